Background: an optimization exercise with open tools, aiming at small area. Do not read the settings as production practice. In this exercise RTL edits were held to simulation tests only and were not proved equivalent to the original. Runs are listed by start time; runs that overlapped did not see each other's results, and the first one shown may already differ from the original design. Some runs may be left out. An edit can pass the tests and still lose a function that they never use. The flow treats the clock pin as an ideal source, which a real chip does not have. No activity file was given, so power comes from the tool's default toggle rates.

$ cat flow/run.sh
#!/bin/bash
# synth_recipe.tcl (not shown) runs the flow's synth.tcl, then flattens the netlist and writes it again
# the make line also repeats each setting of config.mk as NAME=value (left out here)
make -C /OpenROAD-flow-scripts/flow DESIGN_CONFIG=/design/flow/config.mk WORK_HOME=/design/flow/orfs CLKGATE_MAP_FILE= SYNTH_SCRIPT=/design/flow/synth_recipe.tcl finish
$ cat flow/config.mk
export PLATFORM = sky130hd
export DESIGN_NAME = multiple
export DESIGN_NICKNAME = multiple
export VERILOG_FILES = /design/flow/design.v
export SDC_FILE = /design/flow/constraint.sdc
export NUM_CORES = 4
export LEC_CHECK = 0
export CAP_MARGIN = 20
export CORE_MARGIN = 2
export CORE_UTILIZATION = 40
export SLEW_MARGIN = 20
$ cat flow/constraint.sdc
create_clock -name core_clock -period 10.0 [get_ports {CLOCK_50}]
set_input_delay 2.0000 -clock core_clock [delete_from_list [all_inputs] [get_ports {CLOCK_50}]]
set_output_delay 2.0000 -clock core_clock [all_outputs]
set_load 0.01 [all_outputs]
$ cat flow/design.v
module uart_tx (
    input clk,
    input rst,
    input tx_start,
    input [7:0] tx_data,
    output reg tx_line,
    output reg tx_busy
);
    parameter CLOCK_RATE = 50_000_000;
    parameter BAUD_RATE = 9600;
    localparam CLOCK_DIVIDE = CLOCK_RATE / (BAUD_RATE * 16);
    reg [3:0] bit_count;
    reg [7:0] shift_reg;
    reg [9:0] baud_count;
    always @(posedge clk) begin
        if (rst) begin
            tx_busy <= 1'b0;
            tx_line <= 1'b1;
            shift_reg <= 8'd0;
            bit_count <= 4'd0;
            baud_count <= 10'd0;
        end else if (!tx_busy && tx_start) begin
            tx_busy <= 1'b1;
            shift_reg <= tx_data;
            bit_count <= 4'd0;
            tx_line <= 1'b0;   
            baud_count <= 10'd0;
        end else if (tx_busy) begin
            if (baud_count == CLOCK_DIVIDE) begin
                baud_count <= 10'd0;
                if (bit_count < 8) begin
                    tx_line <= shift_reg[0];
                    shift_reg <= {1'b0, shift_reg[7:1]};
                    bit_count <= bit_count + 1'b1;
                end else if (bit_count == 8) begin
                    tx_line <= 1'b1;
                    bit_count <= bit_count + 1'b1;
                end else begin
                    tx_busy <= 1'b0;
                end
            end else begin
                baud_count <= baud_count + 1'b1;
            end
        end
    end
endmodule
module uart_rx (
    input clk,
    input rst,
    input rx_line,
    output reg [7:0] rx_data,
    output reg rx_ready
);
    parameter CLOCK_RATE = 50_000_000;
    parameter BAUD_RATE = 9600;
    localparam CLOCK_DIVIDE = CLOCK_RATE / (BAUD_RATE * 16);
    reg [3:0] bit_count;
    reg [9:0] baud_count;
    reg [7:0] shift_reg;
    reg receiving;
    always @(posedge clk) begin
        if (rst) begin
            receiving <= 1'b0;
            bit_count <= 4'd0;
            baud_count <= 10'd0;
            shift_reg <= 8'd0;
            rx_data <= 8'd0;
            rx_ready <= 1'b0;
        end else begin
            if (!receiving && !rx_line) begin
                receiving <= 1'b1;
                bit_count <= 4'd0;
                baud_count <= {10{1'b1}} - (CLOCK_DIVIDE >> 1);
                rx_ready <= 1'b0;
            end
            if (receiving) begin
                if (baud_count == CLOCK_DIVIDE) begin
                    baud_count <= 10'd0;
                    if (bit_count < 8) begin
                        shift_reg <= {rx_line, shift_reg[7:1]};
                        bit_count <= bit_count + 1'b1;
                    end else if (bit_count == 8) begin
                        rx_data <= shift_reg;
                        rx_ready <= 1'b1;
                        receiving <= 1'b0;
                    end
                end else begin
                    baud_count <= baud_count + 1'b1;
                end
            end
        end
    end
endmodule
module lcd (
    input wire clk,         
    input wire rst,         
    input wire [7:0] input_data,  
    input wire data_valid,   
    output reg [7:0] data,  
    output reg rs,          
    output reg rw,          
    output reg en           
);
    localparam IDLE     = 3'b000,
               INIT     = 3'b001,
               WRITE    = 3'b010,
               FINISH   = 3'b011;
    localparam SLOW_DIV = 16'd9;
    reg [2:0] state;
    reg [19:0] delay_counter;   
    reg [3:0] char_index;
    reg [15:0] clk_divider;
    reg slow_clk;
    wire slow_tick = (clk_divider == SLOW_DIV) && !slow_clk;
    always @(posedge clk) begin
        if (rst) begin
            clk_divider <= 0;
            slow_clk <= 0;
        end else if (clk_divider == SLOW_DIV) begin
            clk_divider <= 0;
            slow_clk <= ~slow_clk;
        end else begin
            clk_divider <= clk_divider + 1;
        end
    end
    always @(posedge clk) begin
        if (rst) begin
            state <= IDLE;
            delay_counter <= 0;
            char_index <= 0;
            en <= 0;
            data <= 8'h00;
            rs <= 0;
            rw <= 0;
        end else if (slow_tick) begin
            case (state)
                IDLE: begin
                    delay_counter <= 20'd0;
                    en <= 0;
                    state <= INIT;
                end
                INIT: begin
                    if (delay_counter < 20'd1_000) begin  
                        delay_counter <= delay_counter + 1;
                    end else begin
                        delay_counter <= 0;
                        state <= WRITE;
                    end
                end
                WRITE: begin
                    if (data_valid) begin
                        data <= input_data;
                        rs <= 1;  
                        en <= 1;
                        if (delay_counter < 20'd20) begin
                            delay_counter <= delay_counter + 1;
                        end else begin
                            en <= 0;
                            delay_counter <= 0;
                            if (char_index < 15) begin
                                char_index <= char_index + 1;
                            end else begin
                                state <= FINISH;
                            end
                        end
                    end
                end
                FINISH: begin
                    en <= 0;
                end
            endcase
        end
    end
endmodule
module multiple (
    input CLOCK_50,        
    input rst,             
    input UART_RXD,       
    output UART_TXD,      
    input SWITCH_1,       
    output [7:0] lcd_data,   
    output lcd_rs,        
    output lcd_rw,        
    output lcd_en         
);
    wire rx_ready;
    wire tx_busy;
    wire [7:0] rx_data;
    reg [7:0] tx_data;
    reg tx_start;
    reg [1:0] state;  
    reg [7:0] lcd_message [0:15];   
    reg [3:0] lcd_index;   
    integer i;
    uart_tx transmitter (
        .clk(CLOCK_50),
        .rst(rst),
        .tx_start(tx_start),
        .tx_data(tx_data),
        .tx_line(UART_TXD),
        .tx_busy(tx_busy)
    );
    uart_rx receiver (
        .clk(CLOCK_50),
        .rst(rst),
        .rx_line(UART_RXD),
        .rx_data(rx_data),
        .rx_ready(rx_ready)
    );
    lcd lcd_display (
        .clk(CLOCK_50),
        .rst(rst),
        .input_data(lcd_message[lcd_index]),   
        .data_valid(rx_ready),   
        .data(lcd_data),
        .rs(lcd_rs),
        .rw(lcd_rw),
        .en(lcd_en)
    );
    always @(posedge CLOCK_50) begin
        if (rst) begin
            for (i = 0; i < 16; i = i + 1)
                lcd_message[i] <= 8'd0;
        end else if (rx_ready) begin
            lcd_message[lcd_index] <= rx_data;   
        end
    end
    always @(posedge CLOCK_50) begin
        if (rst) begin
            state <= 2'b00;
            tx_data <= 8'd0;
            tx_start <= 1'b0;
        end else if (SWITCH_1) begin  
            case (state)
                2'b00: begin
                    if (!tx_busy) begin
                        tx_data <= 8'd50;  
                        tx_start <= 1'b1;
                        state <= 2'b01;
                    end
                end
                2'b01: begin
                    if (tx_busy) begin
                        tx_start <= 1'b0;
                    end else if (!tx_busy) begin
                        state <= 2'b10;
                    end
                end
                2'b10: begin
                    if (!tx_busy) begin
                        tx_data <= 8'd52;  
                        tx_start <= 1'b1;
                        state <= 2'b11;
                    end
                end
                2'b11: begin
                    if (tx_busy) begin
                        tx_start <= 1'b0;
                    end else if (!tx_busy) begin
                        state <= 2'b00;  
                    end
                end
            endcase
        end else begin
            state <= 2'b00;
        end
    end
    always @(posedge CLOCK_50) begin
        if (rst) begin
            lcd_index <= 4'd0;
        end else if (rx_ready && lcd_index < 15) begin
            lcd_index <= lcd_index + 1;   
        end else if (lcd_index == 15) begin
            lcd_index <= 0;  
        end
    end
endmodule
==> results.toml, run 1 <==
[worst_setup_path]
cp-end-kind = "register"
worstSetupPathType = "primary input to register"
worstPathMaxFanout = 40
r2r_cells = 5
cp.required_ns = 10.23
worstSetupStartpointType = "primary input"
critPathSlowestCell = "nor3_1"
arrival_ns = 3.82
cp_cell_sequence = "buf_2, buf_4, nor2b_1, nand2_1, nor3_1, or2_2"
critPathMaxStageDelay_ns = 0.59

[yosys]
yosys.area_share.simple_pct = 21.5
synth_area_leaders = "edfxtp_1, dfxtp_1, and2_1"
synth-xor-area-share_pct = 3.12
syn-num-nets = 1014
synth_mux_area_share_pct = 8.92
yosys.area_share.adder_pct = 2.67
syn-cell-area_um2 = 11200
synth_top_area_share_pct = 34.2
syn_avg_cell_area_um2 = 11.4
syn-instance-count = 986
synth_compound_area_share_pct = 6.13
ys_seq_area_share_pct = 55.1
postSynth.asyncResetShare_pct = 0
synth_edf_count = 128
synth_top_area_cell = "edfxtp_1"
ys_top_cells_by_count = "and2_1, edfxtp_1, dfxtp_1, nor2_1, nand2_1"
synth_top_family_by_area = "simple AND/OR/NAND/NOR gates"
ys_types = 62
ys_ff_latch = 245
yosysMostFrequentCell = "and2_1"
synth_warnings = 4
ys.flop_type = "edfxtp_1"

[min_path]
holdPathStages = 2
min_path_type = "register to register"

[floorplanning]
die_w_um = 172
initial_core_util_pct = 40.5
ios = 16
rows = 61
core_area_um2 = 27700
die_h_um = 172
dieArea_um2 = 29400

[sta]
post-route-min-period_ns = 3.59
finClkSkew_ns = 0.0108
worst_slew_pin_slew_ns = 0.951
rsz0062_at_grt = "false"
maxSlewViolCount = 0
setup_viol = 0
finalWorstSetupSlack_ns = 6.41
fmax_ghz = 0.278
final.setup.tns_ns = 0
slew_headroom_pct = 36.1
finalHoldViolCount = 0
post-route-period-util_pct = 35.9

[job]
max_cap_violations = 0

[clocking]
cts_made_buffers = 27
postCtsSetupRepairBufs = 0
ctsResizeCount = 0
cts.sinks = 245
cts_hold_repair.buffers = 0
cts_tree = "done"
clk_pin_slew_ns = 0.06
clk_latency_ns = 0.53
ctsRootBufferMaster = "clkbuf_16"
htree_num_levels = 1
clk_path_buf_depth = 3

[cells_and_area]
fin_area_um2 = 12500
top_register = "lcd_message"
diodes = 0
fin_nets = 1014
fin_util_pct = 45.1
syn_to_final_growth_pct = 11.3
largestRegisters = "lcd_message: 128 flops, lcd_display.delay_counter: 20 flops, lcd_display.clk_divider: 16 flops"
final_cells = 1384
largest_reg_flops = 128
drive_above_1_share_pct = 10.6

[pwr]
ir_worst_vdd_uv = 121
power_frac_clock_pct = 44.6
comb_power_share_pct = 3.3
p_leak_nw = 4.42
sw_frac_of_total_pct = 21.3
seqPwrFrac_pct = 52.1
switchingPower_mw = 0.451
p_int_mw = 1.66
powerDensity_nw_per_um2 = 169

[global_routing]
grt_pass1_vias = 6873
grt_max_degree = 53
antenna_found_initial = 0
grt_overflow = 0
grt_use_total_pct = 16.1
grt_pass1_wl_mm = 37.5

[routing]
drc = 0
vias = 7130
wl_per_cell_um = 16.6
wirelength_mm = 23.0
vias_per_cell = 5.15
drt_iter0_markers = 562
ant_nets = 0
drt_first_pass_iters = 5

[placed_design]
dpl.hpwl_mm = 15.4
placedInstanceArea_um2 = 11700
io_buffers = 14
place.gp.congestion = 0.781
dp.cells = 1335
post-place-ws_ns = 5.86

[run_status]
outcome = "no timing/DRC/antenna violations"
==> cells by family (layout without fill, tap and decap cells) <==
family / count (synthesis) / in the layout
buffers and inverters: 67 / 87
AOI/OAI and AO/OA: 101 / 101
muxes: 60 / 60
and+or+nand+nor: 448 / 448
DFF: 245 / 245
xor gates and xnor gates: 40 / 40
other: 1 / 1
adders and majority gates: 24 / 24
==> layer usage <==
layer	vias to the layer above	global-route usage (%)	share of wire, %	wire length, um
met1	3456	22.5	48	11100
li1	3520	-	-	-
met4	0	5.49	3.5	798
met3	52	2.25	3.0	687
met5	-	0	0	0
met2	102	25.8	45	10400
==> power groups by stage <==
stage                     logic [mW]  clock network [mW]  registers (mW)
final                         0.0696               0.944            1.10
after global routing          0.0781                1.00            1.10
after CTS                     0.0707               0.960            1.10
after detailed placement      0.0705                   0            1.12
after global placement        0.0691                   0            1.12
after floorplan               0.0591                   0            1.11
==> cell usage in the layout (no fill, tap or decap), types with 13 or more instances in the layout <==
| cell | count |
|---|---|
| edfxtp_1 | 128 |
| ha_1 | 24 |
| nand4_1 | 15 |
| nor2_1 | 116 |
| mux4_2 | 32 |
| clkbuf_16 | 27 |
| a21oi_1 | 37 |
| or2_2 | 18 |
| clkbuf_1 | 14 |
| and2_1 | 133 |
| nand2_1 | 59 |
| clkdlybuf4s50_1 | 13 |
| mux2i_1 | 27 |
| nor3_1 | 15 |
| dfxtp_1 | 116 |
| xor2_1 | 16 |
| inv_1 | 18 |
| a22oi_1 | 19 |
| xnor2_1 | 24 |
| nand3_1 | 17 |
==> critical path: cells and delay by family <==
family                 cells  cell delay, ns
AND/OR/NAND/NOR            4            1.45
buffers and inverters      2            0.35
==> final timing paths <==
check                                                                   to                                        from  slack [ns]
worst min-delay path            lcd_display.delay_counter[19]$_SDFFE_PP0P_  lcd_display.delay_counter[19]$_SDFFE_PP0P_        0.46
worst max register to register             lcd_message[3][6]$_SDFFCE_PN0P_                   lcd_index[0]$_SDFFE_PP0P_        6.97
worst min register to register  lcd_display.delay_counter[19]$_SDFFE_PP0P_  lcd_display.delay_counter[19]$_SDFFE_PP0P_        0.46
worst max-delay path                       lcd_message[3][6]$_SDFFCE_PN0P_                                         rst        6.41
==> through the flow <==
stage          hold WS, ns  power (mW)
2_1_floorplan        0.429        1.17
3_3_place_gp         0.446        1.19
3_5_place_dp         0.455        1.19
4_1_cts              0.468        2.13
5_1_grt              0.486        2.18
6_report             0.462        2.12
==> layout make-up <==
cell class                      instances  area [um^2]
Clock buffer                           45          783
Clock inverter                          4         46.3
Fill cell                            2585        15200
Inverter                               18         67.6
Multi-Input combinational cell        674         4760
Sequential cell                       245         6190
Tap cell                              378          473
Timing Repair Buffer                   20          180
==> run 2: changes to the inputs <==
==> flow/design.v (replaced) <==
module multiple (
    input CLOCK_50,        
    input rst,             
    input UART_RXD,        
    output UART_TXD,       
    input SWITCH_1,        
    output [7:0] lcd_data, 
    output lcd_rs,         
    output lcd_rw,         
    output lcd_en          
);
    reg       rx_busy;
    reg [8:0] rx_sr;
    reg [8:0] rx_baud;
    wire rx_tick  = (rx_baud == 9'd325);
    wire rx_ready = !rx_busy & rx_sr[0];
    wire [7:0] rx_data = rx_sr[8:1];
    always @(posedge CLOCK_50) begin
        if (rst)
            rx_busy <= 1'b0;
        else if (!rx_busy)
            rx_busy <= !UART_RXD;
        else if (rx_tick && rx_sr[0])
            rx_busy <= 1'b0;
    end
    always @(posedge CLOCK_50) begin
        if (rst)
            rx_sr[0] <= 1'b0;
        else if (!rx_busy) begin
            if (!UART_RXD) rx_sr[0] <= 1'b0;
        end else if (rx_tick && !rx_sr[0])
            rx_sr[0] <= rx_sr[1];
    end
    always @(posedge CLOCK_50) begin
        if (!rx_busy) begin
            if (!UART_RXD) rx_sr[8:1] <= 8'h80;
            rx_baud <= 9'd349;    
        end else if (rx_tick) begin
            rx_baud <= 9'd0;
            if (!rx_sr[0]) rx_sr[8:1] <= {UART_RXD, rx_sr[8:2]};
        end else
            rx_baud <= rx_baud + 9'd1;
    end
    reg [127:0] mb;
    reg [3:0]   idx;
    reg         wrapped;
    reg         w15;
    wire at15 = &idx;
    wire rot  = rx_ready | at15;
    wire [7:0] rot_in = rx_ready ? rx_data : mb[7:0];
    wire entry_valid = wrapped & (!at15 | w15);
    always @(posedge CLOCK_50)
        if (rot) mb <= {rot_in, mb[127:8]};
    always @(posedge CLOCK_50) begin
        if (rst) begin
            idx <= 4'd0;
            wrapped <= 1'b0;
            w15 <= 1'b0;
        end else begin
            if (rot) idx <= idx + 4'd1;
            if (at15) wrapped <= 1'b1;
            if (at15 & rx_ready) w15 <= 1'b1;
        end
    end
    reg [4:0] div;
    reg [9:0] cnt;
    reg       lcd_w;
    reg [7:0] data_q;
    wire tick = div[4] & div[1] & div[0];
    wire done = lcd_w & cnt[9];
    wire wr_tick = tick & lcd_w & !cnt[9] & rx_ready;
    wire cnt_en = tick & (!lcd_w | (rx_ready & !cnt[9]));
    wire [10:0] cnt_inc = {1'b0, cnt} + 11'd1;
    wire low_wrap = (&cnt[4:0]) & (lcd_w | (&cnt[9:5]));
    always @(posedge CLOCK_50) begin
        if (rst)
            div <= 5'd10;
        else if (tick)
            div <= 5'd0;
        else
            div <= div + 5'd1;
    end
    always @(posedge CLOCK_50) begin
        if (rst) begin
            cnt <= 10'd22;
            lcd_w <= 1'b0;
        end else if (cnt_en) begin
            cnt <= {cnt_inc[9:5], low_wrap ? 5'd11 : cnt_inc[4:0]};
            if (cnt_inc[10]) lcd_w <= 1'b1;
        end
    end
    always @(posedge CLOCK_50) begin
        if (rst)
            data_q <= 8'h00;
        else if (wr_tick)
            data_q <= entry_valid ? mb[7:0] : 8'h00;
    end
    assign lcd_data = data_q;
    assign lcd_en = lcd_w & (cnt[4:0] != 5'd11);
    assign lcd_rs = lcd_w & ((cnt[4:0] != 5'd11) | (|cnt[9:5]));
    assign lcd_rw = 1'b0;
    reg [1:0] st;
    reg       sel;
    reg       tx_start;
    reg       tx_busy;
    always @(posedge CLOCK_50) begin
        if (rst) begin
            st <= 2'b00;
            tx_start <= 1'b0;
        end else if (SWITCH_1) begin
            if (!st[0]) begin
                if (!tx_busy) begin
                    tx_start <= 1'b1;
                    st[0] <= 1'b1;
                end
            end else if (tx_busy)
                tx_start <= 1'b0;
            else
                st <= {~st[1], 1'b0};
        end else
            st <= 2'b00;
    end
    always @(posedge CLOCK_50)
        if (SWITCH_1 && !st[0] && !tx_busy) sel <= st[1];
    reg       tx_sel;
    reg [3:0] tx_bc;
    reg [8:0] tx_baud;
    wire tx_tick = tx_baud[8] & tx_baud[6] & tx_baud[2] & tx_baud[0];  
    always @(posedge CLOCK_50) begin
        if (rst)
            tx_busy <= 1'b0;
        else if (!tx_busy)
            tx_busy <= tx_start;
        else if (tx_tick && tx_bc == 4'd9)
            tx_busy <= 1'b0;
    end
    always @(posedge CLOCK_50) begin
        if (!tx_busy) begin
            tx_sel <= sel;
            tx_bc <= 4'd0;
            tx_baud <= 9'd0;
        end else if (tx_tick) begin
            tx_baud <= 9'd0;
            tx_bc <= tx_bc + 4'd1;
        end else
            tx_baud <= tx_baud + 9'd1;
    end
    reg tx_bit;
    always @(*) begin
        case (tx_bc)
            4'd2: tx_bit = !tx_sel;
            4'd3: tx_bit = tx_sel;
            4'd5, 4'd6, 4'd9: tx_bit = 1'b1;
            default: tx_bit = 1'b0;
        endcase
    end
    assign UART_TXD = !tx_busy | tx_bit;
endmodule
==> run 2 against run 1 <==
Global-route usage is 4.1 points lower. Combinational power shrank about 60%. Area after synthesis down 39%. Sequential power down about 20%.
==> results.toml, run 2 <==
[yosys]
ys_types = 54
synth_top_area_share_pct = 60.2
ys_seq_area_share_pct = 77.1
synth_edf_count = 138
postSynth.asyncResetShare_pct = 0
syn-num-nets = 452
synth_area_leaders = "edfxtp_1, dfxtp_1, nor2_1"
ys_ff_latch = 196
syn-cell-area_um2 = 6880
syn-instance-count = 437
ys_top_cells_by_count = "edfxtp_1, dfxtp_1, nor2_1, nand2_1, nand3_1"
synth_warnings = 1
yosysMostFrequentCell = "edfxtp_1"
ys.flop_type = "edfxtp_1"
synth_top_area_cell = "edfxtp_1"
syn_avg_cell_area_um2 = 15.7

[routing]
wl_per_cell_um = 14.9
ant_nets = 0
vias_per_cell = 4.96
wirelength_mm = 10.3
vias = 3454
drt_iter0_markers = 369
drc = 0
drt_first_pass_iters = 4

[global_routing]
antenna_found_initial = 0
grt_pass1_wl_mm = 16.8
grt_pass1_vias = 3418
grt_max_degree = 92
grt_use_total_pct = 12.0
grt_overflow = 0

[cells_and_area]
largestRegisters = "mb: 128 flops, cnt: 10 flops"
diodes = 0
top_register = "mb"
final_cell_mix = "edfxtp_1, dfxtp_1, nor2_1, nand2_1, clkbuf_16"
syn_to_final_growth_pct = 14.8
layout_commonest_cell = "edfxtp_1"
fin_util_pct = 47.3
fin_area_um2 = 7900
drive_above_1_share_pct = 10.9
fin_nets = 478
largest_reg_flops = 128

[worst_setup_path]
worstSetupStartpointType = "register"
arrival_ns = 2.27
worstPathMaxFanout = 5
cp.required_ns = 8.00
worstSetupPathType = "register to primary output"
cp-end-kind = "primary output"

[floorplanning]
ios = 16
die_h_um = 135
rows = 47
die_w_um = 135
initial_core_util_pct = 41.2
dieArea_um2 = 18300
core_area_um2 = 16700

[job]
max_cap_violations = 0

[sta]
rsz0062_at_grt = "false"
slew_headroom_pct = 46.3
finalHoldViolCount = 0
final.setup.tns_ns = 0
setup_viol = 0
fmax_ghz = 0.234
whs_ns = 0.411
worst_slew_pin_slew_ns = 0.806
maxSlewViolCount = 0
post-route-period-util_pct = 42.7
finClkSkew_ns = 0.00840
post-route-min-period_ns = 4.27

[clocking]
cts.sinks = 196
clk_pin_slew_ns = 0.07
cts_tree = "done"
cts_hold_repair.buffers = 0
ctsRootBufferMaster = "clkbuf_16"
cts_made_buffers = 17
ctsResizeCount = 0
clk_path_buf_depth = 2
postCtsSetupRepairBufs = 0
clk_latency_ns = 0.42
htree_num_levels = 4

[placed_design]
placedInstanceArea_um2 = 7280
io_buffers = 14
dpl.hpwl_mm = 6.09
place.gp.congestion = 0.832

[pwr]
p_leak_nw = 2.55
p_total_mw = 1.61
powerDensity_nw_per_um2 = 204
ir_worst_vdd_uv = 133

[min_path]
min_path_type = "register to register"

[run_status]
outcome = "no timing/DRC/antenna violations"
run 2: path summary, 6_finish.rpt:
kind | startpoint | slack [ns] | depth (start not counted) | to
setup / recovery | tx_bc[0]$_SDFFE_PN0P_ | 5.73 | 6 | UART_TXD
hold / removal | mb[76]$_DFFE_PP_ | 0.41 | 0 | mb[68]$_DFFE_PP_
setup reg to reg | rx_busy$_SDFF_PP0_ | 7.50 | 5 | idx[1]$_SDFFE_PP0P_
hold reg to reg | mb[76]$_DFFE_PP_ | 0.41 | 0 | mb[68]$_DFFE_PP_
run 2: worst max-delay path, cell delays in order, from the launching register on:
cell and delay [ns]:
dfxtp_1 0.41, inv_1 0.08, ha_1 0.21, nor2b_1 0.12, a2111oi_0 0.39, o21ai_0 0.14, clkdlybuf4s50_1 0.49
run 2: area by class of cell:
type / instances / area [um^2]
well taps: 220 / 275
fillers: 1440 / 8800
clock inverters: 14 / 185
multi-input cells: 222 / 1510
inverters: 9 / 33.8
repair buffers: 17 / 166
flip-flops and latches: 196 / 5310
clock buffers: 18 / 429
run 2: logic make-up (layout without fill, tap and decap cells):
kind of cell	after synthesis	in the layout	synth area share [%]
xor+xnor	21	21	2.67
fa+ha+maj	11	11	2.00
other cells	1	1	0.0545
compound gates	58	58	6.53
simple gates	122	122	9.07
mux	9	9	1.45
flops	196	196	77.1
buf+inv	19	58	1.13
run 2: report_power, final:
part	switching [mW]	internal [mW]	total, mW
logic	0.0149	0.0128	0.0277
clock network	0.289	0.418	0.707
registers	0.0102	0.868	0.878
run 2: through the flow:
step,setup WS (ns),instances
floorplan,5.63,437
global placement,6.30,664
detailed placement,6.20,664
CTS,5.73,696
global route,5.58,696
finish,5.73,696
run 2: routing by layer:
layer	vias up	routed length, um	GRT usage, %
met3	11	294	3.93
met2	40	4940	19.1
li1	1688	-	-
met4	0	135	4.69
met5	-	0	0
met1	1715	4970	15.4
==> run 3: changes to the inputs <==
--- a/flow/design.v
+++ b/flow/design.v
@@ -12,7 +12,7 @@
     reg       rx_busy;
     reg [8:0] rx_sr;
     reg [8:0] rx_baud;
-    wire rx_tick  = (rx_baud == 9'd325);
+    wire rx_tick  = (rx_baud == 9'd28);    
     wire rx_ready = !rx_busy & rx_sr[0];
     wire [7:0] rx_data = rx_sr[8:1];
     always @(posedge CLOCK_50) begin
@@ -34,12 +34,12 @@
     always @(posedge CLOCK_50) begin
         if (!rx_busy) begin
             if (!UART_RXD) rx_sr[8:1] <= 8'h80;
-            rx_baud <= 9'd349;    
+            rx_baud <= 9'd82;     
         end else if (rx_tick) begin
             rx_baud <= 9'd0;
             if (!rx_sr[0]) rx_sr[8:1] <= {UART_RXD, rx_sr[8:2]};
         end else
-            rx_baud <= rx_baud + 9'd1;
+            rx_baud <= {rx_baud[7:0], ~(rx_baud[8] ^ rx_baud[4])};
     end
     reg [127:0] mb;
     reg [3:0]   idx;
@@ -66,28 +66,35 @@
     reg [9:0] cnt;
     reg       lcd_w;
     reg [7:0] data_q;
-    wire tick = div[4] & div[1] & div[0];
-    wire done = lcd_w & cnt[9];
-    wire wr_tick = tick & lcd_w & !cnt[9] & rx_ready;
-    wire cnt_en = tick & (!lcd_w | (rx_ready & !cnt[9]));
-    wire [10:0] cnt_inc = {1'b0, cnt} + 11'd1;
-    wire low_wrap = (&cnt[4:0]) & (lcd_w | (&cnt[9:5]));
+    wire tick = (div == 5'd29);                  
+    wire [4:0] lo = cnt[4:0];
+    wire [4:0] hi = cnt[9:5];
+    wire done = (hi == 5'd23);                   
+    wire lo_wrap = (lo == 5'd27);                
+    wire init_end = (cnt == 10'd712);            
+    wire wr_tick = tick & lcd_w & !done & rx_ready;
+    wire [4:0] lo_next = lo_wrap ? 5'd0 : {lo[3:0], ~(lo[4] ^ lo[2])};
+    wire [4:0] hi_next = lo_wrap ? {hi[3:0], ~(hi[4] ^ hi[2])} : hi;
     always @(posedge CLOCK_50) begin
         if (rst)
-            div <= 5'd10;
+            div <= 5'd17;                        
         else if (tick)
             div <= 5'd0;
         else
-            div <= div + 5'd1;
+            div <= {div[3:0], ~(div[4] ^ div[2])};
     end
     always @(posedge CLOCK_50) begin
         if (rst) begin
-            cnt <= 10'd22;
+            cnt <= 10'd0;
             lcd_w <= 1'b0;
-        end else if (cnt_en) begin
-            cnt <= {cnt_inc[9:5], low_wrap ? 5'd11 : cnt_inc[4:0]};
-            if (cnt_inc[10]) lcd_w <= 1'b1;
-        end
+        end else if (tick && !lcd_w) begin
+            if (init_end) begin
+                lcd_w <= 1'b1;
+                cnt <= 10'd0;
+            end else
+                cnt <= {cnt[8:0], ~(cnt[9] ^ cnt[6])};
+        end else if (wr_tick)
+            cnt <= {hi_next, lo_next};
     end
     always @(posedge CLOCK_50) begin
         if (rst)
@@ -96,8 +103,8 @@
             data_q <= entry_valid ? mb[7:0] : 8'h00;
     end
     assign lcd_data = data_q;
-    assign lcd_en = lcd_w & (cnt[4:0] != 5'd11);
-    assign lcd_rs = lcd_w & ((cnt[4:0] != 5'd11) | (|cnt[9:5]));
+    assign lcd_en = lcd_w & (|lo);
+    assign lcd_rs = lcd_w & (|cnt);
     assign lcd_rw = 1'b0;
     reg [1:0] st;
     reg       sel;
@@ -125,7 +132,7 @@
     reg       tx_sel;
     reg [3:0] tx_bc;
     reg [8:0] tx_baud;
-    wire tx_tick = tx_baud[8] & tx_baud[6] & tx_baud[2] & tx_baud[0];  
+    wire tx_tick = (tx_baud == 9'd28);           
     always @(posedge CLOCK_50) begin
         if (rst)
             tx_busy <= 1'b0;
@@ -141,16 +148,16 @@
             tx_baud <= 9'd0;
         end else if (tx_tick) begin
             tx_baud <= 9'd0;
-            tx_bc <= tx_bc + 4'd1;
+            tx_bc <= {tx_bc[2:0], ~(tx_bc[3] ^ tx_bc[2])};
         end else
-            tx_baud <= tx_baud + 9'd1;
+            tx_baud <= {tx_baud[7:0], ~(tx_baud[8] ^ tx_baud[4])};
     end
     reg tx_bit;
     always @(*) begin
         case (tx_bc)
-            4'd2: tx_bit = !tx_sel;
-            4'd3: tx_bit = tx_sel;
-            4'd5, 4'd6, 4'd9: tx_bit = 1'b1;
+            4'd3: tx_bit = !tx_sel;              
+            4'd7: tx_bit = tx_sel;               
+            4'd13, 4'd11, 4'd9: tx_bit = 1'b1;   
             default: tx_bit = 1'b0;
         endcase
     end
--- a/flow/config.mk
+++ b/flow/config.mk
@@ -8,4 +8,5 @@
 export CAP_MARGIN = 20
 export CORE_MARGIN = 2
 export CORE_UTILIZATION = 40
+export CTS_BUF_LIST = sky130_fd_sc_hd__clkbuf_8
 export SLEW_MARGIN = 20
==> run 3 against run 2 <==
First-iteration DRC count is 21% lower. Sequential power is 0.5% lower. Combinational power is 28% lower. Core utilization is 1.6 points lower. Fmax is 1.6% lower. Die area is 2.6% lower. Final cell count is 1.6% lower. Critical path type unchanged. Largest cell class unchanged. Largest power group unchanged.
==> results.toml, run 3 <==
[global_routing]
grt_pass1_vias = 3188
antenna_found_initial = 0
grt_max_degree = 97
grt_overflow = 0
grt_pass1_wl_mm = 15.7
grt_use_total_pct = 11.5

[cells_and_area]
multiInputGateArea_um2 = 1300
syn_to_final_growth_pct = 12.3
top_register = "mb"
fin_nets = 462
fill_cells = 1446
largestRegisters = "mb: 128 flops, cnt: 10 flops"
drive_above_1_share_pct = 9.25
layout_commonest_cell = "edfxtp_1"
final_cell_mix = "edfxtp_1, dfxtp_1, nand2_1, nor2_1, a21oi_1"
largest_reg_flops = 128
diodes = 0
regArea_um2 = 5310

[min_path]
min_path_type = "register to register"
holdPathStages = 0

[pwr]
ir_worst_vdd_uv = 86.9
p_total_mw = 1.47
p_leak_nw = 2.53
powerDensity_nw_per_um2 = 195

[yosys]
ys.flop_type = "edfxtp_1"
synth_warnings = 1
ys_top_cells_by_count = "edfxtp_1, dfxtp_1, nand2_1, nor2_1, a21oi_1"
syn-num-nets = 440
ys_types = 46
synth_edf_count = 138
syn_avg_cell_area_um2 = 15.6
syn-cell-area_um2 = 6700
ys_ff_latch = 196
synth_top_area_cell = "edfxtp_1"
synth_area_leaders = "edfxtp_1, dfxtp_1, nand2_1"
synth_top_area_share_pct = 61.9
ys_seq_area_share_pct = 79.2
syn-instance-count = 430
yosysMostFrequentCell = "edfxtp_1"
postSynth.asyncResetShare_pct = 0

[floorplanning]
die_w_um = 133
ios = 16
core_area_um2 = 16500
initial_core_util_pct = 40.7
dieArea_um2 = 17800
rows = 47
die_h_um = 133

[worst_setup_path]
r2r_cells = 3
worstPathMaxFanout = 5
worstSetupStartpointType = "register"
worstSetupPathType = "register to primary output"
cp.required_ns = 8.00
arrival_ns = 2.33
cp-end-kind = "primary output"

[clocking]
cts.sinks = 196
htree_num_levels = 4
clk_path_buf_depth = 2
postCtsSetupRepairBufs = 0
clk_pin_slew_ns = 0.09
cts_hold_repair.buffers = 0
clk_latency_ns = 0.45
cts_tree = "done"
ctsRootBufferMaster = "clkbuf_8"
ctsResizeCount = 0
cts_made_buffers = 17

[job]
max_cap_violations = 0

[sta]
finClkSkew_ns = 0.0113
post-route-min-period_ns = 4.33
slew_headroom_pct = 44.9
finalHoldViolCount = 0
final.setup.tns_ns = 0
maxSlewViolCount = 0
rsz0062_at_grt = "false"
post-route-period-util_pct = 43.3
worst_slew_pin_slew_ns = 0.826
setup_viol = 0
fmax_ghz = 0.231

[routing]
ant_nets = 0
drt_first_pass_iters = 4
drt_iter0_markers = 292
wirelength_mm = 9.66
vias_per_cell = 4.76
vias = 3260
drc = 0
wl_per_cell_um = 14.1

[run_status]
outcome = "no timing/DRC/antenna violations"

[placed_design]
place.gp.congestion = 0.734
io_buffers = 14
dpl.hpwl_mm = 5.73
-- run 3: cell type report --
class                      count  share of cell area, %
clock inverter                15                   3.01
multi-input combinational    215                   17.2
clock buffer                  17                   3.11
timing repair buffer          16                   2.11
inverter                       6                  0.300
sequential                   196                   70.6
tap                          220                   3.66
-- run 3: logic make-up after synthesis --
kind of cell / count (synthesis) / share of synthesized area [%]
buffers and inverters: 19 / 1.55
muxes: 9 / 1.35
and+or+nand+nor: 153 / 12.1
xor gates and xnor gates: 9 / 1.18
adders and majority gates: 6 / 1.12
other: 1 / 0.0560
AOI/OAI and AO/OA: 37 / 3.40
DFF: 196 / 79.2
-- run 3: worst paths after layout --
kind,to,start,slack (ns)
setup / recovery,lcd_rs,cnt[4]$_SDFFE_PP0P_,5.67
hold / removal,mb[80]$_DFFE_PP_,mb[88]$_DFFE_PP_,0.42
setup reg to reg,mb[63]$_DFFE_PP_,rx_busy$_SDFF_PP0_,7.41
hold reg to reg,mb[80]$_DFFE_PP_,mb[88]$_DFFE_PP_,0.42
-- run 3: where the power goes --
| part | internal, mW | leakage (nW) | total (mW) | switching, mW |
|---|---|---|---|---|
| registers | 0.867 | 1.72 | 0.874 | 0.00742 |
| logic | 0.00958 | 0.580 | 0.0199 | 0.0103 |
| clock network | 0.301 | 0.234 | 0.574 | 0.274 |
| total | 1.18 | 2.53 | 1.47 | 0.291 |
-- run 3: worst max-delay path: stages (launching register included) --
cell,delay [ns]
dfxtp_1,0.36
or3_1,0.41
or3_1,0.35
o31a_1,0.30
clkdlybuf4s50_1,0.47
-- run 3: per-stage QoR --
step           hold slack (ns)  area [um^2]  worst slack [ns]  std cells  utilization [%]
6_report                 0.419         7520              5.67        685             45.7
5_1_grt                  0.428         7520              5.58        685             45.7
4_1_cts                  0.422         7510              5.62        685             45.6
3_5_place_dp             0.405         7050              6.15        653             42.8
3_3_place_gp             0.403         7050              6.18        653             42.8
2_1_floorplan            0.400         6700              5.84        430                -
-- run 3: metal layers --
metal	vias up	share of wire, %	track usage [%]
li1	1588	-	-
met1	1614	50	15.9
met2	44	46	16.7
met3	14	2.9	3.39
met4	0	1.7	5.97
met5	-	0	0
==> run 4: changes to the inputs <==
--- a/flow/config.mk
+++ b/flow/config.mk
@@ -7,6 +7,6 @@
 export LEC_CHECK = 0
 export CAP_MARGIN = 20
 export CORE_MARGIN = 2
-export CORE_UTILIZATION = 40
-export CTS_BUF_LIST = sky130_fd_sc_hd__clkbuf_8
+export CORE_UTILIZATION = 80
+export CTS_BUF_LIST = sky130_fd_sc_hd__clkbuf_4
 export SLEW_MARGIN = 20
==> run 4 against run 3 <==
The run now fails in detailed placement. Synthesized cell count did not move. Area after synthesis did not move.
==> results.toml, run 4 <==
[run_status]
outcome = "did not finish"
haltStage = "detailed placement"
error_line = "[ERROR DPL-0033] detailed placement checks failed during check placement."

[placed_design]
io_buffers = 14
dpl.hpwl_mm = 7.10
place.gp.congestion = 0.858

[yosys]
synth_area_leaders = "edfxtp_1, dfxtp_1, nand2_1"
syn-instance-count = 430
ys.flop_type = "edfxtp_1"
syn-cell-area_um2 = 6700
yosysMostFrequentCell = "edfxtp_1"
ys_seq_area_share_pct = 79.2
synth_top_area_share_pct = 61.9
postSynth.asyncResetShare_pct = 0
ys_types = 46
synth_edf_count = 138
synth_top_area_cell = "edfxtp_1"
synth_warnings = 1
syn_avg_cell_area_um2 = 15.6
ys_top_cells_by_count = "edfxtp_1, dfxtp_1, nand2_1, nor2_1, a21oi_1"
syn-num-nets = 440
ys_ff_latch = 196

[floorplanning]
rows = 33
die_w_um = 95.5
initial_core_util_pct = 81.9
die_h_um = 95.5
ios = 16
-- run 4: cell counts after synthesis --
No cell type changed its count.
-- run 4: power by group through the flow --
stage / Sequential, mW / Clock [mW] / Combinational (mW)
after floorplan: 0.889 / 0 / 0.0170
after global placement: 0.892 / 0 / 0.0188
-- run 4: how the worst max path moves through the flow --
stage | end | startpoint | slack [ns] | cells after the start
global placement | lcd_rs | cnt[4]$_SDFFE_PP0P_ | 6.19 | 4
floorplan | idx[3]$_SDFFE_PP0P_ | idx[0]$_SDFFE_PP0P_ | 5.84 | 6
-- run 4: cells by family after synthesis --
family | count (synthesis) | synth area share [%]
AOI/OAI and AO/OA | 37 | 3.40
xor gates and xnor gates | 9 | 1.18
adders and majority gates | 6 | 1.12
buffers and inverters | 19 | 1.55
DFF | 196 | 79.2
muxes | 9 | 1.35
other | 1 | 0.0560
and+or+nand+nor | 153 | 12.1
==> run 5: changes to the inputs <==
--- a/flow/config.mk
+++ b/flow/config.mk
@@ -7,6 +7,6 @@
 export LEC_CHECK = 0
 export CAP_MARGIN = 20
 export CORE_MARGIN = 2
-export CORE_UTILIZATION = 80
-export CTS_BUF_LIST = sky130_fd_sc_hd__clkbuf_4
+export CORE_UTILIZATION = 65
+export CTS_BUF_LIST = sky130_fd_sc_hd__clkbuf_8
 export SLEW_MARGIN = 20
==> run 5 against run 4 <==
The run now finishes clean. Synthesized cell count stayed put. Area after synthesis unchanged.
==> results.toml, run 5 <==
[clocking]
clk_path_buf_depth = 2
clk_latency_ns = 0.45
htree_num_levels = 4
cts_tree = "done"
clk_pin_slew_ns = 0.09
ctsRootBufferMaster = "clkbuf_8"
cts.sinks = 196
ctsResizeCount = 0
cts_made_buffers = 17
cts_hold_repair.buffers = 0
postCtsSetupRepairBufs = 0

[cells_and_area]
drive_above_1_share_pct = 7.96
largest_reg_flops = 128
syn_to_final_growth_pct = 8.93
fin_area_um2 = 7300
fin_nets = 462
top_register = "mb"
diodes = 0
final_cells = 601
final_cell_mix = "edfxtp_1, dfxtp_1, nand2_1, nor2_1"
layout_commonest_cell = "edfxtp_1"
largestRegisters = "mb: 128 flops, cnt: 10 flops"

[yosys]
postSynth.asyncResetShare_pct = 0
synth_area_leaders = "edfxtp_1, dfxtp_1, nand2_1"
synth_warnings = 1
syn_avg_cell_area_um2 = 15.6
syn-num-nets = 440
ys_ff_latch = 196
synth_top_area_cell = "edfxtp_1"
ys_seq_area_share_pct = 79.2
synth_top_area_share_pct = 61.9
syn-instance-count = 430
yosysMostFrequentCell = "edfxtp_1"
ys_top_cells_by_count = "edfxtp_1, dfxtp_1, nand2_1, nor2_1, a21oi_1"
ys_types = 46
syn-cell-area_um2 = 6700
synth_edf_count = 138
ys.flop_type = "edfxtp_1"

[floorplanning]
ios = 16
die_h_um = 106
core_area_um2 = 10200
die_w_um = 106
rows = 37
initial_core_util_pct = 65.8
dieArea_um2 = 11100

[pwr]
p_total_mw = 1.34
ir_worst_vdd_uv = 128
powerDensity_nw_per_um2 = 183
p_leak_nw = 2.51

[worst_setup_path]
worstPathMaxFanout = 5
cp_common_cell = "or3_1"
worstSetupPathType = "register to primary output"
worstSetupStartpointType = "register"
arrival_ns = 2.31
cp_cell_sequence = "or3_1, or3_1, o31a_1, clkdlybuf4s50_1"
r2r_cells = 3
rrSetupSlack_ns = 7.36
cp.required_ns = 8.00
r2r-start = "rx_busy$_SDFF_PP0_"
critPathSlowestCell = "clkdlybuf4s50_1"
cp-end-kind = "primary output"
critPathMaxStageDelay_ns = 0.47
reg2reg_to = "mb[69]$_DFFE_PP_"

[global_routing]
grt_use_total_pct = 18.2
antenna_found_initial = 0
grt_max_degree = 97
grt_overflow = 0
grt_pass1_wl_mm = 15.0
grt_pass1_vias = 3046

[sta]
post-route-period-util_pct = 43.1
worst_slew_pin_slew_ns = 0.803
fmax_ghz = 0.232
rsz0062_at_grt = "false"
finClkSkew_ns = 0.00954
finalWorstSetupSlack_ns = 5.69
setup_viol = 0
maxSlewViolCount = 0
slew_headroom_pct = 46.5
final.setup.tns_ns = 0
finalHoldViolCount = 0
post-route-min-period_ns = 4.31

[min_path]
min_path_type = "register to register"
min-delay-start = "mb[64]$_DFFE_PP_"
holdPathStages = 0
min_to = "mb[56]$_DFFE_PP_"

[placed_design]
place.gp.congestion = 0.828
post-place-ws_ns = 6.18
dp.cells = 569
io_buffers = 14
placedInstanceArea_um2 = 6950
dpl.hpwl_mm = 5.52

[routing]
vias = 3224
wl_per_cell_um = 15.5
vias_per_cell = 5.36
drt_iter0_markers = 177
drc = 0
drt_first_pass_iters = 4
wirelength_mm = 9.32
ant_nets = 0

[job]
max_cap_violations = 0

[run_status]
outcome = "no timing/DRC/antenna violations"
run 5: cell counts after synthesis:
Identical to the previous run, type by type.
run 5: cell families after synthesis:
group | Yosys count | share of synthesized area, %
AOI/OAI and AO/OA | 37 | 3.40
xor gates and xnor gates | 9 | 1.18
adders and majority gates | 6 | 1.12
buffers and inverters | 19 | 1.55
DFF | 196 | 79.2
muxes | 9 | 1.35
other | 1 | 0.0560
and+or+nand+nor | 153 | 12.1
run 5: layout make-up:
| class | instances | area [um^2] |
|---|---|---|
| well taps | 136 | 170 |
| flip-flops and latches | 196 | 5310 |
| repair buffers | 16 | 159 |
| clock buffers | 19 | 262 |
| clock inverters | 13 | 81.3 |
| fillers | 670 | 2890 |
| multi-input cells | 215 | 1300 |
| inverters | 6 | 22.5 |
run 5: layer usage:
metal | wire length [um] | vias to the layer above | share of wire [%] | track usage (%)
met2 | 4320 | 53 | 46 | 25.9
met1 | 4520 | 1580 | 49 | 25.8
met5 | 0 | - | 0 | 0
met4 | 79 | 0 | 0.85 | 7.61
li1 | - | 1586 | - | -
met3 | 393 | 5 | 4.2 | 6.68
run 5: how the worst max path moves through the flow:
| stage | slack, ns | cells after the start | from | endpoint |
|---|---|---|---|---|
| after floorplan | 5.84 | 6 | idx[0]$_SDFFE_PP0P_ | idx[3]$_SDFFE_PP0P_ |
| after global placement | 6.20 | 4 | cnt[4]$_SDFFE_PP0P_ | lcd_rs |
| after detailed placement | 6.18 | 4 | cnt[4]$_SDFFE_PP0P_ | lcd_rs |
| after CTS | 5.66 | 4 | cnt[4]$_SDFFE_PP0P_ | lcd_rs |
| after global routing | 5.58 | 4 | cnt[4]$_SDFFE_PP0P_ | lcd_rs |
| final | 5.69 | 4 | cnt[4]$_SDFFE_PP0P_ | lcd_rs |
run 5: metrics by stage:
step	util [%]	hold WS, ns
after floorplan	-	0.400
after detailed placement	68.2	0.405
final	71.6	0.413
after global placement	68.2	0.402
after CTS	71.6	0.418
after global routing	71.6	0.428
run 5: worst max-delay path: cells and delay by family, from the launching register on:
family / cells / cell delay, ns
AOI/OAI and AO/OA: 1 / 0.30
buffers and inverters: 1 / 0.47
DFF: 1 / 0.36
and+or+nand+nor: 2 / 0.73
run 5: power by group:
part / switching [mW] / internal (mW) / total [mW]
logic: 0.00990 / 0.00955 / 0.0195
clock network: 0.242 / 0.202 / 0.444
registers: 0.00753 / 0.867 / 0.874
==> run 6: changes to the inputs <==
==> flow/flow/run.sh (new file) <==
#!/bin/bash
# Standard ORFS flow with two layout options changed: plain buf_1 cells for
# the port buffers, and no dummy loads in the clock tree.
bash standard.sh \
  "BUFFER_PORTS_ARGS=-buffer_cell sky130_fd_sc_hd__buf_1" \
  "CTS_ARGS=-sink_clustering_enable -repair_clock_nets -dont_use_dummy_load -buf_list sky130_fd_sc_hd__clkbuf_8" \
  finish > flow.log 2>&1
==> flow/standard.sh (new file) <==
#!/bin/bash
# synth_recipe.tcl (not shown) runs the flow's synth.tcl, then flattens the netlist and writes it again
# the make line also repeats each setting of config.mk as NAME=value (left out here)
make -C /OpenROAD-flow-scripts/flow DESIGN_CONFIG=/design/flow/config.mk WORK_HOME=/design/flow/orfs CLKGATE_MAP_FILE= SYNTH_SCRIPT=/design/flow/synth_recipe.tcl "${@:-finish}"
removed: flow/run.sh
==> run 6 against run 5 <==
Die area unchanged. Area after synthesis unchanged. Core utilization shrank 1.9 points. Critical endpoint unchanged. Combinational power fell by 7%.
==> results.toml, run 6 <==
[yosys]
ys_ff_latch = 196
ys_top_cells_by_count = "edfxtp_1, dfxtp_1, nand2_1, nor2_1, a21oi_1"
ys.flop_type = "edfxtp_1"
syn_avg_cell_area_um2 = 15.6
synth_top_area_share_pct = 61.9
synth_area_leaders = "edfxtp_1, dfxtp_1, nand2_1"
syn-num-nets = 440
syn-cell-area_um2 = 6700
postSynth.asyncResetShare_pct = 0
synth_top_area_cell = "edfxtp_1"
yosysMostFrequentCell = "edfxtp_1"
ys_seq_area_share_pct = 79.2
ys_types = 46
synth_edf_count = 138
syn-instance-count = 430
synth_warnings = 1

[global_routing]
grt_overflow = 0
grt_pass1_vias = 2965
grt_use_total_pct = 17.6
grt_max_degree = 97
grt_pass1_wl_mm = 14.7
antenna_found_initial = 0

[sta]
post-route-min-period_ns = 3.93
post-route-period-util_pct = 39.3
maxSlewViolCount = 0
worst_slew_pin_slew_ns = 0.811
slew_headroom_pct = 46.0
finalWorstSetupSlack_ns = 6.07
rsz0062_at_grt = "false"
final.setup.tns_ns = 0
whs_ns = 0.414
setup_viol = 0
finalHoldViolCount = 0
fmax_ghz = 0.254
finClkSkew_ns = 0.0209

[pwr]
seqPwrFrac_pct = 69.5
powerDensity_nw_per_um2 = 177
sw_frac_of_total_pct = 18.5
p_total_mw = 1.26
power_frac_clock_pct = 29.1
p_int_mw = 1.03
comb_power_share_pct = 1.4
p_leak_nw = 2.39
switchingPower_mw = 0.233
ir_worst_vdd_uv = 122

[routing]
drt_iter0_markers = 165
drc = 0
wl_per_cell_um = 15.0
wirelength_mm = 8.81
vias_per_cell = 5.47
drt_first_pass_iters = 5
ant_nets = 0
vias = 3205

[cells_and_area]
largest_reg_flops = 128
fin_util_pct = 69.7
drive_above_1_share_pct = 6.44
multiInputGateArea_um2 = 1300
syn_to_final_growth_pct = 6.00
fin_nets = 462
diodes = 0
regArea_um2 = 5310
fill_cells = 693
top_register = "mb"
final_cell_mix = "edfxtp_1, dfxtp_1, nand2_1, nor2_1, a21oi_1"
layout_commonest_cell = "edfxtp_1"
fin_area_um2 = 7100
final_cells = 586
largestRegisters = "mb: 128 flops, cnt: 10 flops"

[worst_setup_path]
rrSetupSlack_ns = 7.42
arrival_ns = 1.93
r2r-start = "rx_busy$_SDFF_PP0_"
endpoint = "lcd_rs"
worstPathMaxFanout = 5
startpoint = "cnt[4]$_SDFFE_PP0P_"
r2r_cells = 3
worstSetupStartpointType = "register"
cp-end-kind = "primary output"
reg2reg_to = "mb[81]$_DFFE_PP_"
worstSetupPathType = "register to primary output"
cp.required_ns = 8.00

[run_status]
outcome = "no timing/DRC/antenna violations"

[clocking]
cts_made_buffers = 17
ctsRootBufferMaster = "clkbuf_8"
ctsResizeCount = 0
clk_latency_ns = 0.44
htree_num_levels = 4
cts_tree = "done"
cts_hold_repair.buffers = 0
clk_path_buf_depth = 2
clk_pin_slew_ns = 0.09
postCtsSetupRepairBufs = 0
cts.sinks = 196

[placed_design]
io_buffers = 14
post-place-ws_ns = 6.52
dp.cells = 569
dpl.hpwl_mm = 5.26
place.gp.congestion = 0.806
placedInstanceArea_um2 = 6860

[floorplanning]
dieArea_um2 = 11100
ios = 16
rows = 37
core_area_um2 = 10200
die_w_um = 106
die_h_um = 106
initial_core_util_pct = 65.8

[min_path]
min_path_type = "register to register"

[job]
max_cap_violations = 0
==> run 6: cell counts after synthesis <==
Identical to the previous run, type by type.
==> run 6: per-layer routing <==
| metal | routed length (um) | GRT usage (%) | vias up |
|---|---|---|---|
| met5 | 0 | 0 | - |
| met4 | 97 | 6.48 | 0 |
| met3 | 452 | 5.94 | 9 |
| met2 | 3850 | 24.1 | 61 |
| met1 | 4410 | 26.5 | 1567 |
| li1 | - | - | 1568 |
==> run 6: worst max-delay path, stage by stage, from the launching register on <==
cell	delay (ns)
dfxtp_1	0.35
or3_1	0.40
or3_1	0.33
o31a_1	0.30
buf_1	0.13
==> run 6: worst min-delay path by stage <==
stage	slack, ns	cells past startpoint	start	to
after floorplan	0.40	0	mb[8]$_DFFE_PP_	mb[0]$_DFFE_PP_
final	0.41	0	mb[49]$_DFFE_PP_	mb[41]$_DFFE_PP_
after detailed placement	0.40	0	mb[117]$_DFFE_PP_	mb[109]$_DFFE_PP_
after global placement	0.40	0	mb[111]$_DFFE_PP_	mb[103]$_DFFE_PP_
after CTS	0.41	0	mb[48]$_DFFE_PP_	mb[40]$_DFFE_PP_
after global routing	0.41	0	mb[24]$_DFFE_PP_	mb[16]$_DFFE_PP_
==> run 6: cell type report <==
type	instances	area share [%]
multi-input combinational	215	18.3
clock buffer	17	3.30
inverter	6	0.317
tap	136	2.40
timing repair buffer	16	1.00
sequential	196	74.7
==> run 6: kinds of logic after synthesis <==
kind of cell | Yosys count | share of synthesized area (%)
AOI/OAI and AO/OA | 37 | 3.40
xor gates and xnor gates | 9 | 1.18
adders and majority gates | 6 | 1.12
buffers and inverters | 19 | 1.55
DFF | 196 | 79.2
muxes | 9 | 1.35
other | 1 | 0.0560
and+or+nand+nor | 153 | 12.1
==> run 6: power groups by stage <==
stage	logic [mW]	clock network (mW)	registers (mW)
after floorplan	0.0170	0	0.889
after global placement	0.0177	0	0.893
after detailed placement	0.0183	0	0.893
after CTS	0.0184	0.381	0.875
after global routing	0.0210	0.408	0.876
final	0.0182	0.366	0.875
==> run 7: changes to the inputs <==
==> flow/run.sh (new file) <==
#!/bin/bash
# synth_recipe.tcl (not shown) runs the flow's synth.tcl, then flattens the netlist and writes it again
# the make line also repeats each setting of config.mk as NAME=value (left out here)
make -C /OpenROAD-flow-scripts/flow DESIGN_CONFIG=/design/flow/config.mk WORK_HOME=/design/flow/orfs CLKGATE_MAP_FILE= SYNTH_SCRIPT=/design/flow/synth_recipe.tcl finish
--- a/flow/config.mk
+++ b/flow/config.mk
@@ -5,8 +5,8 @@
 export SDC_FILE = /design/flow/constraint.sdc
 export NUM_CORES = 4
 export LEC_CHECK = 0
-export CAP_MARGIN = 20
+export CAP_MARGIN = 0
 export CORE_MARGIN = 2
 export CORE_UTILIZATION = 65
 export CTS_BUF_LIST = sky130_fd_sc_hd__clkbuf_8
-export SLEW_MARGIN = 20
+export SLEW_MARGIN = 0
removed: flow/flow/run.sh
removed: flow/standard.sh
==> run 7 against run 6 <==
Design area rose by 2.7%. Register-to-register slack got worse by 0.30 ns. Critical path depth did not move. Area after synthesis did not move. Count of clock-buffer cells in the layout rose by 2. Hold slack got worse by 0.0026 ns. First-iteration DRC count rose by 4.2%. Non-clock buffer count did not move.
==> results.toml, run 7 <==
[cells_and_area]
multiInputGateArea_um2 = 1300
fin_nets = 462
largestRegisters = "mb: 128 flops, cnt: 10 flops"
top_register = "mb"
syn_to_final_growth_pct = 8.87
regArea_um2 = 5310
drive_above_1_share_pct = 7.96
final_cell_mix = "edfxtp_1, dfxtp_1, nand2_1, nor2_1"
fill_cells = 670
largest_reg_flops = 128
final_cells = 601
diodes = 0
fin_area_um2 = 7290
layout_commonest_cell = "edfxtp_1"

[yosys]
synth_area_leaders = "edfxtp_1, dfxtp_1, nand2_1"
syn-cell-area_um2 = 6700
synth_top_family_by_area = "simple AND/OR/NAND/NOR gates"
synth_edf_count = 138
synth_warnings = 1
postSynth.asyncResetShare_pct = 0
syn_avg_cell_area_um2 = 15.6
synth_compound_area_share_pct = 3.40
synth_mux_area_share_pct = 1.35
synth-xor-area-share_pct = 1.18
ys.flop_type = "edfxtp_1"
synth_top_area_cell = "edfxtp_1"
synth_top_area_share_pct = 61.9
syn-num-nets = 440
ys_ff_latch = 196
syn-instance-count = 430
yosysMostFrequentCell = "edfxtp_1"
yosys.area_share.adder_pct = 1.12
ys_seq_area_share_pct = 79.2
yosys.area_share.simple_pct = 12.1
ys_top_cells_by_count = "edfxtp_1, dfxtp_1, nand2_1, nor2_1, a21oi_1"
ys_types = 46

[sta]
worst_slew_pin_slew_ns = 1.11
slew_headroom_pct = 26.0
fmax_ghz = 0.232
rsz0062_at_grt = "false"
setup_viol = 0
finalHoldViolCount = 0
post-route-period-util_pct = 43.1
final.setup.tns_ns = 0
post-route-min-period_ns = 4.31
finClkSkew_ns = 0.00863
maxSlewViolCount = 0

[clocking]
clk_pin_slew_ns = 0.09
postCtsSetupRepairBufs = 0
cts_made_buffers = 17
htree_num_levels = 4
cts_tree = "done"
ctsRootBufferMaster = "clkbuf_8"
cts_hold_repair.buffers = 0
clk_latency_ns = 0.45
clk_path_buf_depth = 2
ctsResizeCount = 0
cts.sinks = 196

[floorplanning]
rows = 37
initial_core_util_pct = 65.8
die_w_um = 106
dieArea_um2 = 11100
ios = 16
core_area_um2 = 10200
die_h_um = 106

[worst_setup_path]
reg2reg_to = "mb[109]$_DFFE_PP_"
cp_common_cell = "or3_1"
rrSetupSlack_ns = 7.12
r2r_cells = 3
cp_cell_sequence = "or3_1, or3_1, o31a_1, clkdlybuf4s50_1"
r2r-start = "rx_busy$_SDFF_PP0_"
cp.required_ns = 8.00
worstSetupPathType = "register to primary output"
critPathSlowestCell = "clkdlybuf4s50_1"
arrival_ns = 2.31
cp-end-kind = "primary output"
worstSetupStartpointType = "register"
worstPathMaxFanout = 5
critPathMaxStageDelay_ns = 0.47

[min_path]
min-delay-start = "mb[64]$_DFFE_PP_"
min_to = "mb[56]$_DFFE_PP_"
holdPathStages = 0
min_path_type = "register to register"

[placed_design]
dp.cells = 569
dpl.hpwl_mm = 5.52
io_buffers = 14
placedInstanceArea_um2 = 6950
place.gp.congestion = 0.828

[global_routing]
grt_overflow = 0
grt_use_total_pct = 18.2
grt_max_degree = 97
antenna_found_initial = 0
grt_pass1_wl_mm = 15.0
grt_pass1_vias = 3046

[routing]
drt_first_pass_iters = 5
vias_per_cell = 5.39
wl_per_cell_um = 15.5
vias = 3237
drt_iter0_markers = 172
ant_nets = 0
wirelength_mm = 9.32
drc = 0

[job]
max_cap_violations = 0

[pwr]
p_leak_nw = 2.51
p_total_mw = 1.34
ir_worst_vdd_uv = 128
powerDensity_nw_per_um2 = 183

[run_status]
outcome = "no timing/DRC/antenna violations"
==> run 7: layout make-up <==
class                      instances  area share (%)
sequential                       196            72.8
multi-input combinational        215            17.8
clock buffer                      19            3.59
tap                              136            2.33
timing repair buffer              16            2.13
clock inverter                    13            1.12
inverter                           6           0.309
==> run 7: logic make-up after synthesis <==
family | after synthesis
xor gates and xnor gates | 9
muxes | 9
buffers and inverters | 19
DFF | 196
other | 1
and+or+nand+nor | 153
adders and majority gates | 6
AOI/OAI and AO/OA | 37
==> run 7: worst max-delay path: cells and delay by family (launching register included) <==
kind                   cells  cell delay (ns)
AO/OA/AOI/OAI              1             0.30
buffers and inverters      1             0.47
flip-flops                 1             0.36
AND/OR/NAND/NOR            2             0.73
==> run 7: stage by stage <==
stage          hold WS, ns  utilization (%)  setup WS [ns]
5_1_grt              0.428             71.6           5.58
3_3_place_gp         0.402             68.2           6.20
4_1_cts              0.418             71.6           5.66
6_report             0.412             71.6           5.69
3_5_place_dp         0.405             68.2           6.18
2_1_floorplan        0.400                -           5.84
==> run 7: how the worst max path moves through the flow <==
stage	slack (ns)	depth (start not counted)	from	to
floorplan	5.84	6	idx[0]$_SDFFE_PP0P_	idx[3]$_SDFFE_PP0P_
global placement	6.20	4	cnt[4]$_SDFFE_PP0P_	lcd_rs
detailed placement	6.18	4	cnt[4]$_SDFFE_PP0P_	lcd_rs
CTS	5.66	4	cnt[4]$_SDFFE_PP0P_	lcd_rs
global route	5.58	4	cnt[4]$_SDFFE_PP0P_	lcd_rs
finish	5.69	4	cnt[4]$_SDFFE_PP0P_	lcd_rs
==> run 7: report_power, final <==
part	internal [mW]	leakage, nW	switching [mW]
Sequential	0.867	1.72	0.00756
Combinational	0.00956	0.579	0.00997
Clock	0.202	0.208	0.242
Total	1.08	2.51	0.260
==> run 7: routing by layer <==
metal  vias up  wire, um  track usage [%]
li1       1585         -                -
met1      1582      4500             25.8
met2        57      4290             25.9
met3        13       401             6.68
met4         0       121             7.61
met5         -         0                0
==> run 8: changes to the inputs <==
==> flow/flow/run.sh (new file) <==
#!/bin/bash
# Standard ORFS flow (standard.sh) with these layout options changed:
#  - port buffers use sky130_fd_sc_hd__buf_1;
#  - the clock tree uses clkbuf_4 and no dummy loads; after CTS, leaf
#    buffers whose sinks would see too slow a clock edge become clkbuf_8
#    (flow/resize_clk.tcl, run as ORFS's POST_CTS_TCL hook).
# Each tool's output goes to ORFS's own logs; make's output to flow.log.
HERE=$(pwd)
bash standard.sh \
  "BUFFER_PORTS_ARGS=-buffer_cell sky130_fd_sc_hd__buf_1" \
  "CTS_ARGS=-sink_clustering_enable -repair_clock_nets -dont_use_dummy_load -buf_list sky130_fd_sc_hd__clkbuf_4" \
  "POST_CTS_TCL=$HERE/flow/resize_clk.tcl" \
  finish > flow.log 2>&1
==> flow/flow/resize_clk.tcl (new file) <==
# Upsize clock-tree buffers whose flip-flop sinks see a slew above the threshold.
set_propagated_clock [all_clocks]
estimate_parasitics -placement
set changed 0
foreach inst [get_cells *] {
  set m [get_property $inst ref_name]
  if {$m == "sky130_fd_sc_hd__clkbuf_4"} {
    set out [get_pins -of_objects $inst -filter "direction==output"]
    set net [get_nets -of_objects $out]
    set w 0
    foreach p [get_pins -of_objects $net -filter "direction==input"] {
      set s [get_property $p slew_max]
      if {$s > $w} { set w $s }
    }
    if {$w > 0.112} {
      replace_cell $inst sky130_fd_sc_hd__clkbuf_8
      incr changed
      puts "resize_clk: [get_property $inst name] worst sink slew $w -> clkbuf_8"
    }
  }
}
puts "resize_clk: upsized $changed clock buffers"
if {$changed > 0} {
  detailed_placement
  check_placement -verbose
  estimate_parasitics -placement
}
==> flow/standard.sh (new file) <==
#!/bin/bash
# synth_recipe.tcl (not shown) runs the flow's synth.tcl, then flattens the netlist and writes it again
# the make line also repeats each setting of config.mk as NAME=value (left out here)
make -C /OpenROAD-flow-scripts/flow DESIGN_CONFIG=/design/flow/config.mk WORK_HOME=/design/flow/orfs CLKGATE_MAP_FILE= SYNTH_SCRIPT=/design/flow/synth_recipe.tcl "${@:-finish}"
==> flow/config.mk (replaced) <==
export PLATFORM = sky130hd
export DESIGN_NAME = multiple
export DESIGN_NICKNAME = multiple
export VERILOG_FILES = /design/flow/design.v
export SDC_FILE = /design/flow/constraint.sdc
export NUM_CORES = 4
export LEC_CHECK = 0
export CAP_MARGIN = 20
export CORE_MARGIN = 2
export CORE_UTILIZATION = 65
export CTS_BUF_LIST = sky130_fd_sc_hd__clkbuf_4
export SLEW_MARGIN = 20
removed: flow/run.sh
==> run 8 against run 7 <==
Design area decreased by 3.1%. Final cell count shrank 2.5%. Register-to-register slack better by 0.29 ns. Sequential power hardly changed. Critical endpoint unchanged.
==> results.toml, run 8 <==
[global_routing]
grt_pass1_vias = 2981
grt_pass1_wl_mm = 14.7
grt_max_degree = 97
grt_overflow = 0
grt_use_total_pct = 17.7
antenna_found_initial = 0

[floorplanning]
die_h_um = 106
core_area_um2 = 10200
die_w_um = 106
ios = 16
dieArea_um2 = 11100
initial_core_util_pct = 65.8
rows = 37

[worst_setup_path]
worstSetupStartpointType = "register"
critPathMaxStageDelay_ns = 0.40
path_buf_inv = 1
arrival_ns = 1.93
cp-end-kind = "primary output"
critical_path.top_delay_family = "simple AND/OR/NAND/NOR gates"
worstPathMaxFanout = 5
cp_common_cell = "or3_1"
worstSetupPathType = "register to primary output"
cp_cell_sequence = "or3_1, or3_1, o31a_1, buf_1"
cp.required_ns = 8.00
critPathSlowestCell = "or3_1"

[sta]
setup_viol = 0
finClkSkew_ns = 0.0343
finalWorstSetupSlack_ns = 6.07
finalHoldViolCount = 0
worst_slew_pin_slew_ns = 0.824
rsz0062_at_grt = "false"
final.setup.tns_ns = 0
fmax_ghz = 0.255
post-route-min-period_ns = 3.93
post-route-period-util_pct = 39.3
whs_ns = 0.386
maxSlewViolCount = 0
slew_headroom_pct = 45.1

[min_path]
min_path_type = "register to register"

[yosys]
ys.flop_type = "edfxtp_1"
ys_types = 46
syn-num-nets = 440
syn-cell-area_um2 = 6700
synth_warnings = 1
ys_top_cells_by_count = "edfxtp_1, dfxtp_1, nand2_1, nor2_1, a21oi_1"
ys_seq_area_share_pct = 79.2
postSynth.asyncResetShare_pct = 0
syn-instance-count = 430
yosysMostFrequentCell = "edfxtp_1"
syn_avg_cell_area_um2 = 15.6
synth_top_area_cell = "edfxtp_1"
synth_area_leaders = "edfxtp_1, dfxtp_1, nand2_1"
synth_edf_count = 138
synth_top_area_share_pct = 61.9
ys_ff_latch = 196

[clocking]
cts.sinks = 196
clk_latency_ns = 0.45
clk_pin_slew_ns = 0.11
cts_tree = "done"

[cells_and_area]
diodes = 0
layout_commonest_cell = "edfxtp_1"
largest_reg_flops = 128
fill_cells = 696
fin_nets = 462
final_cell_mix = "edfxtp_1, dfxtp_1, nand2_1, nor2_1, a21oi_1"
syn_to_final_growth_pct = 5.53
drive_above_1_share_pct = 6.44
largestRegisters = "mb: 128 flops, cnt: 10 flops"
top_register = "mb"

[pwr]
ir_worst_vdd_uv = 164
p_leak_nw = 2.38
powerDensity_nw_per_um2 = 175

[run_status]
outcome = "no timing/DRC/antenna violations"

[placed_design]
io_buffers = 14
place.gp.congestion = 0.806
dpl.hpwl_mm = 5.26
post-place-ws_ns = 6.52

[job]
max_cap_violations = 0

[routing]
vias_per_cell = 5.46
ant_nets = 0
drt_first_pass_iters = 4
drt_iter0_markers = 171
wirelength_mm = 8.86
vias = 3199
wl_per_cell_um = 15.1
drc = 0
[run 8: kinds of logic after synthesis]
kind of cell    Yosys count  synth area share [%]
fa+ha+maj                 6                  1.12
buf+inv                  19                  1.55
compound gates           37                  3.40
flops                   196                  79.2
xor+xnor                  9                  1.18
other cells               1                0.0560
mux                       9                  1.35
simple gates            153                  12.1
[run 8: final timing paths]
check                                         start  slack (ns)  depth (start not counted)           endpoint
worst max-delay path            cnt[4]$_SDFFE_PP0P_        6.07                          4             lcd_rs
worst min-delay path               mb[63]$_DFFE_PP_        0.39                          0   mb[55]$_DFFE_PP_
worst max register to register   rx_busy$_SDFF_PP0_        7.41                          3  mb[101]$_DFFE_PP_
worst min register to register     mb[63]$_DFFE_PP_        0.39                          0   mb[55]$_DFFE_PP_
[run 8: where the power goes]
part,leakage (nW),switching [mW],internal [mW]
Combinational,0.546,0.00999,0.00824
Sequential,1.72,0.00752,0.867
Clock,0.109,0.214,0.130
[run 8: cell type report]
type	instances	area, um^2	area share (%)
multi-input combinational	215	1300	18.3
sequential	196	5310	75.1
timing repair buffer	16	71.3	1.01
inverter	6	22.5	0.319
clock buffer	17	203	2.87
tap	136	170	2.41
[run 8: stage by stage]
step / cells / power [mW] / cell area (um^2) / util (%)
after detailed placement: 569 / 0.911 / 6860 / 67.4
after global placement: 569 / 0.910 / 6860 / 67.4
after global routing: 586 / 1.28 / 7070 / 69.4
after floorplan: 430 / 0.906 / 6700 / -
final: 586 / 1.24 / 7070 / 69.4
[run 8: routing by layer]
metal	vias up	routed length, um	global-route usage, %
met5	-	0	0
met4	0	144	8.18
met3	14	313	5.75
met2	38	3830	23.8
met1	1573	4580	26.6
li1	1574	-	-
==> run 9: changes to the inputs <==
--- a/flow/design.v
+++ b/flow/design.v
@@ -96,13 +96,10 @@
         end else if (wr_tick)
             cnt <= {hi_next, lo_next};
     end
-    always @(posedge CLOCK_50) begin
-        if (rst)
-            data_q <= 8'h00;
-        else if (wr_tick)
+    always @(posedge CLOCK_50)
+        if (wr_tick)
             data_q <= entry_valid ? mb[7:0] : 8'h00;
-    end
-    assign lcd_data = data_q;
+    assign lcd_data = data_q & {8{lcd_rs}};
     assign lcd_en = lcd_w & (|lo);
     assign lcd_rs = lcd_w & (|cnt);
     assign lcd_rw = 1'b0;
--- a/flow/flow/resize_clk.tcl
+++ b/flow/flow/resize_clk.tcl
@@ -12,7 +12,7 @@
       set s [get_property $p slew_max]
       if {$s > $w} { set w $s }
     }
-    if {$w > 0.112} {
+    if {$w > 0.126} {
       replace_cell $inst sky130_fd_sc_hd__clkbuf_8
       incr changed
       puts "resize_clk: [get_property $inst name] worst sink slew $w -> clkbuf_8"
==> run 9 against run 8 <==
Non-clock buffer count unchanged. Fmax decreased by 7.0%. Area after synthesis decreased by 0.60%. Critical path type unchanged.
==> results.toml, run 9 <==
[routing]
ant_nets = 0
wirelength_mm = 8.36
wl_per_cell_um = 15.0
vias = 3067
drt_iter0_markers = 183
vias_per_cell = 5.51
drc = 0
drt_first_pass_iters = 4

[floorplanning]
initial_core_util_pct = 67.5
die_h_um = 105
die_w_um = 105
core_area_um2 = 9860
dieArea_um2 = 11100
rows = 36
ios = 16

[yosys]
syn-cell-area_um2 = 6660
ys_seq_area_share_pct = 80.9
synth_top_area_share_pct = 65.9
synth_top_area_cell = "edfxtp_1"
synth_area_leaders = "edfxtp_1, dfxtp_1, and2_1"
ys_top_cells_by_count = "edfxtp_1, dfxtp_1, and2_1, nor2_1, nand2_1"
ys_ff_latch = 196
ys_types = 38
syn_avg_cell_area_um2 = 16.6
ys.flop_type = "edfxtp_1"
syn-num-nets = 411
syn-instance-count = 401
postSynth.asyncResetShare_pct = 0
synth_edf_count = 146
yosysMostFrequentCell = "edfxtp_1"
synth_warnings = 1

[sta]
maxSlewViolCount = 0
whs_ns = 0.376
fmax_ghz = 0.237
finalHoldViolCount = 0
slew_headroom_pct = 36.8
post-route-period-util_pct = 42.2
finClkSkew_ns = 0.0402
post-route-min-period_ns = 4.22
setup_viol = 0
rsz0062_at_grt = "false"
final.setup.tns_ns = 0
worst_slew_pin_slew_ns = 0.948

[global_routing]
grt_overflow = 0
grt_max_degree = 82
grt_pass1_vias = 2854
grt_pass1_wl_mm = 14.0
grt_use_total_pct = 16.8
antenna_found_initial = 0

[cells_and_area]
final_cell_mix = "edfxtp_1, dfxtp_1, and2_1, nor2_1"
fin_nets = 436
diodes = 0
final_cells = 557
drive_above_1_share_pct = 7.08
top_register = "mb"
multiInputGateArea_um2 = 1220
fill_cells = 669
largestRegisters = "mb: 128 flops, cnt: 10 flops"
regArea_um2 = 5390
syn_to_final_growth_pct = 5.37
layout_commonest_cell = "edfxtp_1"
largest_reg_flops = 128

[placed_design]
place.gp.congestion = 0.703
dpl.hpwl_mm = 5.15
io_buffers = 14
dp.cells = 540

[pwr]
ir_worst_vdd_uv = 124
p_leak_nw = 2.33
powerDensity_nw_per_um2 = 171

[worst_setup_path]
worstPathMaxFanout = 9
worstSetupPathType = "register to primary output"
cp.required_ns = 8.00
worstSetupStartpointType = "register"
arrival_ns = 2.22
cp-end-kind = "primary output"

[clocking]
cts_tree = "done"
cts.sinks = 196
clk_pin_slew_ns = 0.12
clk_latency_ns = 0.43

[min_path]
min_path_type = "register to register"

[run_status]
outcome = "no timing/DRC/antenna violations"

[job]
max_cap_violations = 0
run 9: layer usage:
layer | global-route usage [%] | vias to the layer above | wire (um)
li1 | - | 1503 | -
met2 | 23.3 | 49 | 3550
met4 | 6.86 | 0 | 123
met1 | 24.9 | 1503 | 4340
met5 | 0 | - | 0
met3 | 5.43 | 12 | 352
run 9: kinds of logic after synthesis:
logic type	after synthesis	share of synthesized area, %
other	1	0.0563
AOI/OAI and AO/OA	27	2.44
DFF	196	80.9
adders and majority gates	6	1.13
xor gates and xnor gates	9	1.18
muxes	17	2.71
buffers and inverters	15	0.921
and+or+nand+nor	130	10.7
run 9: power breakdown:
| part | switching, mW | internal (mW) |
|---|---|---|
| logic | 0.00989 | 0.00839 |
| registers | 0.00748 | 0.871 |
| clock network | 0.203 | 0.101 |
run 9: path summary, 6_finish.rpt:
path | startpoint | end | slack, ns | depth (start not counted)
worst min register to register | mb[69]$_DFFE_PP_ | mb[61]$_DFFE_PP_ | 0.38 | 0
worst max register to register | rx_busy$_SDFF_PP0_ | mb[94]$_DFFE_PP_ | 7.03 | 3
worst min-delay path | mb[69]$_DFFE_PP_ | mb[61]$_DFFE_PP_ | 0.38 | 0
worst max-delay path | cnt[4]$_SDFFE_PP0P_ | lcd_data[6] | 5.78 | 5
run 9: per-stage QoR:
stage                     setup slack [ns]  utilization [%]  area (um^2)  total power, mW
after floorplan                       5.84                -         6660            0.910
after global placement                6.23             69.5         6860            0.914
after detailed placement              6.19             69.5         6860            0.916
after global routing                  5.62             71.1         7020             1.25
final                                 5.78             71.1         7020             1.20
run 9: area by class of cell:
class,count,share of cell area (%)
flip-flops and latches,196,76.8
multi-input cells,190,17.4
well taps,133,2.37
clock buffers,17,2.27
repair buffers,16,0.963
inverters,5,0.268
run 9: critical path, stage by stage, from the launching register on:
cell,delay [ns]
dfxtp_1,0.37
or3_1,0.40
or3_1,0.33
o31a_1,0.38
and2_1,0.21
buf_1,0.13
==> run 10: changes to the inputs <==
--- a/flow/flow/resize_clk.tcl
+++ b/flow/flow/resize_clk.tcl
@@ -12,7 +12,7 @@
       set s [get_property $p slew_max]
       if {$s > $w} { set w $s }
     }
-    if {$w > 0.126} {
+    if {$w > 0.120} {
       replace_cell $inst sky130_fd_sc_hd__clkbuf_8
       incr changed
       puts "resize_clk: [get_property $inst name] worst sink slew $w -> clkbuf_8"
==> run 10 against run 9 <==
Final cell count stayed put. First-iteration DRC count is 1.6% lower. Sequential cell count unchanged. Clock skew is 0.0058 ns lower. Still clean. Synthesized cell count is the same. Worst setup slack got worse by 0.0058 ns.
==> results.toml, run 10 <==
[run_status]
outcome = "no timing/DRC/antenna violations"

[floorplanning]
core_area_um2 = 9860
ios = 16
die_h_um = 105
die_w_um = 105
dieArea_um2 = 11100
initial_core_util_pct = 67.5
rows = 36

[worst_setup_path]
path_buf_inv = 1
reg2reg_to = "mb[98]$_DFFE_PP_"
arrival_ns = 2.23
worstSetupStartpointType = "register"
r2r-start = "rx_busy$_SDFF_PP0_"
rrSetupSlack_ns = 7.04
cp-end-kind = "primary output"
cp_common_cell = "or3_1"
worstSetupPathType = "register to primary output"
critical_path.top_delay_family = "simple AND/OR/NAND/NOR gates"
cp_cell_sequence = "or3_1, or3_1, o31a_1, and2_1, buf_1"
critPathSlowestCell = "or3_1"
worstPathMaxFanout = 9
r2r_cells = 3
cp.required_ns = 8.00
cp.depth = 5
critPathMaxStageDelay_ns = 0.40

[pwr]
powerDensity_nw_per_um2 = 172
p_leak_nw = 2.33
p_int_mw = 0.989
power_frac_clock_pct = 25.9
sw_frac_of_total_pct = 18.3
seqPwrFrac_pct = 72.6
p_total_mw = 1.21
ir_worst_vdd_uv = 124
switchingPower_mw = 0.221
comb_power_share_pct = 1.5

[routing]
wl_per_cell_um = 15.0
drc = 0
drt_iter0_markers = 180
drt_first_pass_iters = 4
wirelength_mm = 8.37
ant_nets = 0
vias_per_cell = 5.50
vias = 3063

[sta]
post-route-period-util_pct = 42.3
maxSlewViolCount = 0
post-route-min-period_ns = 4.23
finalHoldViolCount = 0
finClkSkew_ns = 0.0344
worst_slew_pin_slew_ns = 0.949
rsz0062_at_grt = "false"
setup_viol = 0
final.setup.tns_ns = 0
fmax_ghz = 0.237
slew_headroom_pct = 36.7

[cells_and_area]
top_register = "mb"
fill_cells = 667
largestRegisters = "mb: 128 flops, cnt: 10 flops"
layout_commonest_cell = "edfxtp_1"
drive_above_1_share_pct = 7.08
syn_to_final_growth_pct = 5.56
fin_nets = 436
regArea_um2 = 5390
multiInputGateArea_um2 = 1220
largest_reg_flops = 128
diodes = 0
final_cell_mix = "edfxtp_1, dfxtp_1, and2_1, nor2_1"

[yosys]
synth_top_area_share_pct = 65.9
ys_top_cells_by_count = "edfxtp_1, dfxtp_1, and2_1, nor2_1, nand2_1"
synth_compound_area_share_pct = 2.44
yosys.area_share.simple_pct = 10.7
syn-instance-count = 401
yosys.area_share.adder_pct = 1.13
postSynth.asyncResetShare_pct = 0
synth_area_leaders = "edfxtp_1, dfxtp_1, and2_1"
ys_ff_latch = 196
syn-cell-area_um2 = 6660
synth_warnings = 1
synth_top_family_by_area = "simple AND/OR/NAND/NOR gates"
ys.flop_type = "edfxtp_1"
synth_top_area_cell = "edfxtp_1"
ys_types = 38
syn-num-nets = 411
synth_edf_count = 146
yosysMostFrequentCell = "edfxtp_1"
synth-xor-area-share_pct = 1.18
ys_seq_area_share_pct = 80.9
syn_avg_cell_area_um2 = 16.6
synth_mux_area_share_pct = 2.71

[placed_design]
dpl.hpwl_mm = 5.15
io_buffers = 14
place.gp.congestion = 0.703

[global_routing]
antenna_found_initial = 0
grt_pass1_vias = 2854
grt_pass1_wl_mm = 14.0
grt_overflow = 0
grt_max_degree = 82
grt_use_total_pct = 16.8

[clocking]
cts_tree = "done"
cts.sinks = 196
clk_latency_ns = 0.43
clk_pin_slew_ns = 0.11

[min_path]
min_path_type = "register to register"
holdPathStages = 0
min-delay-start = "mb[94]$_DFFE_PP_"
min_to = "mb[86]$_DFFE_PP_"

[job]
max_cap_violations = 0
==> run 10: cell type report <==
| type | count | area share (%) |
|---|---|---|
| clock buffers | 17 | 2.44 |
| inverters | 5 | 0.267 |
| multi-input cells | 190 | 17.3 |
| flip-flops and latches | 196 | 76.6 |
| well taps | 133 | 2.37 |
| repair buffers | 16 | 0.961 |
==> run 10: layer usage <==
| layer | routed length [um] | part of all wire (%) | vias up | track usage (%) |
|---|---|---|---|---|
| met1 | 4310 | 52 | 1505 | 24.9 |
| met4 | 116 | 1.4 | 0 | 6.86 |
| met2 | 3570 | 43 | 47 | 23.3 |
| met5 | 0 | 0 | - | 0 |
| li1 | - | - | 1499 | - |
| met3 | 364 | 4.4 | 12 | 5.43 |
==> run 10: kinds of logic after synthesis <==
logic type | Yosys count
fa+ha+maj | 6
compound gates | 27
simple gates | 130
other cells | 1
buf+inv | 15
xor+xnor | 9
flops | 196
mux | 17
==> run 10: through the flow <==
step / setup WS [ns] / hold slack [ns] / cell area (um^2) / utilization, % / cells
floorplan: 5.84 / 0.400 / 6660 / - / 401
global placement: 6.23 / 0.401 / 6860 / 69.5 / 540
detailed placement: 6.19 / 0.405 / 6860 / 69.5 / 540
global route: 5.61 / 0.386 / 7030 / 71.2 / 557
finish: 5.77 / 0.393 / 7030 / 71.2 / 557
==> run 10: worst max-delay path by stage <==
stage / slack [ns] / start / end
after global placement: 6.23 / cnt[4]$_SDFFE_PP0P_ / lcd_data[6]
after floorplan: 5.84 / idx[0]$_SDFFE_PP0P_ / idx[3]$_SDFFE_PP0P_
after global routing: 5.61 / cnt[4]$_SDFFE_PP0P_ / lcd_data[6]
after detailed placement: 6.19 / cnt[4]$_SDFFE_PP0P_ / lcd_data[6]
final: 5.77 / cnt[4]$_SDFFE_PP0P_ / lcd_data[6]
==> run 10: power groups by stage <==
stage	Clock, mW	Combinational [mW]	Sequential [mW]
floorplan	0	0.0163	0.893
global placement	0	0.0176	0.897
detailed placement	0	0.0183	0.897
global route	0.358	0.0208	0.880
finish	0.313	0.0183	0.879

## afterwards: timing with drivers on the ports
How much do the figures lean on ideal ports? The routed layouts below were timed once more, with nothing changed but the port constraints. Step 1 (the two cells are an assumption about what drives the block):
set clk [get_ports {CLOCK_50}]
set_driving_cell -lib_cell sky130_fd_sc_hd__clkbuf_16 $clk
set_driving_cell -lib_cell sky130_fd_sc_hd__buf_2 [delete_from_list [all_inputs] $clk]
Step 2, shift: input delay + t, output delay - t, t = (earliest + latest rising clock arrival at the registers) / 2. This alone moves slack from input paths to output paths. a / b / c = ideal ports / drivers / drivers and shift; a / b = the first two.
run	t, ns	slack for setup (ns)	worst setup path after step 2	worst register clock-pin slew, ns	worst slew at a driven data input, ns
run 1	0.573	6.406 / 6.434 / 5.861	input to register	0.06 / 0.06	0.04
run 2	0.459	5.734 / 5.694 / 6.152	register to output	0.07 / 0.07	0.04
run 3	0.477	5.667 / 5.631 / 6.109	register to output	0.10 / 0.10	0.03
run 5	0.479	5.693 / 5.659 / 6.138	register to output	0.09 / 0.09	0.04
run 6	0.467	6.066 / 6.033 / 6.500	register to output	0.09 / 0.09	0.03
run 7	0.480	5.694 / 5.661 / 6.141	register to output	0.09 / 0.09	0.04
run 8	0.470	6.074 / 6.041 / 6.510	register to output	0.11 / 0.11	0.03
run 9	0.443	5.778 / 5.747 / 6.190	register to output	0.12 / 0.12	0.03
run 10	0.446	5.772 / 5.742 / 6.187	register to output	0.12 / 0.12	0.03
After both steps setup and hold are still met in every run listed. The setup slack of run 1, which loses most, moves by +0.028 ns with the drivers and by -0.545 ns with both steps.
